Context: an optimization exercise on an open-source flow, tuned for a short achievable clock period and few clock cycles. The choices shown serve that exercise and are no tape-out recipe. At most, simulation tests tie the RTL to the original design; equivalence was not proved. Order is by start time. A run may have started before the one above it ended, and the first run may already hold edits. Some runs may be left out. An edit can pass the tests and still lose a function that they never use. Only the layout flow was run in runs 2 to 4 and 7; the RTL was not checked for function there. Power and IR drop assume default switching activity.

==> flow/design.v <==
module alu (
    input  [18:0] a,
    input  [18:0] b,
    input  [4:0]  opcode,
    output reg [37:0] outau
);
always @(*) begin
    case (opcode)
        5'b00000: outau = {19'b0, a + b};         
        5'b00001: outau = {19'b0, a - b};         
        5'b00010: outau = a * b;                  
        5'b00011: outau = (b != 0) ? {19'b0, a / b} : 38'b0;  
        5'b00100: outau = {19'b0, a + 19'd1};     
        5'b00101: outau = {19'b0, a - 19'd1};     
        5'b00110: outau = {19'b0, a & b};         
        5'b00111: outau = {19'b0, a | b};         
        5'b01000: outau = {19'b0, a ^ b};         
        5'b01001: outau = {19'b0, ~a};            
        default : outau = 38'b0;                  
    endcase
end
endmodule
module program_counter (
    input clk,
    input rst,
    input pc_enable,
    input [1:0] pc_sel,            
    input [18:0] target_addr,      
    output reg [18:0] pc
);
always @(posedge clk or posedge rst) begin
    if (rst) begin
        pc <= 19'd0;
    end 
    else if (pc_enable) begin
        case (pc_sel)
            2'b00: pc <= pc + 1;         
            2'b01: pc <= target_addr;        
            2'b10: pc <= target_addr;        
            2'b11: pc <= target_addr;        
        endcase
    end
end
endmodule
module inst_reg (
    input clk,
    input load_IR,
    input [18:0] ins,               
    output reg [4:0] opcode,        
    output reg [3:0] rs1, rs2, rd,  
    output reg [13:0] addr_imm,     
    output reg [5:0] branch_offset  
);
    localparam OPC_ADD   = 5'd0,
               OPC_SUB   = 5'd1,
               OPC_MUL   = 5'd2,
               OPC_DIV   = 5'd3,
               OPC_INC   = 5'd4,
               OPC_DEC   = 5'd5,
               OPC_AND   = 5'd6,
               OPC_OR    = 5'd7,
               OPC_XOR   = 5'd8,
               OPC_NOT   = 5'd9,
               OPC_LD    = 5'd10,
               OPC_ST    = 5'd11,
               OPC_BEQ   = 5'd12,
               OPC_BNE   = 5'd13,
               OPC_JMP   = 5'd14,
               OPC_CALL  = 5'd15;
    always @(posedge clk) begin
        if (load_IR) begin
            opcode <= ins[18:14];
            rs1 <= 4'd0;
            rs2 <= 4'd0;
            rd <= 4'd0;
            addr_imm <= 14'd0;
            branch_offset <= 6'd0;
            case (ins[18:14])
                OPC_ADD, OPC_SUB, OPC_MUL, OPC_DIV,
                OPC_INC, OPC_DEC, OPC_AND, OPC_OR,
                OPC_XOR, OPC_NOT: begin
                    rs1 <= ins[13:10];
                    rs2 <= ins[9:6];
                    rd  <= ins[5:2];
                end
                OPC_LD, OPC_ST: begin
                    rs1 <= ins[13:10];             
                    rs2 <= ins[9:6];               
                    addr_imm <= {8'd0, ins[5:0]};  
                end
                OPC_BEQ, OPC_BNE: begin
                    rs1 <= ins[13:10];            
                    rs2 <= ins[9:6];              
                    branch_offset <= ins[5:0];    
                end
                OPC_JMP, OPC_CALL: begin
                    addr_imm <= ins[13:0];        
                end
                default: begin
                end
            endcase
        end
    end
endmodule
module reg_file (
    input clk,
    input rst,
    input reg_write,                  
    input [4:0] read_reg1,            
    input [4:0] read_reg2,            
    input [4:0] write_reg,            
    input [18:0] write_data,          
    output [18:0] read_data1,         
    output [18:0] read_data2          
);
    reg [18:0] registers [0:31];
    assign read_data1 = registers[read_reg1];
    assign read_data2 = registers[read_reg2];
    integer i;
    always @(posedge clk or posedge rst) begin
        if (rst) begin
            for (i = 0; i < 32; i = i + 1)
                registers[i] <= 19'd0;
        end else if (reg_write) begin
                        registers[write_reg] <= write_data;
        end
    end
endmodule
module control_unit (
    input clk, rst,
    input [4:0] opcode,                     	 
    input regs_equal,				 
    output reg mem_read,			 
    output reg mem_write,			 
    output reg reg_write,			 
    output reg load_IR,				 
    output reg pc_enable,			 
    output reg [4:0] ALU_op,			 
    output reg [1:0] pc_sel,			 
    output halted				 
);
    parameter FETCH = 3'b000, EXECUTE = 3'b001, MEMORY = 3'b010,
              WRITBK = 3'b011, CONTROL = 3'b100, HALT = 3'b101;
    reg [2:0] state, next_state;
    assign halted = (state == HALT);
    always @(posedge clk or posedge rst) begin
        if (rst)
            state <= FETCH;
        else
            state <= next_state;
    end
    always @(*) begin
        case (state)
            FETCH: next_state = EXECUTE;
            EXECUTE: begin
                case (opcode)
                    5'b01010, 5'b01011: next_state = MEMORY;   				 
                    5'b01100, 5'b01101, 5'b01110, 5'b01111: next_state = CONTROL;	 
                    5'b00000, 5'b00001, 5'b00010, 5'b00011, 5'b00100,
                    5'b00101, 5'b00110, 5'b00111, 5'b01000, 5'b01001: next_state = WRITBK;  
                    5'b11111: next_state = HALT;					 
                    default: next_state = FETCH;					 
                endcase
            end
            MEMORY: begin
                if (opcode == 5'b01010)
                    next_state = WRITBK;	  
                else
                    next_state = FETCH;  	 
            end
            WRITBK: next_state = FETCH;
            CONTROL: next_state = FETCH;
            HALT: next_state = HALT;
            default: next_state = FETCH;
        endcase
    end
    always @(*) begin
        mem_read = 0;
        mem_write = 0;
        reg_write = 0;
        load_IR = 0;
        pc_enable = 0;
        ALU_op = 5'b00000;
        pc_sel = 2'b00;
        case (state)
            FETCH: begin
                mem_read = 1;
                load_IR = 1;
                pc_enable = 1;
                pc_sel = 2'b00;
            end
            EXECUTE: begin
                ALU_op = opcode;
            end
            MEMORY: begin
                if (opcode == 5'b01010)
                    mem_read = 1;        
                else
                    mem_write = 1;       
            end
            WRITBK: begin
                ALU_op = opcode;
                if (opcode != 5'b01011)  
                    reg_write = 1;
            end
            CONTROL: begin
                case (opcode)
                    5'b01100: begin pc_enable = regs_equal;  pc_sel = 2'b01; end  
                    5'b01101: begin pc_enable = !regs_equal; pc_sel = 2'b01; end  
                    5'b01110, 5'b01111: begin pc_enable = 1; pc_sel = 2'b10; end  
                    default: ;
                endcase
            end
            default: ;
        endcase
    end
endmodule
module top_module (
    input clk,
    input rst,
    output [18:0] imem_addr,               
    input  [18:0] imem_rdata,              
    output [8:0]  dmem_addr,               
    input  [18:0] dmem_rdata,              
    output [18:0] dmem_wdata,              
    output        dmem_we,                 
    output        halt                     
);
    wire [4:0] opcode;
    wire [3:0] rs1, rs2, rd;
    wire [13:0] addr_imm;
    wire [5:0] branch_offset;
    wire [4:0] alu_opcode;
    wire [1:0] pc_sel;
    wire [18:0] reg_data1, reg_data2;
    wire [37:0] alu_result;
    wire mem_read, mem_write, reg_write, load_IR, pc_enable;
    wire [18:0] pc_value;
    wire [18:0] target_addr;
    reg [18:0] mem_read_data;
    always @(posedge clk) begin
        if (mem_read)
            mem_read_data <= dmem_rdata;
    end
    wire is_load = (opcode == 5'b01010);
    wire [3:0]  wb_reg  = is_load ? rs2 : rd;
    wire [18:0] wb_data = is_load ? mem_read_data : alu_result[18:0];
    wire [18:0] ea      = reg_data1 + {5'd0, addr_imm};
    assign imem_addr  = pc_value;
    assign dmem_addr  = ea[8:0];
    assign dmem_wdata = reg_data2;
    assign dmem_we    = mem_write;
    assign target_addr = (pc_sel == 2'b01) ? (pc_value + {{13{branch_offset[5]}}, branch_offset}) : {5'd0, addr_imm};
    program_counter PC (
        .clk(clk),
        .rst(rst),
        .pc_enable(pc_enable),
        .pc_sel(pc_sel),
        .target_addr(target_addr),
        .pc(pc_value)
    );
    inst_reg IR (
        .clk(clk),
        .load_IR(load_IR),
        .ins(imem_rdata),
        .opcode(opcode),
        .rs1(rs1),
        .rs2(rs2),
        .rd(rd),
        .addr_imm(addr_imm),
        .branch_offset(branch_offset)
    );
    control_unit CU (
        .clk(clk),
        .rst(rst),
        .opcode(opcode),
        .regs_equal(reg_data1 == reg_data2),
        .mem_read(mem_read),
        .mem_write(mem_write),
        .reg_write(reg_write),
        .load_IR(load_IR),
        .pc_enable(pc_enable),
        .ALU_op(alu_opcode),
        .pc_sel(pc_sel),
        .halted(halt)
    );
    reg_file RF (
        .clk(clk),
        .rst(rst),
        .reg_write(reg_write),
        .read_reg1({1'b0, rs1}),
        .read_reg2({1'b0, rs2}),
        .write_reg({1'b0, wb_reg}),
        .write_data(wb_data),
        .read_data1(reg_data1),
        .read_data2(reg_data2)
    );
    alu ALU (
        .a(reg_data1),
        .b(reg_data2),
        .opcode(alu_opcode),
        .outau(alu_result)
    );
endmodule
==> flow/run.sh <==
#!/bin/bash
# synth_recipe.tcl (not shown) runs the flow's synth.tcl, then flattens the netlist and writes it again
# the make line also repeats each setting of config.mk as NAME=value (left out here)
make -C /OpenROAD-flow-scripts/flow DESIGN_CONFIG=/design/flow/config.mk WORK_HOME=/design/flow/orfs CLKGATE_MAP_FILE= SYNTH_SCRIPT=/design/flow/synth_recipe.tcl finish
==> flow/config.mk <==
export PLATFORM = sky130hd
export DESIGN_NAME = top_module
export DESIGN_NICKNAME = top_module
export VERILOG_FILES = /design/flow/design.v
export SDC_FILE = /design/flow/constraint.sdc
export NUM_CORES = 4
export LEC_CHECK = 0
export CAP_MARGIN = 20
export CORE_MARGIN = 2
export CORE_UTILIZATION = 40
export SLEW_MARGIN = 20
==> flow/constraint.sdc <==
create_clock -name core_clock -period 38.5 [get_ports {clk}]
set_input_delay 7.7000 -clock core_clock [delete_from_list [all_inputs] [get_ports {clk}]]
set_output_delay 7.7000 -clock core_clock [all_outputs]
set_load 0.01 [all_outputs]
==> key figures, run 1 <==
Global route
  • Antenna violations before repair: 4
  • GRT Total Usage: 33.6%
  • Largest net degree at the start of global routing: 82
  • Global-route wire length before repair: 257000 um
  • Vias in the first global route: 38200
  • Total grt overflow: 0

Synth
  • Ys Warns: 7
  • Share of Yosys cell area claimed by the top area cell type: 20.6%
  • Most frequent cell after synthesis: nand2_1
  • Commonest cells in the netlist: nand2_1, nor2_1, a21oi_1, ha_1, o21ai_0
  • Mean post-synth cell area: between 8 and 9 um2
  • Ys flop type: dfrtp_1
  • Sequential area share after synthesis: 24.9%
  • Post-synth EDFFs: 56
  • Share of flip-flops with an asynchronous set or reset: between 80% and 90%
  • Cell taking the most area after synthesis: dfrtp_1
  • Synth area leaders: dfrtp_1, ha_1, fa_1
  • Post-synthesis net count: 5321
  • Yosys cell types: 111
  • Flops & latches, synth: around 390
  • Mapped Cells: around 4800
  • Post-Syn Area: 0.0397 mm2

Final layout
  • Nets@finish: ~5600
  • Core Util, Final: 48.2%
  • Share of layout cells above drive strength 1: 17.6%
  • Fillers: 9609
  • Syn-to-layout area delta: 19.7%
  • Post-route insts no fill: 6409
  • Design area: approximately 0.047 mm2

Min path
  • Worst Hold End: CU.state[2]
  • HP Class: register to register
  • Hold Path Stages: 1

Floorplanning
  • DIE WIDTH: 319 um
  • Core area: 0.0984 mm2
  • Die height: 319 um
  • Die Footprint: 0.102 mm2
  • Initial core utilization: 40.3%
  • FP Rows: between 100 and 150
  • I/O pins: 89

Critical path
  • Required @ worst endpoint: 38.92 ns
  • Most used cell, CP: o21a_1
  • Flop-to-flop setup slack: 1.17 ns
  • Reg2reg end: RF.registers[9][0]
  • Critical path class: register to register
  • Startpoint types: register
  • Worst Setup End Kind: register
  • Reg-to-Reg Start: IR.rs2[3]
  • Arr. time, crit path: 37.75 ns
  • Worst Path Max Fanout: 13
  • Buffer and inverter count on the worst path: 23
  • CP max-delay cell: or4_4
  • Worst reg-to-reg path cell count: 198
  • Family with the most delay on the worst path: compound AO/OA/AOI/OAI gates
  • Crit path largest cell delay: 0.57 ns

Clock network
  • # clock sinks: 385
  • CTS root buf: clkbuf_16
  • Worst skew pair latency: between 0.5 and 0.6 ns
  • TritonCTS clock tree: yes
  • Total CTS buffers: approximately 40
  • Clock slew at reported path FFs: roughly 0.07 ns
  • Clock Path Buffers: 3
  • H-tree depth: 2
  • Cts hold-fix bufs: 0

Timing
  • Max Fclk: 26.8 MHz
  • Worst-margin pin slew: 1.10 ns
  • Max Slew Vio Count: 0
  • WHS: between 0.4 and 0.5 ns
  • Final setup fails: 0
  • Post-route clock period utilization: 97.0%
  • Final hold viol count: 0
  • Rel. slew slack: 26.5%
  • Min cycle time layout: approximately 37 ns
  • Clock Skews: 0.0370 ns

Route
  • DRT Wirelength: around 180000 um
  • Iter 0 DRT Violations: 4772
  • Vias: 40700
  • Number of vias per cell: 6.35
  • Detail Route Antenna Nets: 0
  • Wire per inst: 27.8 um
  • Remaining DRCs: 0
  • DRT Pass-1 Iters: 7

Outcome
  • Status: finished clean

Run
  • Max-cap violations: 0

Placement
  • Cells after DPL: 6239
  • Post-DP HPWL: 127000 um
  • GPL Wtd Cong: 1.01
  • Number of port buffers: 88
  • Post-DP Area: 0.0440 mm2
[sequential cells by signal, indices dropped and copies added, names as in the netlist, named ones only]
name,cells
IR.rs2,4
RF.registers,304
IR.opcode,5
IR.rs1,4
IR.branch_offset,6
IR.rd,4
CU.state,3
PC.pc,19
mem_read_data,19
IR.addr_imm,14
[logic make-up (layout without fill, tap and decap cells)]
logic type | after synthesis | after routing | share of synthesized area, %
and+or+nand+nor | 1514 | 1515 | 17.9
buffers and inverters | 581 | 905 | 5.98
xor gates and xnor gates | 182 | 182 | 4.22
AOI/OAI and AO/OA | 1470 | 1470 | 24.3
muxes | 179 | 179 | 4.98
other | 0 | 1 | 0
adders and majority gates | 485 | 485 | 17.7
DFF | 385 | 385 | 24.9
[cell usage in the layout (no fill, tap or decap), types with 56 or more instances in the layout]
cell type,synthesis,layout
buf_4,12,393
o21a_1,88,85
ha_1,358,338
edfxtp_1,56,56
a21oi_1,383,363
mux2i_1,73,68
nand2_1,462,451
nor2b_1,69,57
clkdlybuf4s50_1,0,88
fa_1,127,127
xor2_1,65,65
nand3_1,94,86
o21ai_0,344,312
a22oi_1,70,66
nor3_1,125,110
inv_1,297,293
mux2_2,96,94
nor2_1,445,422
dfrtp_1,326,326
a21o_1,65,63
xnor2_1,111,111
[routing by layer]
metal	part of all wire (%)	global-route usage [%]	vias up	wire length (um)
met5	0.022	0	-	40
met1	43	48.1	19800	75800
li1	-	-	17900	-
met4	4.8	13.0	6	8520
met2	41	48.3	2527	73000
met3	12	8.27	453	20700
[final cells by class]
| type | count | area (um2) | share of cell area, % |
|---|---|---|---|
| antenna | 1 | 2.50 | 0.00527 |
| clock buffer | 54 | 1170 | 2.46 |
| clock inverter | 18 | 195 | 0.411 |
| inverter | 308 | 1180 | 2.49 |
| multi-input combinational | 3831 | 28900 | 60.8 |
| sequential | 385 | 9900 | 20.8 |
| tap | 1287 | 1610 | 3.39 |
| timing repair buffer | 525 | 4540 | 9.57 |
[repair_timing]
item	CTS	global route
endpoints found under the hold margin	0	0
endpoints found under the setup margin	16	32
pin swaps	10	137
buffers inserted	4	86
gates resized for setup	27	264
cloned	0	7
[metrics by stage]
stage	setup slack (ns)	setup TNS [ns]
after floorplan	0.0346	0
after detailed placement	-0.771	-12.07
after CTS	0.000895	0
final	1.17	0
after global placement	-0.255	-3.84
after global routing	-0.368	-5.59
[how the worst max path moves through the flow]
stage                     startpoint             endpoint  slack, ns  depth (start not counted)
final                      IR.rs2[3]   RF.registers[9][0]       1.17                        198
after global routing       IR.rs2[3]   RF.registers[9][0]      -0.37                        200
after CTS                  IR.rs2[1]   RF.registers[9][0]     0.0009                        190
after detailed placement   IR.rs2[0]  RF.registers[12][0]      -0.77                        186
after global placement     IR.rs2[3]  RF.registers[13][0]      -0.26                        188
after floorplan            IR.rs2[1]   RF.registers[9][0]       0.03                        200
Testbench counts, summed over its fixed seeds: cycles 169,994.
Power of run 1 is left out: the tool's default activity adds up to more than one toggle a clock period on the data nets, which glitch-free logic cannot reach.
==> run 2, diff against run 1 <==
==> flow/design.v (replaced) <==
module top_module (
    input clk,
    input rst,
    output [18:0] imem_addr,
    input  [18:0] imem_rdata,
    output [8:0]  dmem_addr,
    input  [18:0] dmem_rdata,
    output [18:0] dmem_wdata,
    output        dmem_we,
    output        halt
);
    reg [18:0] pc;                  
    reg [18:0] ir;                  
    reg [18:0] ir_pc1;              
    reg        d_valid;
    reg        e_valid;             
    reg        e_wr;                
    reg [3:0]  e_rd;
    reg [4:0]  e_op;
    reg [18:0] e_a, e_b;
    reg        e_slow;              
    reg        e_first;             
    reg [8:0]  da;                  
    reg [18:0] dw;                  
    reg        we;                  
    reg        halt_r;
    reg        dv_busy;
    reg [2:0]  dv_cnt;
    reg [18:0] dv_r;
    reg [19:0] dv_n;
    reg [15:0] dv_q;
    reg [18:0] rf [0:15];
    assign imem_addr  = pc;
    assign dmem_addr  = da;
    assign dmem_wdata = dw;
    assign dmem_we    = we;
    assign halt       = halt_r;
    wire [4:0] op  = ir[18:14];
    wire [3:0] rs1 = ir[13:10];
    wire [3:0] rs2 = ir[9:6];
    wire [3:0] rd  = ir[5:2];
    wire [5:0] imm = ir[5:0];
    wire d_alu  = (op <= 5'd9);
    wire d_ld   = (op == 5'd10);
    wire d_st   = (op == 5'd11);
    wire d_beq  = (op == 5'd12);
    wire d_bne  = (op == 5'd13);
    wire d_jmp  = (op == 5'd14) | (op == 5'd15);
    wire d_halt = (op == 5'd31);
    wire d_br   = d_beq | d_bne;
    wire d_wr   = d_alu | d_ld;
    wire [3:0] d_dst = d_ld ? rs2 : rd;
    wire d_slow = (op == 5'd2) | (op == 5'd3) | d_ld;
    wire [18:0] x_add = e_a + e_b;
    wire [18:0] x_sub = e_a - e_b;
    wire [18:0] x_inc = e_a + 19'd1;
    wire [18:0] x_dec = e_a - 19'd1;
    reg  [18:0] e_fast;             
    always @(*) begin
        case (e_op)
            5'd0: e_fast = x_add;
            5'd1: e_fast = x_sub;
            5'd4: e_fast = x_inc;
            5'd5: e_fast = x_dec;
            5'd6: e_fast = e_a & e_b;
            5'd7: e_fast = e_a | e_b;
            5'd8: e_fast = e_a ^ e_b;
            default: e_fast = ~e_a;
        endcase
    end
    wire [18:0] x_mul = e_a * e_b;
    wire [22:0] bm [1:15];
    genvar gk;
    generate
        for (gk = 1; gk < 16; gk = gk + 1) begin : g_mult
            assign bm[gk] = e_b * gk;
        end
    endgenerate
    function [3:0] therm;
        input [15:1] t;
        begin
            therm[3] = t[8];
            therm[2] = t[8] ? t[12] : t[4];
            therm[1] = t[8] ? (t[12] ? t[14] : t[10]) : (t[4] ? t[6] : t[2]);
            therm[0] = t[8] ? (t[12] ? (t[14] ? t[15] : t[13]) : (t[10] ? t[11] : t[9]))
                            : (t[4] ? (t[6] ? t[7] : t[5]) : (t[2] ? t[3] : t[1]));
        end
    endfunction
    wire [15:1] ge_f;
    generate
        for (gk = 1; gk < 16; gk = gk + 1) begin : g_fast
            assign ge_f[gk] = ({4'd0, e_a} >= bm[gk]);
        end
    endgenerate
    wire [3:0] q_fast = therm(ge_f);
    wire b_zero  = (e_b == 19'd0);
    wire dv_big  = !b_zero && ({4'd0, e_a[18:4]} >= {4'd0, e_b});    
    reg  [22:0] dbm [1:15];
    wire [22:0] dv_x = {dv_r, dv_n[19:16]};
    wire [15:1] ge_e;
    wire [22:0] dif [0:15];
    assign dif[0] = dv_x;
    generate
        for (gk = 1; gk < 16; gk = gk + 1) begin : g_eng
            assign dif[gk]  = dv_x - dbm[gk];
            assign ge_e[gk] = (dv_x >= dbm[gk]);
        end
    endgenerate
    wire [3:0] q_eng = therm(ge_e);
    wire [18:0] r_eng = dif[q_eng][18:0];
    wire e_div   = (e_op == 5'd3);
    wire dv_start = e_valid && e_div && e_first && dv_big;
    wire dv_last  = dv_busy && (dv_cnt == 3'd1);
    wire e_hold   = dv_start || (dv_busy && !dv_last);    
    reg [18:0] e_result;
    always @(*) begin
        case (e_op)
            5'd2:  e_result = x_mul;
            5'd3:  e_result = dv_busy ? {dv_q[14:0], q_eng} : (b_zero ? 19'd0 : {15'd0, q_fast});
            5'd10: e_result = dmem_rdata;
            default: e_result = e_fast;
        endcase
    end
    wire e_match1 = e_valid && e_wr && (e_rd == rs1);
    wire e_match2 = e_valid && e_wr && (e_rd == rs2);
    wire [18:0] rf1 = rf[rs1];
    wire [18:0] rf2 = rf[rs2];
    wire hz = e_valid && e_wr && e_slow &&
              (((d_ld | d_st | d_br) && (e_rd == rs1)) || (d_br && (e_rd == rs2)));
    wire [18:0] v1 = e_match1 ? e_fast : rf1;
    wire [18:0] v2 = e_match2 ? e_fast : rf2;
    wire [18:0] l1 = e_match1 ? e_result : rf1;
    wire [18:0] l2 = e_match2 ? e_result : rf2;
    wire stall   = d_valid && (hz || e_hold);
    wire go      = d_valid && !stall && !halt_r;
    wire taken   = go && ((d_beq && (v1 == v2)) || (d_bne && (v1 != v2)) || d_jmp);
    wire [18:0] target = d_jmp ? {5'd0, ir[13:0]} : (ir_pc1 + {{13{imm[5]}}, imm});
    wire [8:0]  ea = v1[8:0] + {3'd0, imm};
    wire d_stop  = go && d_halt;
    integer i;
    always @(posedge clk or posedge rst) begin
        if (rst) begin
            for (i = 0; i < 16; i = i + 1) rf[i] <= 19'd0;
        end else if (e_valid && e_wr && !e_hold) begin
            rf[e_rd] <= e_result;
        end
    end
    always @(posedge clk or posedge rst) begin
        if (rst) begin
            pc      <= 19'd0;
            d_valid <= 1'b0;
            halt_r  <= 1'b0;
        end else if (halt_r || d_stop) begin
            halt_r  <= 1'b1;
            d_valid <= 1'b0;
        end else if (taken) begin
            pc      <= target;
            d_valid <= 1'b0;
        end else if (!stall) begin
            pc      <= pc + 19'd1;
            d_valid <= 1'b1;
        end
    end
    always @(posedge clk) begin
        if (!stall) begin
            ir     <= imem_rdata;
            ir_pc1 <= pc + 19'd1;
        end
    end
    always @(posedge clk or posedge rst) begin
        if (rst) begin
            e_valid <= 1'b0;
            e_wr    <= 1'b0;
            we      <= 1'b0;
            e_first <= 1'b0;
        end else if (e_hold) begin
            e_first <= 1'b0;
        end else begin
            e_valid <= go;
            e_wr    <= go && d_wr;
            we      <= go && d_st;
            e_first <= 1'b1;
        end
    end
    always @(posedge clk) begin
        if (!e_hold) begin
            e_rd   <= d_dst;
            e_op   <= op;
            e_slow <= d_slow;
            e_a    <= l1;
            e_b    <= l2;
            da     <= ea;
            dw     <= l2;
        end
    end
    always @(posedge clk or posedge rst) begin
        if (rst) begin
            dv_busy <= 1'b0;
            dv_cnt  <= 3'd0;
        end else if (dv_start) begin
            dv_busy <= 1'b1;
            dv_cnt  <= 3'd5;
        end else if (dv_busy) begin
            dv_busy <= !dv_last;
            dv_cnt  <= dv_cnt - 3'd1;
        end
    end
    always @(posedge clk) begin
        if (dv_start) begin
            dv_r <= 19'd0;
            dv_n <= {1'b0, e_a};
            dv_q <= 16'd0;
            for (i = 1; i < 16; i = i + 1) dbm[i] <= bm[i];
        end else if (dv_busy) begin
            dv_r <= r_eng;
            dv_n <= {dv_n[15:0], 4'd0};
            dv_q <= {dv_q[11:0], q_eng};
        end
    end
endmodule
==> key figures, run 2 <==
Critical path
  • Worst Path Max Fanout: 31
  • Worst reg-to-reg path cell count: 32
  • Worst Setup End Kind: primary output
  • Critical path class: register to primary output
  • Crit path largest cell delay: 0.66 ns
  • Family with the most delay on the worst path: buffers and inverters
  • Reg2reg end: dv_r[16]
  • Flop-to-flop setup slack: 29.22 ns
  • Startpoint types: register
  • Required @ worst endpoint: slightly above 30 ns
  • Buffer and inverter count on the worst path: 2
  • CP max-delay cell: clkdlybuf4s50_1
  • Reg-to-Reg Start: dbm[3][0]
  • Worst-path cell chain: buf_4 > clkdlybuf4s50_1
  • Arr. time, crit path: 2.27 ns

Synth
  • Synth area leaders: ha_1, dfrtp_1, edfxtp_1
  • Share of Yosys cell area claimed by the top area cell type: between 10% and 20%
  • Most frequent cell after synthesis: ha_1
  • Share of flip-flops with an asynchronous set or reset: 52.0%
  • Mapped Cells: 7487
  • Yosys cell types: 100
  • Ys Warns: 3
  • Sequential area share after synthesis: 26.0%
  • Mean post-synth cell area: 8.85 um2
  • Post-synthesis net count: 8722
  • Cell taking the most area after synthesis: ha_1
  • Commonest cells in the netlist: ha_1, inv_1, nand2_1, o21ai_0, nor2_1
  • Post-Syn Area: 0.0662 mm2
  • Post-synth EDFFs: 273
  • Flops & latches, synth: between 600 and 700
  • Ys flop type: dfrtp_1

Route
  • Remaining DRCs: 0
  • Number of vias per cell: just over 6
  • Vias: ~61000
  • Iter 0 DRT Violations: approximately 6600
  • Detail Route Antenna Nets: 0
  • DRT Pass-1 Iters: 9
  • Wire per inst: 28.4 um
  • DRT Wirelength: approximately 280000 um

Min path
  • Hold Path Stages: 2
  • Worst Hold End: rf[1][14]
  • Hold_sp: rf[1][14]
  • HP Class: register to register

Clock network
  • Total CTS buffers: between 80 and 90
  • Clock slew at reported path FFs: 0.06 ns
  • TritonCTS clock tree: yes
  • Setup Buffers After CTS: 0
  • Post-CTS Resized: 0
  • # clock sinks: between 600 and 700
  • Worst skew pair latency: around 0.73 ns
  • CTS root buf: clkbuf_16
  • Cts hold-fix bufs: 0
  • H-tree depth: 3
  • Clock Path Buffers: 3

Timing
  • Rel. slew slack: 13.1%
  • Setup TNS: 0 ns
  • Min cycle time layout: between 9 and 10 ns
  • Final setup fails: 0
  • Final hold viol count: 0
  • Clock Skews: 0.0628 ns
  • RSZ-0062 raised after global routing: false
  • Post-route clock period utilization: between 20% and 30%
  • Max Fclk: between 100 and 150 MHz
  • Worst-margin pin slew: 1.30 ns
  • Max Slew Vio Count: 0

Outcome
  • Status: finished clean

Placement
  • Post-DP HPWL: 204000 um
  • GPL Wtd Cong: 1.00
  • Number of port buffers: 88

Floorplanning
  • FP Rows: 149
  • Die height: around 410 um
  • Core area: 0.165 mm2
  • DIE WIDTH: 411 um
  • I/O pins: 89
  • Initial core utilization: 40.2%
  • Die Footprint: 0.169 mm2

Global route
  • Largest net degree at the start of global routing: 149
  • Vias in the first global route: 59800
  • Antenna violations before repair: 14
  • Total grt overflow: 0
  • GRT Total Usage: between 30% and 40%
  • Global-route wire length before repair: 404000 um

Final layout
  • Regs by FF count: rf: 304 flops, dbm: 159 flops, dv_n: 20 flops
  • Max reg flops: between 300 and 400
  • Most frequent cells in the layout: ha_1, inv_1, nand2_1, o21ai_0, nor2_1
  • Share of layout cells above drive strength 1: 7.09%
  • Largest Register: rf
  • Syn-to-layout area delta: 10.1%
  • Nets@finish: 8770
  • Commonest non-fill, non-tap cell in the layout: ha_1

Run
  • Max-cap violations: 0
## run 2: area by class of cell
class                   count  area [um2]
flip-flops and latches    641       17200
multi-input cells        5757       45000
inverters                 778        2930
clock buffers             108        2270
fillers                 16100       91700
well taps                2189        2740
clock inverters            38         420
diodes                      7        17.5
repair buffers            276        2340
## run 2: worst min-delay path, stage by stage (launching register included)
cell,delay (ns)
dfrtp_1,0.34
nand2_1,0.05
o21ai_0,0.06
## run 2: kinds of logic (layout without fill, tap and decap cells)
family	Yosys count	count (layout)	synth area share, %
compound gates	2099	2099	20.9
simple gates	1945	1945	14.1
fa+ha+maj	1195	1195	25.1
buf+inv	1089	1200	6.27
flops	641	641	26.0
xor+xnor	272	272	3.62
mux	246	246	4.08
other cells	0	7	0
## run 2: per-layer routing
layer | part of all wire (%) | global-route usage, % | up-vias
met5 | 0.012 | 0 | -
li1 | - | - | 27100
met1 | 38 | 38.9 | 29700
met4 | 8.2 | 22.7 | 6
met2 | 45 | 51.4 | 3049
met3 | 8.8 | 7.14 | 919
## run 2: worst max path at each step
stage	from	end	slack, ns	cells past startpoint
after floorplan	rst	d_valid	21.58	1
after global placement	dmem_rdata[0]	e_b[0]	28.06	8
after detailed placement	dmem_rdata[0]	e_b[0]	28.06	8
after CTS	e_b[3]	dmem_wdata[3]	28.52	2
after global routing	e_b[3]	dmem_wdata[3]	28.51	2
final	e_b[3]	dmem_wdata[3]	28.53	2
## run 2: stage by stage
stage / worst slack, ns / instance area, um2 / hold WS (ns) / utilization, % / instances
2_1_floorplan: 21.58 / 66200 / 0.424 / - / 7487
3_3_place_gp: 28.06 / 70200 / 0.467 / 42.6 / 9639
3_5_place_dp: 28.06 / 70200 / 0.473 / 42.6 / 9639
4_1_cts: 28.52 / 72900 / 0.490 / 44.3 / 9785
5_1_grt: 28.51 / 72900 / 0.519 / 44.3 / 9789
6_report: 28.53 / 72900 / 0.492 / 44.3 / 9794
Power of run 2 is left out for the same reason.
==> run 3, diff against run 2 <==
--- a/flow/design.v
+++ b/flow/design.v
@@ -25,4 +25,8 @@
     reg        we;                  
     reg        halt_r;
+    reg [18:0] ldr;                 
+    reg [3:0]  w_rd;
+    reg        w_valid;             
+    reg        e_lda, e_ldb;        
     reg        dv_busy;
     reg [2:0]  dv_cnt;
@@ -52,8 +56,10 @@
     wire [3:0] d_dst = d_ld ? rs2 : rd;
     wire d_slow = (op == 5'd2) | (op == 5'd3) | d_ld;
-    wire [18:0] x_add = e_a + e_b;
-    wire [18:0] x_sub = e_a - e_b;
-    wire [18:0] x_inc = e_a + 19'd1;
-    wire [18:0] x_dec = e_a - 19'd1;
+    wire [18:0] ea_v = e_lda ? ldr : e_a;
+    wire [18:0] eb_v = e_ldb ? ldr : e_b;
+    wire [18:0] x_add = ea_v + eb_v;
+    wire [18:0] x_sub = ea_v - eb_v;
+    wire [18:0] x_inc = ea_v + 19'd1;
+    wire [18:0] x_dec = ea_v - 19'd1;
     reg  [18:0] e_fast;             
     always @(*) begin
@@ -63,16 +69,16 @@
             5'd4: e_fast = x_inc;
             5'd5: e_fast = x_dec;
-            5'd6: e_fast = e_a & e_b;
-            5'd7: e_fast = e_a | e_b;
-            5'd8: e_fast = e_a ^ e_b;
-            default: e_fast = ~e_a;
+            5'd6: e_fast = ea_v & eb_v;
+            5'd7: e_fast = ea_v | eb_v;
+            5'd8: e_fast = ea_v ^ eb_v;
+            default: e_fast = ~ea_v;
         endcase
     end
-    wire [18:0] x_mul = e_a * e_b;
+    wire [18:0] x_mul = ea_v * eb_v;
     wire [22:0] bm [1:15];
     genvar gk;
     generate
         for (gk = 1; gk < 16; gk = gk + 1) begin : g_mult
-            assign bm[gk] = e_b * gk;
+            assign bm[gk] = eb_v * gk;
         end
     endgenerate
@@ -90,10 +96,10 @@
     generate
         for (gk = 1; gk < 16; gk = gk + 1) begin : g_fast
-            assign ge_f[gk] = ({4'd0, e_a} >= bm[gk]);
+            assign ge_f[gk] = ({4'd0, ea_v} >= bm[gk]);
         end
     endgenerate
     wire [3:0] q_fast = therm(ge_f);
-    wire b_zero  = (e_b == 19'd0);
-    wire dv_big  = !b_zero && ({4'd0, e_a[18:4]} >= {4'd0, e_b});    
+    wire b_zero  = (eb_v == 19'd0);
+    wire dv_big  = !b_zero && ({4'd0, ea_v[18:4]} >= {4'd0, eb_v});    
     reg  [22:0] dbm [1:15];
     wire [22:0] dv_x = {dv_r, dv_n[19:16]};
@@ -118,5 +124,4 @@
             5'd2:  e_result = x_mul;
             5'd3:  e_result = dv_busy ? {dv_q[14:0], q_eng} : (b_zero ? 19'd0 : {15'd0, q_fast});
-            5'd10: e_result = dmem_rdata;
             default: e_result = e_fast;
         endcase
@@ -127,9 +132,14 @@
     wire [18:0] rf2 = rf[rs2];
     wire hz = e_valid && e_wr && e_slow &&
-              (((d_ld | d_st | d_br) && (e_rd == rs1)) || (d_br && (e_rd == rs2)));
-    wire [18:0] v1 = e_match1 ? e_fast : rf1;
-    wire [18:0] v2 = e_match2 ? e_fast : rf2;
-    wire [18:0] l1 = e_match1 ? e_result : rf1;
-    wire [18:0] l2 = e_match2 ? e_result : rf2;
+              (((d_ld | d_st | d_br) && (e_rd == rs1)) || ((d_br | (d_st & e_ld)) && (e_rd == rs2)));
+    wire w_match1 = w_valid && (w_rd == rs1);
+    wire w_match2 = w_valid && (w_rd == rs2);
+    wire [18:0] r1 = w_match1 ? ldr : rf1;
+    wire [18:0] r2 = w_match2 ? ldr : rf2;
+    wire [18:0] v1 = e_match1 ? e_fast : r1;
+    wire [18:0] v2 = e_match2 ? e_fast : r2;
+    wire e_ld    = e_valid && (e_op == 5'd10);
+    wire [18:0] l1 = e_match1 ? e_result : r1;
+    wire [18:0] l2 = e_match2 ? e_result : r2;
     wire stall   = d_valid && (hz || e_hold);
     wire go      = d_valid && !stall && !halt_r;
@@ -142,7 +152,21 @@
         if (rst) begin
             for (i = 0; i < 16; i = i + 1) rf[i] <= 19'd0;
-        end else if (e_valid && e_wr && !e_hold) begin
-            rf[e_rd] <= e_result;
-        end
+        end else begin
+            for (i = 0; i < 16; i = i + 1)
+                if (e_valid && e_wr && !e_ld && !e_hold && e_rd == i)
+                    rf[i] <= e_result;
+                else if (w_valid && w_rd == i)
+                    rf[i] <= ldr;
+        end
+    end
+    always @(posedge clk or posedge rst) begin
+        if (rst)
+            w_valid <= 1'b0;
+        else
+            w_valid <= e_ld;
+    end
+    always @(posedge clk) begin
+        ldr  <= dmem_rdata;
+        w_rd <= e_rd;
     end
     always @(posedge clk or posedge rst) begin
@@ -190,7 +214,10 @@
             e_a    <= l1;
             e_b    <= l2;
+            e_lda  <= e_match1 && e_ld;
+            e_ldb  <= e_match2 && e_ld;
             da     <= ea;
+        end
+        if (!e_hold && d_st)
             dw     <= l2;
-        end
     end
     always @(posedge clk or posedge rst) begin
@@ -209,5 +236,5 @@
         if (dv_start) begin
             dv_r <= 19'd0;
-            dv_n <= {1'b0, e_a};
+            dv_n <= {1'b0, ea_v};
             dv_q <= 16'd0;
             for (i = 1; i < 16; i = i + 1) dbm[i] <= bm[i];
--- a/flow/config.mk
+++ b/flow/config.mk
@@ -6,4 +6,5 @@
 export NUM_CORES = 4
 export LEC_CHECK = 0
+export ABC_CLOCK_PERIOD_IN_PS = 8000
 export CAP_MARGIN = 20
 export CORE_MARGIN = 2
==> key figures, run 3 <==
Critical path
  • Arr. time, crit path: 10.01 ns
  • Critical path depth: 32
  • CP max-delay cell: o21ai_0
  • Buffer and inverter count on the worst path: 6
  • Critical path class: register to register
  • Startpoint types: register
  • Most used cell, CP: o21ai_0
  • Worst Path Max Fanout: 26
  • Reg-to-Reg Start: e_ldb
  • Required @ worst endpoint: 38.91 ns
  • Worst reg-to-reg path cell count: 32
  • Crit path largest cell delay: 0.67 ns
  • CP startpoint: e_ldb
  • Reg2reg end: e_b[0]
  • Flop-to-flop setup slack: 28.90 ns
  • Family with the most delay on the worst path: compound AO/OA/AOI/OAI gates
  • Worst Setup End Kind: register
  • Crit path capture: e_b[0]

Route
  • Iter 0 DRT Violations: 8593
  • Remaining DRCs: 0
  • Detail Route Antenna Nets: 0
  • Metal3 WL: 38700 um
  • Top sig layer: met5
  • Wire per inst: about 29 um
  • Vias: 67300
  • Metal-1 WL: ~130000 um
  • DRT Pass-1 Iters: 7
  • Number of vias per cell: roughly 6.3
  • Met2 wire length: 123000 um
  • DRT Wirelength: 306000 um

Floorplanning
  • I/O pins: 89
  • Initial core utilization: 40.4%
  • Core area: ~0.18 mm2
  • FP Rows: 155
  • DIE WIDTH: 429 um
  • Die Footprint: approximately 0.18 mm2
  • Die height: approximately 430 um

Synth
  • Commonest cells in the netlist: ha_1, inv_1, nor2_1, nand2_1, a21oi_1
  • Ys Warns: 3
  • Sequential area share after synthesis: 25.4%
  • Mapped Cells: 8155
  • Flops & latches, synth: approximately 690
  • Post-Syn Area: roughly 0.072 mm2
  • Yosys cell types: around 120
  • Share of Yosys cell area claimed by the top area cell type: 16.9%
  • Mean post-synth cell area: 8.85 um2
  • Ys flop type: dfrtp_1
  • Synth area leaders: ha_1, edfxtp_1, dfrtp_1
  • Post-synthesis net count: 9389
  • Most frequent cell after synthesis: ha_1
  • Post-synth EDFFs: 294
  • Share of flip-flops with an asynchronous set or reset: 48.7%
  • Cell taking the most area after synthesis: ha_1

Global route
  • Vias in the first global route: between 60000 and 70000
  • GRT Total Usage: 32.1%
  • Largest net degree at the start of global routing: 148
  • Antenna violations before repair: 10
  • Total grt overflow: 0
  • Global-route wire length before repair: about 440000 um

Final layout
  • Commonest non-fill, non-tap cell in the layout: ha_1
  • Syn-to-layout area delta: 9.83%
  • Nets@finish: 9409
  • Most frequent cells in the layout: ha_1, inv_1, nand2_1, nor2_1, a21oi_1
  • Largest Register: rf
  • Core Util, Final: about 44%
  • Max reg flops: roughly 300
  • Regs by FF count: rf: 304 flops, dbm: 159 flops, dv_n: 20 flops
  • Share of layout cells above drive strength 1: 8.93%
  • Fillers: 17400

Timing
  • Post-route clock period utilization: between 20% and 30%
  • Final hold viol count: 0
  • Rel. slew slack: about 12%
  • Max Fclk: 104 MHz
  • Max Slew Vio Count: 0
  • Clock Skews: 0.0461 ns
  • Min cycle time layout: 9.60 ns
  • RSZ-0062 raised after global routing: false
  • Setup TNS: 0 ns
  • Worst-margin pin slew: 1.32 ns
  • WHS: ~0.5 ns
  • Final setup fails: 0

Placement
  • Post-DP HPWL: 225000 um
  • Number of port buffers: 88
  • GPL Wtd Cong: 1.02

Min path
  • HP Class: register to register
  • Hold_sp: dv_n[15]

Clock network
  • CTS root buf: clkbuf_16
  • H-tree depth: 3
  • Clock Path Buffers: 3
  • Setup Buffers After CTS: 0
  • # clock sinks: 686
  • Total CTS buffers: 84
  • Cts hold-fix bufs: 0
  • Post-CTS Resized: 0
  • Clock slew at reported path FFs: 0.06 ns
  • Worst skew pair latency: 0.73 ns
  • TritonCTS clock tree: yes

Run
  • Max-cap violations: 0

Outcome
  • Status: finished clean
[run 3: final cells by class]
type | instances | area [um2] | share of cell area (%)
antenna | 9 | 22.5 | 0.0284
clock buffer | 107 | 2270 | 2.86
clock inverter | 48 | 541 | 0.682
inverter | 772 | 2910 | 3.66
multi-input combinational | 6302 | 49500 | 62.5
sequential | 686 | 18300 | 23.1
tap | 2355 | 2950 | 3.72
timing repair buffer | 329 | 2740 | 3.45
[run 3: routing by layer]
metal / vias to the layer above / global-route usage (%)
met5: - / 0.911
met4: 10 / 12.6
met1: 32800 / 45.2
met3: 789 / 9.59
met2: 4150 / 45.6
li1: 29600 / -
[run 3: through the flow]
stage	instances	cell area [um2]	worst slack (ns)
2_1_floorplan	8155	72200	21.55
3_3_place_gp	10400	76400	27.88
3_5_place_dp	10400	76400	27.86
4_1_cts	10600	79200	28.63
5_1_grt	10600	79300	28.60
6_report	10600	79300	28.90
[run 3: worst reg2reg max path: cells and delay by family, from the launching register on]
kind            cells  cell delay (ns)
flops               1             0.41
simple gates       10             1.97
compound gates     10             2.99
buf+inv             6             1.81
mux                 1             0.16
fa+ha+maj           4             1.67
xor+xnor            1             0.30
[run 3: logic make-up after synthesis]
logic type | count (synthesis) | share of synthesized area, %
flip-flops | 686 | 25.4
AND/OR/NAND/NOR | 2125 | 14.1
XOR/XNOR | 290 | 3.56
adder cells (fa/ha/maj) | 1194 | 23.0
multiplexers | 492 | 7.28
AO/OA/AOI/OAI | 2201 | 20.3
buffers and inverters | 1167 | 6.41
[run 3: how the worst min path moves through the flow]
stage	end	slack, ns	cells past startpoint
2_1_floorplan	w_rd[0]	0.35	0
3_3_place_gp	dv_n[19]	0.47	2
3_5_place_dp	dv_q[4]	0.48	2
4_1_cts	dv_q[4]	0.49	2
5_1_grt	dv_n[19]	0.51	2
6_report	dv_n[19]	0.49	2
Power of run 3 is not shown: the default activity estimate is doubtful for this run.
==> run 4, diff against run 3 <==
==> flow/flow/run.sh (new file) <==
#!/bin/bash
# The standard layout (standard.sh, unchanged synthesis), with repair_timing
# asked to leave 29.5 ns of setup slack so that it keeps working on timing.
set -euo pipefail
bash standard.sh SETUP_SLACK_MARGIN=29.5 finish > standard_flow.log 2>&1
==> flow/standard.sh (new file) <==
#!/bin/bash
# synth_recipe.tcl (not shown) runs the flow's synth.tcl, then flattens the netlist and writes it again
# the make line also repeats each setting of config.mk as NAME=value (left out here)
make -C /OpenROAD-flow-scripts/flow DESIGN_CONFIG=/design/flow/config.mk WORK_HOME=/design/flow/orfs CLKGATE_MAP_FILE= SYNTH_SCRIPT=/design/flow/synth_recipe.tcl "${@:-finish}"
removed: flow/run.sh
==> key figures, run 4 <==
Outcome
  • Status: finished clean

Global route
  • Global-route wire length before repair: 443000 um
  • GRT Total Usage: 32.4%
  • Antenna violations before repair: 18
  • Vias in the first global route: 64500
  • Largest net degree at the start of global routing: 149
  • Total grt overflow: 0

Final layout
  • Core Util, Final: 44.5%
  • Post-route insts no fill: 10600
  • Largest Register: rf
  • Share of layout cells above drive strength 1: 10.2%
  • Nets@finish: about 9400
  • Commonest non-fill, non-tap cell in the layout: ha_1
  • Max reg flops: 304
  • Regs by FF count: rf: 304 flops, dbm: 159 flops, dv_n: 20 flops
  • Syn-to-layout area delta: 10.3%
  • Design area: 0.0796 mm2
  • Most frequent cells in the layout: ha_1, inv_1, nand2_1, nor2_1, a21oi_1

Route
  • Wire per inst: 29.0 um
  • Remaining DRCs: 0
  • DRT Pass-1 Iters: 7
  • Iter 0 DRT Violations: 7954
  • DRT Wirelength: roughly 310000 um
  • Vias: 67500
  • Detail Route Antenna Nets: 0
  • Number of vias per cell: 6.34

Timing
  • Max Slew Vio Count: 0
  • Final hold viol count: 0
  • Min cycle time layout: 9.07 ns
  • Rel. slew slack: about 16%
  • Final setup fails: 0
  • Post-route clock period utilization: 23.6%
  • RSZ-0062 raised after global routing: true
  • Worst-margin pin slew: around 1.3 ns
  • Clock Skews: 0.0598 ns
  • Max Fclk: 110 MHz
  • Setup TNS: 0 ns

Synth
  • Share of Yosys cell area claimed by the top area cell type: 16.9%
  • Post-synth EDFFs: between 200 and 300
  • Share of flip-flops with an asynchronous set or reset: 48.7%
  • Ys flop type: dfrtp_1
  • Post-synthesis net count: 9389
  • Flops & latches, synth: roughly 690
  • Yosys cell types: 115
  • Commonest cells in the netlist: ha_1, inv_1, nor2_1, nand2_1, a21oi_1
  • Post-Syn Area: between 0.07 and 0.08 mm2
  • Most frequent cell after synthesis: ha_1
  • Mapped Cells: 8155
  • Ys Warns: 3
  • Synth area leaders: ha_1, edfxtp_1, dfrtp_1
  • Cell taking the most area after synthesis: ha_1
  • Sequential area share after synthesis: 25.4%
  • Mean post-synth cell area: 8.85 um2

Critical path
  • Buffer and inverter count on the worst path: 1
  • Required @ worst endpoint: around 31 ns
  • Critical path class: register to primary output
  • Arr. time, crit path: between 1 and 1.5 ns
  • Worst Setup End Kind: primary output
  • Worst Path Max Fanout: 1
  • Flop-to-flop setup slack: 29.80 ns
  • Family with the most delay on the worst path: flip-flops
  • Crit path largest cell delay: 0.45 ns
  • Worst-path cell chain: buf_6
  • CP max-delay cell: edfxtp_1
  • Startpoint types: register

Floorplanning
  • I/O pins: 89
  • Die height: 429 um
  • Initial core utilization: 40.4%
  • Core area: around 0.18 mm2
  • FP Rows: ~160
  • Die Footprint: 0.184 mm2
  • DIE WIDTH: 429 um

Clock network
  • TritonCTS clock tree: yes
  • CTS root buf: clkbuf_16
  • Total CTS buffers: 84
  • Clock slew at reported path FFs: 0.06 ns
  • H-tree depth: 3
  • Worst skew pair latency: 0.76 ns
  • Cts hold-fix bufs: 0
  • # clock sinks: between 600 and 700
  • Clock Path Buffers: 3

Min path
  • HP Class: register to register

Placement
  • Number of port buffers: 88
  • Post-DP Area: around 0.076 mm2
  • Post-DP HPWL: around 230000 um
  • GPL Wtd Cong: 1.01
  • Cells after DPL: around 10000

Run
  • Max-cap violations: 0
run 4: changes by cell type in the layout (fill, tap and decap cells not counted), sizes merged:
cell           change
buf               +79
clkdlybuf4s50     -49
clkbuf             +9
clkinv             -7
inv                +3
bufinv             +1
clkdlybuf4s18      -1
clkinvlp           -1
diode              +1
run 4: area by class of cell:
cell class / instances / area (um2)
antenna: 10 / 25.0
clock buffer: 114 / 2410
clock inverter: 44 / 578
fill: 17400 / 99200
inverter: 772 / 2910
multi-input combinational: 6302 / 49600
sequential: 686 / 18400
tap: 2355 / 2950
timing repair buffer: 360 / 2840
run 4: final timing paths:
check | cells past startpoint | start | endpoint
setup / recovery | 1 | dw[18] | dmem_wdata[18]
hold / removal | 2 | dv_n[15] | dv_n[19]
setup reg to reg | 23 | e_ldb | e_b[0]
hold reg to reg | 2 | dv_n[15] | dv_n[19]
max in group asynchronous | 4 | rst | rf[10][12]
min in group asynchronous | 3 | rst | rf[12][16]
run 4: logic make-up (layout without fill, tap and decap cells):
logic type,after synthesis,in the layout,synth area share (%)
multiplexers,492,492,7.28
flip-flops,686,686,25.4
XOR/XNOR,290,290,3.56
AND/OR/NAND/NOR,2125,2125,14.1
other,0,10,0
adder cells (fa/ha/maj),1194,1194,23.0
buffers and inverters,1167,1290,6.41
AO/OA/AOI/OAI,2201,2201,20.3
run 4: per-stage QoR:
stage / setup WS [ns] / hold WS, ns
final: 29.43 / 0.492
after global routing: 29.44 / 0.526
after CTS: 29.33 / 0.497
after detailed placement: 28.52 / 0.484
after global placement: 28.56 / 0.473
after floorplan: 26.34 / 0.346
run 4: what timing repair did:
| item | in CTS | in global routing |
|---|---|---|
| pin swaps | 0 | 1 |
| gates resized for setup | 220 | 17 |
| endpoints found under the setup margin | 204 | 239 |
| setup buffers | 18 | 8 |
| cloned | 0 | 1 |
run 4: per-layer routing:
| layer | global-route usage [%] | routed length (um) |
|---|---|---|
| met1 | 45.2 | 131000 |
| met2 | 46.4 | 125000 |
| met3 | 9.60 | 38100 |
| met4 | 13.5 | 14300 |
| met5 | 0 | 104 |
run 4: worst reg2reg max path, delay by kind of cell (launching register included):
family          cells  cell delay [ns]
compound gates      8             2.62
simple gates        6             2.34
buf+inv             5             1.67
fa+ha+maj           3             1.10
flops               1             0.40
mux                 1             0.30
Power of run 4 is not shown: the default activity estimate is doubtful for this run.
==> run 5, diff against run 4 <==
--- a/flow/design.v
+++ b/flow/design.v
@@ -11,4 +11,5 @@
 );
     reg [18:0] pc;                  
+    reg [18:0] pc_o;                
     reg [18:0] ir;                  
     reg [18:0] ir_pc1;              
@@ -28,5 +29,4 @@
     reg [3:0]  w_rd;
     reg        w_valid;             
-    reg        e_lda, e_ldb;        
     reg        dv_busy;
     reg [2:0]  dv_cnt;
@@ -35,5 +35,6 @@
     reg [15:0] dv_q;
     reg [18:0] rf [0:15];
-    assign imem_addr  = pc;
+    reg [15:0] rf_ok;
+    assign imem_addr  = pc_o;
     assign dmem_addr  = da;
     assign dmem_wdata = dw;
@@ -56,6 +57,6 @@
     wire [3:0] d_dst = d_ld ? rs2 : rd;
     wire d_slow = (op == 5'd2) | (op == 5'd3) | d_ld;
-    wire [18:0] ea_v = e_lda ? ldr : e_a;
-    wire [18:0] eb_v = e_ldb ? ldr : e_b;
+    wire [18:0] ea_v = e_a;
+    wire [18:0] eb_v = e_b;
     wire [18:0] x_add = ea_v + eb_v;
     wire [18:0] x_sub = ea_v - eb_v;
@@ -101,5 +102,9 @@
     wire [3:0] q_fast = therm(ge_f);
     wire b_zero  = (eb_v == 19'd0);
-    wire dv_big  = !b_zero && ({4'd0, ea_v[18:4]} >= {4'd0, eb_v});    
+    wire big1 = !b_zero && (ea_v[18:4]  >= eb_v);
+    wire big2 = !b_zero && (ea_v[18:8]  >= eb_v);
+    wire big3 = !b_zero && (ea_v[18:12] >= eb_v);
+    wire big4 = !b_zero && (ea_v[18:16] >= eb_v);
+    wire dv_big  = big1;
     reg  [22:0] dbm [1:15];
     wire [22:0] dv_x = {dv_r, dv_n[19:16]};
@@ -129,6 +134,6 @@
     wire e_match1 = e_valid && e_wr && (e_rd == rs1);
     wire e_match2 = e_valid && e_wr && (e_rd == rs2);
-    wire [18:0] rf1 = rf[rs1];
-    wire [18:0] rf2 = rf[rs2];
+    wire [18:0] rf1 = rf_ok[rs1] ? rf[rs1] : 19'd0;
+    wire [18:0] rf2 = rf_ok[rs2] ? rf[rs2] : 19'd0;
     wire hz = e_valid && e_wr && e_slow &&
               (((d_ld | d_st | d_br) && (e_rd == rs1)) || ((d_br | (d_st & e_ld)) && (e_rd == rs2)));
@@ -142,21 +147,36 @@
     wire [18:0] l1 = e_match1 ? e_result : r1;
     wire [18:0] l2 = e_match2 ? e_result : r2;
+    wire ld1 = e_match1 && e_ld;
+    wire ld2 = e_match2 && e_ld;
     wire stall   = d_valid && (hz || e_hold);
     wire go      = d_valid && !stall && !halt_r;
-    wire taken   = go && ((d_beq && (v1 == v2)) || (d_bne && (v1 != v2)) || d_jmp);
-    wire [18:0] target = d_jmp ? {5'd0, ir[13:0]} : (ir_pc1 + {{13{imm[5]}}, imm});
+    wire cond    = (d_beq && (v1 == v2)) || (d_bne && (v1 != v2));
+    wire taken   = go && d_br && cond;
+    wire [18:0] target = ir_pc1 + {{13{imm[5]}}, imm};
+    wire [18:0] fi    = imem_rdata;
+    wire [18:0] pc1   = pc + 19'd1;
+    wire f_jmp  = (fi[18:15] == 4'b0111);
+    wire accept = !halt_r && !d_stop && !taken && !stall;
+    wire [18:0] pc_base = (halt_r || d_stop) ? pc : taken ? target : stall ? pc : pc1;
+    wire [18:0] pc_next = (accept && f_jmp) ? {5'd0, fi[13:0]} : pc_base;
     wire [8:0]  ea = v1[8:0] + {3'd0, imm};
     wire d_stop  = go && d_halt;
     integer i;
-    always @(posedge clk or posedge rst) begin
-        if (rst) begin
-            for (i = 0; i < 16; i = i + 1) rf[i] <= 19'd0;
+    wire rf_we = e_valid && e_wr && !e_ld && !e_hold;
+    always @(posedge clk or posedge rst) begin
+        if (rst) begin
+            rf_ok <= 16'd0;
         end else begin
             for (i = 0; i < 16; i = i + 1)
-                if (e_valid && e_wr && !e_ld && !e_hold && e_rd == i)
-                    rf[i] <= e_result;
-                else if (w_valid && w_rd == i)
-                    rf[i] <= ldr;
-        end
+                if ((rf_we && e_rd == i) || (w_valid && w_rd == i))
+                    rf_ok[i] <= 1'b1;
+        end
+    end
+    always @(posedge clk) begin
+        for (i = 0; i < 16; i = i + 1)
+            if (rf_we && e_rd == i)
+                rf[i] <= e_result;
+            else if (w_valid && w_rd == i)
+                rf[i] <= ldr;
     end
     always @(posedge clk or posedge rst) begin
@@ -175,21 +195,24 @@
             d_valid <= 1'b0;
             halt_r  <= 1'b0;
-        end else if (halt_r || d_stop) begin
-            halt_r  <= 1'b1;
-            d_valid <= 1'b0;
-        end else if (taken) begin
-            pc      <= target;
-            d_valid <= 1'b0;
-        end else if (!stall) begin
-            pc      <= pc + 19'd1;
-            d_valid <= 1'b1;
+        end else begin
+            pc <= pc_next;
+            if (halt_r || d_stop) begin
+                halt_r  <= 1'b1;
+                d_valid <= 1'b0;
+            end else if (taken) begin
+                d_valid <= 1'b0;
+            end else if (!stall) begin
+                d_valid <= 1'b1;
+            end
         end
     end
     always @(posedge clk) begin
         if (!stall) begin
-            ir     <= imem_rdata;
-            ir_pc1 <= pc + 19'd1;
-        end
-    end
+            ir      <= fi;
+            ir_pc1  <= pc1;
+        end
+    end
+    always @(posedge clk)
+        pc_o <= rst ? 19'd0 : pc_next;
     always @(posedge clk or posedge rst) begin
         if (rst) begin
@@ -212,12 +235,9 @@
             e_op   <= op;
             e_slow <= d_slow;
-            e_a    <= l1;
-            e_b    <= l2;
-            e_lda  <= e_match1 && e_ld;
-            e_ldb  <= e_match2 && e_ld;
-            da     <= ea;
-        end
-        if (!e_hold && d_st)
-            dw     <= l2;
+            e_a    <= ld1 ? dmem_rdata : l1;
+            e_b    <= ld2 ? dmem_rdata : l2;
+        end
+        da <= ea;
+        dw <= l2;
     end
     always @(posedge clk or posedge rst) begin
@@ -227,5 +247,5 @@
         end else if (dv_start) begin
             dv_busy <= 1'b1;
-            dv_cnt  <= 3'd5;
+            dv_cnt  <= big4 ? 3'd5 : big3 ? 3'd4 : big2 ? 3'd3 : 3'd2;
         end else if (dv_busy) begin
             dv_busy <= !dv_last;
@@ -235,7 +255,18 @@
     always @(posedge clk) begin
         if (dv_start) begin
-            dv_r <= 19'd0;
-            dv_n <= {1'b0, ea_v};
             dv_q <= 16'd0;
+            if (big4) begin
+                dv_r <= 19'd0;
+                dv_n <= {1'b0, ea_v};
+            end else if (big3) begin
+                dv_r <= {16'd0, ea_v[18:16]};
+                dv_n <= {ea_v[15:0], 4'd0};
+            end else if (big2) begin
+                dv_r <= {12'd0, ea_v[18:12]};
+                dv_n <= {ea_v[11:0], 8'd0};
+            end else begin
+                dv_r <= {8'd0, ea_v[18:8]};
+                dv_n <= {ea_v[7:0], 12'd0};
+            end
             for (i = 1; i < 16; i = i + 1) dbm[i] <= bm[i];
         end else if (dv_busy) begin
==> flow/flow/run.sh (replaced) <==
#!/bin/bash
# The standard layout (standard.sh, unchanged synthesis), with repair_timing
# asked to leave 30.0 ns of setup slack so that it keeps working on timing.
set -euo pipefail
bash standard.sh SETUP_SLACK_MARGIN=30.0 finish > standard_flow.log 2>&1
--- a/flow/config.mk
+++ b/flow/config.mk
@@ -6,7 +6,6 @@
 export NUM_CORES = 4
 export LEC_CHECK = 0
-export ABC_CLOCK_PERIOD_IN_PS = 8000
-export CAP_MARGIN = 20
+export CAP_MARGIN = 40
 export CORE_MARGIN = 2
 export CORE_UTILIZATION = 40
-export SLEW_MARGIN = 20
+export SLEW_MARGIN = 40
==> key figures, run 5 <==
Power
  • Leakage power: 35.9 nW
  • Pint: between 3 and 4 mW
  • Largest vdd supply drop: about 0.050 mV
  • Seq pwr share: 15.6%
  • Combinational share of power: a little under three quarters
  • Power Density: 88.5 mW/mm2
  • Sw Pwr: 3.77 mW
  • Clock Power Share: between 10% and 20%
  • Sw frac: 53.3%

Critical path
  • Critical path class: register to primary output
  • Crit path largest cell delay: 0.40 ns
  • Crit path capture: halt
  • Arr. time, crit path: between 1 and 1.5 ns
  • Startpoint types: register
  • Reg-to-Reg Start: e_b[9]
  • CP startpoint: halt_r
  • Worst reg-to-reg path cell count: 26
  • Worst-path cell chain: buf_6
  • Family with the most delay on the worst path: flip-flops
  • CP max-delay cell: dfrtp_1
  • Worst Path Max Fanout: 2
  • Required @ worst endpoint: 30.80 ns
  • Worst Setup End Kind: primary output
  • Flop-to-flop setup slack: between 30 and 40 ns
  • Buffer and inverter count on the worst path: 1
  • Reg2reg end: pc_o[0]
  • Critical path depth: 1

Clock network
  • CTS root buf: clkbuf_16
  • Clock slew at reported path FFs: 0.06 ns
  • Worst skew pair latency: 0.78 ns
  • H-tree depth: 3
  • Clock Path Buffers: 3
  • # clock sinks: 719
  • TritonCTS clock tree: yes
  • Cts hold-fix bufs: 0
  • Total CTS buffers: 86

Run
  • Max-cap violations: 0

Timing
  • WHS: 0.487 ns
  • Worst-margin pin slew: 0.981 ns
  • Max Slew Vio Count: 0
  • RSZ-0062 raised after global routing: true
  • Final hold viol count: 0
  • Final setup fails: 0
  • Setup TNS: 0 ns
  • Min cycle time layout: between 8 and 9 ns
  • Max Fclk: between 100 and 150 MHz
  • Clock Skews: 0.0455 ns
  • Rel. slew slack: 34.2%
  • Post-route clock period utilization: 23.3%

Final layout
  • Syn-to-layout area delta: 10.9%
  • Share of layout cells above drive strength 1: 9.73%
  • Commonest non-fill, non-tap cell in the layout: ha_1
  • Regs by FF count: rf: 304 flops, dbm: 159 flops, dv_n: 20 flops
  • Max reg flops: between 300 and 400
  • Most frequent cells in the layout: ha_1, inv_1, nand2_1, o21ai_0, edfxtp_1
  • Nets@finish: 9302
  • Fillers: 17300
  • Largest Register: rf

Floorplanning
  • FP Rows: 155
  • DIE WIDTH: 428 um
  • Core area: between 0.15 and 0.2 mm2
  • Initial core utilization: 40.3%
  • Die height: between 400 and 500 um
  • Die Footprint: 0.183 mm2
  • I/O pins: 89

Synth
  • Ys Warns: 3
  • Mapped Cells: 7973
  • Post-synthesis net count: 9240
  • Share of flip-flops with an asynchronous set or reset: 6.40%
  • Post-Syn Area: 0.0719 mm2
  • Yosys cell types: 98
  • Share of Yosys cell area claimed by the top area cell type: between 20% and 30%
  • Sequential area share after synthesis: 28.5%
  • Most frequent cell after synthesis: ha_1
  • Flops & latches, synth: between 700 and 800
  • Synth area leaders: edfxtp_1, ha_1, fa_1
  • Post-synth EDFFs: 588
  • Commonest cells in the netlist: ha_1, inv_1, nand2_1, o21ai_0, edfxtp_1
  • Cell taking the most area after synthesis: edfxtp_1
  • Ys flop type: edfxtp_1
  • Mean post-synth cell area: 9.02 um2

Global route
  • GRT Total Usage: 34.3%
  • Largest net degree at the start of global routing: 71
  • Vias in the first global route: between 60000 and 70000
  • Global-route wire length before repair: 460000 um
  • Antenna violations before repair: 15
  • Total grt overflow: 0

Route
  • DRT Wirelength: 325000 um
  • Wire per inst: slightly above 30 um
  • Number of vias per cell: approximately 6.4
  • Detail Route Antenna Nets: 0
  • DRT Pass-1 Iters: 9
  • Vias: about 67000
  • Remaining DRCs: 0
  • Iter 0 DRT Violations: 8897

Placement
  • Post-DP HPWL: 237000 um
  • GPL Wtd Cong: 1.04
  • Number of port buffers: 88

Min path
  • HP Class: register to register

Outcome
  • Status: finished clean
## run 5: worst min path at each step
stage	from	endpoint	slack, ns	depth (start not counted)
after floorplan	e_rd[0]	w_rd[0]	0.35	0
after global placement	rf_ok[10]	rf_ok[10]	0.46	1
after detailed placement	we	we	0.47	2
after CTS	e_wr	e_wr	0.48	2
after global routing	rf_ok[0]	rf_ok[0]	0.50	1
final	e_wr	e_wr	0.49	2
## run 5: tightest hold or removal path, cell delays in order, from the launching register on
cell and delay, ns:
dfrtp_1 0.35, nand2_1 0.05, o31ai_1 0.05
## run 5: cell families (layout without fill, tap and decap cells)
group	count (synthesis)	after routing	synth area share, %
compound gates	2260	2260	20.9
xor+xnor	319	319	3.90
fa+ha+maj	1227	1227	23.6
buf+inv	1186	1319	6.31
flops	719	719	28.5
mux	200	201	3.14
other cells	0	8	0
simple gates	2062	2063	13.6
## run 5: through the flow
step | total power, mW | std cells | util [%] | worst slack (ns) | area [um2]
floorplan | 4.26 | 7973 | - | 29.50 | 72000
global placement | 5.92 | 10300 | 42.7 | 28.43 | 76300
detailed placement | 6.00 | 10300 | 42.8 | 28.46 | 76500
CTS | 6.89 | 10400 | 44.5 | 29.49 | 79500
global route | 7.49 | 10500 | 44.7 | 29.50 | 79800
finish | 7.06 | 10500 | 44.7 | 29.52 | 79800
## run 5: final cells by class
cell class | count | area, um2 | share of cell area [%]
clock buffers | 121 | 2490 | 3.12
inverters | 799 | 3010 | 3.77
clock inverters | 40 | 472 | 0.591
repair buffers | 359 | 2900 | 3.63
diodes | 8 | 20.0 | 0.0251
well taps | 2355 | 2950 | 3.69
multi-input cells | 6070 | 47400 | 59.4
flip-flops and latches | 719 | 20600 | 25.8
## run 5: repair_timing
action                                  CTS  global route
pin swaps                                 4             7
cloned                                    0             2
endpoints found under the setup margin   85            78
resized for setup                       258            47
buffers inserted                          4            14
## run 5: power by group through the flow
stage	registers, mW	clock network (mW)	logic (mW)
after global placement	1.11	0	4.80
after floorplan	1.18	0	3.08
final	1.10	0.875	5.08
after global routing	1.11	0.904	5.47
after detailed placement	1.11	0	4.88
after CTS	1.10	0.877	4.91
## run 5: layer usage
metal / part of all wire, % / up-vias / track usage, %
met4: 7.6 / 16 / 21.6
met1: 38 / 32600 / 43.4
met5: 0.042 / - / 0
met3: 11 / 1141 / 8.60
met2: 43 / 4192 / 52.3
li1: - / 29100 / -
Testbench counts for the RTL of run 5, summed over its fixed seeds: cycles 59,443.
==> run 6, diff against run 5 <==
--- a/flow/config.mk
+++ b/flow/config.mk
@@ -9,3 +9,5 @@
 export CORE_MARGIN = 2
 export CORE_UTILIZATION = 40
+export CTS_CLUSTER_DIAMETER = 100
+export CTS_CLUSTER_SIZE = 20
 export SLEW_MARGIN = 40
==> key figures, run 6 <==
Route
  • DRT Pass-1 Iters: 6
  • Wire per inst: 31.0 um
  • Iter 0 DRT Violations: 8526
  • DRT Wirelength: 322000 um
  • Remaining DRCs: 0
  • Detail Route Antenna Nets: 0
  • Number of vias per cell: 6.38
  • Vias: ~66000

Floorplanning
  • Initial core utilization: 40.3%
  • DIE WIDTH: 428 um
  • FP Rows: between 150 and 200
  • Core area: 0.179 mm2
  • Die Footprint: 0.183 mm2
  • I/O pins: 89
  • Die height: 428 um

Critical path
  • Critical path class: register to primary output
  • Reg2reg end: pc_o[9]
  • Arr. time, crit path: 1.25 ns
  • Worst Setup End Kind: primary output
  • Worst reg-to-reg path cell count: 25
  • Crit path largest cell delay: 0.41 ns
  • Buffer and inverter count on the worst path: 1
  • Crit path capture: dmem_we
  • Reg-to-Reg Start: e_b[9]
  • Required @ worst endpoint: approximately 30 ns
  • Startpoint types: register
  • Family with the most delay on the worst path: flip-flops
  • CP startpoint: we
  • Critical path depth: 1
  • Worst Path Max Fanout: 2
  • Flop-to-flop setup slack: a little over 30 ns
  • CP max-delay cell: dfrtp_1
  • Worst-path cell chain: buf_6

Clock network
  • Worst skew pair latency: 0.75 ns
  • Clock slew at reported path FFs: 0.09 ns
  • TritonCTS clock tree: yes
  • H-tree depth: 2
  • CTS root buf: clkbuf_16
  • # clock sinks: 719
  • Clock Path Buffers: 3
  • Total CTS buffers: 47

Timing
  • Min cycle time layout: 8.95 ns
  • Worst-margin pin slew: 0.970 ns
  • Final setup fails: 0
  • Final hold viol count: 0
  • Max Slew Vio Count: 0
  • Setup TNS: 0 ns
  • Clock Skews: 0.0722 ns
  • Max Fclk: 112 MHz
  • Post-route clock period utilization: 23.2%
  • RSZ-0062 raised after global routing: true
  • Rel. slew slack: 35.0%

Min path
  • Hold Path Stages: 2
  • HP Class: register to register
  • Hold_sp: dv_q[3]

Final layout
  • Post-route insts no fill: just over 10000
  • Most frequent cells in the layout: ha_1, inv_1, nand2_1, o21ai_0, edfxtp_1
  • Core Util, Final: 43.9%
  • Commonest non-fill, non-tap cell in the layout: ha_1
  • Regs by FF count: rf: 304 flops, dbm: 159 flops, dv_n: 20 flops
  • Nets@finish: 9262
  • Share of layout cells above drive strength 1: slightly below 9%
  • Syn-to-layout area delta: 8.91%
  • Fillers: 17400
  • Largest Register: rf
  • Max reg flops: 304

Global route
  • GRT Total Usage: 34.0%
  • Largest net degree at the start of global routing: 71
  • Vias in the first global route: 64000
  • Antenna violations before repair: 11
  • Total grt overflow: 0
  • Global-route wire length before repair: 457000 um

Synth
  • Mapped Cells: 7973
  • Cell taking the most area after synthesis: edfxtp_1
  • Share of Yosys cell area claimed by the top area cell type: 24.5%
  • Yosys cell types: 98
  • Commonest cells in the netlist: ha_1, inv_1, nand2_1, o21ai_0, edfxtp_1
  • Mean post-synth cell area: 9.02 um2
  • Share of flip-flops with an asynchronous set or reset: 6.40%
  • Sequential area share after synthesis: between 20% and 30%
  • Most frequent cell after synthesis: ha_1
  • Synth area leaders: edfxtp_1, ha_1, fa_1
  • Post-synthesis net count: roughly 9000
  • Post-Syn Area: 0.0719 mm2
  • Ys Warns: 3
  • Flops & latches, synth: 719
  • Post-synth EDFFs: 588
  • Ys flop type: edfxtp_1

Power
  • Power Density: 86.1 mW/mm2
  • Largest vdd supply drop: 0.0637 mV
  • Leakage power: approximately 35 nW

Placement
  • GPL Wtd Cong: about 1.0
  • Cells after DPL: roughly 10000
  • Post-DP HPWL: approximately 240000 um
  • Number of port buffers: 88

Outcome
  • Status: finished clean

Run
  • Max-cap violations: 0
## run 6: cell counts after synthesis
No cell type changed its count.
## run 6: cell type report
class                           instances  area, um2  area share (%)
Timing Repair Buffer                  358       2900            3.70
Clock buffer                           70       1270            1.62
Inverter                              799       3010            3.84
Multi-Input combinational cell       6070      47400            60.5
Clock inverter                         15        229           0.292
Tap cell                             2355       2950            3.76
Antenna cell                           11       27.5          0.0351
Sequential cell                       719      20600            26.2
## run 6: logic make-up (layout without fill, tap and decap cells)
logic type	after synthesis	in the layout	share of synthesized area [%]
compound gates	2260	2260	20.9
simple gates	2062	2063	13.6
fa+ha+maj	1227	1227	23.6
buf+inv	1186	1242	6.31
flops	719	719	28.5
xor+xnor	319	319	3.90
mux	200	201	3.14
other cells	0	11	0
## run 6: worst min-delay path by stage
| stage | slack (ns) | to |
|---|---|---|
| floorplan | 0.35 | w_rd[0] |
| global placement | 0.46 | rf_ok[10] |
| detailed placement | 0.47 | we |
| CTS | 0.49 | dv_q[3] |
| global route | 0.51 | rf_ok[0] |
| finish | 0.49 | dv_q[3] |
## run 6: timing repair
item,CTS,global route
hold endpoints to repair,0,0
pin swaps,4,8
setup buffers,3,14
hold buffers,0,0
setup endpoints to repair,86,81
gates resized for setup,266,42
cloned,0,2
## run 6: power by group
| group | switching [mW] | internal, mW |
|---|---|---|
| logic | 3.29 | 1.78 |
| registers | 0.0843 | 1.02 |
| clock network | 0.324 | 0.246 |
## run 6: metal layers
layer / track usage, % / share of wire [%]
met5: 0 / 0.016
met4: 22.1 / 7.8
met3: 8.26 / 11
met2: 51.5 / 43
met1: 43.1 / 38
## run 6: stage by stage
stage                     power, mW  setup WS (ns)  area, um2  hold slack (ns)
after floorplan                4.26          29.50      72000            0.346
after global placement         5.92          28.43      76300            0.464
after detailed placement       6.00          28.46      76500            0.473
after CTS                      6.58          29.53      78000            0.493
after global routing           7.17          29.53      78300            0.511
final                          6.74          29.55      78300            0.492
==> run 7, diff against run 6 <==
--- a/flow/design.v
+++ b/flow/design.v
@@ -26,4 +26,5 @@
     reg        we;                  
     reg        halt_r;
+    reg        halt_o;              
     reg [18:0] ldr;                 
     reg [3:0]  w_rd;
@@ -40,5 +41,5 @@
     assign dmem_wdata = dw;
     assign dmem_we    = we;
-    assign halt       = halt_r;
+    assign halt       = halt_o;
     wire [4:0] op  = ir[18:14];
     wire [3:0] rs1 = ir[13:10];
@@ -215,9 +216,12 @@
     always @(posedge clk)
         pc_o <= rst ? 19'd0 : pc_next;
+    always @(posedge clk) begin
+        we     <= go && d_st;
+        halt_o <= halt_r || d_stop;
+    end
     always @(posedge clk or posedge rst) begin
         if (rst) begin
             e_valid <= 1'b0;
             e_wr    <= 1'b0;
-            we      <= 1'b0;
             e_first <= 1'b0;
         end else if (e_hold) begin
@@ -226,5 +230,4 @@
             e_valid <= go;
             e_wr    <= go && d_wr;
-            we      <= go && d_st;
             e_first <= 1'b1;
         end
--- a/flow/config.mk
+++ b/flow/config.mk
@@ -8,5 +8,5 @@
 export CAP_MARGIN = 40
 export CORE_MARGIN = 2
-export CORE_UTILIZATION = 40
+export CORE_UTILIZATION = 60
 export CTS_CLUSTER_DIAMETER = 100
 export CTS_CLUSTER_SIZE = 20
==> key figures, run 7 <==
Critical path
  • Critical path class: register to primary output
  • Required @ worst endpoint: 30.80 ns
  • Family with the most delay on the worst path: flip-flops
  • Worst Setup End Kind: primary output
  • Crit path largest cell delay: 0.36 ns
  • Startpoint types: register
  • CP startpoint: pc_o[5]
  • Arr. time, crit path: 1.15 ns
  • Buffer and inverter count on the worst path: 1
  • Reg-to-Reg Start: e_b[5]
  • Worst Path Max Fanout: 1
  • CP max-delay cell: dfxtp_2
  • Worst-path cell chain: buf_6

Final layout
  • Commonest non-fill, non-tap cell in the layout: ha_1
  • Max reg flops: 304
  • Design area: 0.0769 mm2
  • Regs by FF count: rf: 304 flops, dbm: 159 flops, dv_n: 20 flops
  • Nets@finish: slightly above 9000
  • Share of layout cells above drive strength 1: between 8 and 9%
  • Fillers: 9752
  • Largest Register: rf
  • Most frequent cells in the layout: ha_1, inv_1, nand2_1, edfxtp_1, o21ai_0
  • Syn-to-layout area delta: 7.49%

Synth
  • Commonest cells in the netlist: ha_1, inv_1, nand2_1, o21ai_0, edfxtp_1
  • Ys flop type: edfxtp_1
  • Most frequent cell after synthesis: ha_1
  • Post-synth EDFFs: around 600
  • Mean post-synth cell area: 9.12 um2
  • Sequential area share after synthesis: 28.7%
  • Mapped Cells: between 7000 and 8000
  • Cell taking the most area after synthesis: edfxtp_1
  • Share of flip-flops with an asynchronous set or reset: roughly 6.3%
  • Post-Syn Area: a little over 0.07 mm2
  • Synth area leaders: edfxtp_1, ha_1, fa_1
  • Ys Warns: 3
  • Flops & latches, synth: 720
  • Post-synthesis net count: 9109
  • Share of Yosys cell area claimed by the top area cell type: 24.7%
  • Yosys cell types: 100

Clock network
  • Clock slew at reported path FFs: 0.10 ns
  • Cts hold-fix bufs: 0
  • H-tree depth: 2
  • Worst skew pair latency: 0.74 ns
  • # clock sinks: 720
  • CTS root buf: clkbuf_16
  • Clock Path Buffers: 3
  • Total CTS buffers: 47
  • TritonCTS clock tree: yes

Timing
  • Final setup fails: 0
  • Min cycle time layout: 8.85 ns
  • Clock Skews: about 0.072 ns
  • Worst-margin pin slew: between 0.9 and 1 ns
  • Final hold viol count: 0
  • RSZ-0062 raised after global routing: true
  • Max Fclk: 113 MHz
  • Rel. slew slack: between 30% and 40%
  • Post-route clock period utilization: 23.0%
  • Setup TNS: 0 ns
  • Max Slew Vio Count: 0

Power
  • Combinational share of power: 70.9%
  • Seq pwr share: 19.3%
  • Sw Pwr: 3.00 mW
  • Sw frac: 53.0%
  • Clock Power Share: around a tenth
  • Power Density: 73.5 mW/mm2
  • Pint: 2.66 mW
  • Leakage power: 34.4 nW
  • Largest vdd supply drop: between 0.05 and 0.06 mV

Run
  • Max-cap violations: 0

Placement
  • Post-DP Area: 0.0749 mm2
  • Post-DP HPWL: 219000 um
  • Number of port buffers: 88
  • GPL Wtd Cong: roughly 1.1

Floorplanning
  • Die height: ~350 um
  • I/O pins: 89
  • FP Rows: 126
  • Core area: 0.118 mm2
  • Die Footprint: between 0.1 and 0.15 mm2
  • DIE WIDTH: 349 um
  • Initial core utilization: between 60 and 70%

Route
  • DRT Wirelength: between 300000 and 400000 um
  • DRT Pass-1 Iters: 12
  • Detail Route Antenna Nets: 0
  • Remaining DRCs: 0
  • Vias: 67000
  • Wire per inst: 32.3 um
  • Iter 0 DRT Violations: 9496
  • Number of vias per cell: 7.08

Global route
  • Largest net degree at the start of global routing: 132
  • Global-route wire length before repair: 439000 um
  • Antenna violations before repair: 26
  • Total grt overflow: 0
  • GRT Total Usage: 49.4%
  • Vias in the first global route: 64700

Min path
  • HP Class: register to register
  • Hold_sp: dv_q[2]

Outcome
  • Status: finished clean
-- run 7: changes by cell type in the layout (fill, tap and decap cells not counted), sizes merged, moves of 25 or more --
cell | previous run | this run
o31ai | 51 | 26
nor2 | 452 | 410
a22oi | 87 | 124
a222oi | 44 | 18
buf | 320 | 287
mux2 | 74 | 110
-- run 7: logic make-up after synthesis --
logic type      share of synthesized area [%]
mux                                      3.85
fa+ha+maj                                23.8
xor+xnor                                 4.19
flops                                    28.7
compound gates                           20.3
simple gates                             13.0
buf+inv                                  6.18
-- run 7: power by group through the flow --
| stage | sequential [mW] | combinational, mW | clock [mW] |
|---|---|---|---|
| finish | 1.09 | 4.01 | 0.555 |
| global route | 1.10 | 4.27 | 0.575 |
| CTS | 1.08 | 3.81 | 0.548 |
| detailed placement | 1.10 | 3.77 | 0 |
| global placement | 1.09 | 3.69 | 0 |
| floorplan | 1.14 | 2.40 | 0 |
-- run 7: layout make-up --
class                           instances  area (um2)  share of cell area, %
Antenna cell                           21        52.6                 0.0684
Sequential cell                       720       20600                   26.8
Timing Repair Buffer                  328        2750                   3.57
Inverter                              775        2940                   3.82
Tap cell                             1536        1920                   2.50
Multi-Input combinational cell       5990       47200                   61.3
Clock buffer                           74        1290                   1.67
Clock inverter                         14         193                  0.251
-- run 7: per-layer routing --
metal / vias up / share of wire, % / GRT usage [%]
met4: 18 / 11 / 42.5
met2: 5166 / 42 / 73.2
li1: 28500 / - / -
met1: 31700 / 34 / 57.0
met3: 1626 / 13 / 17.0
met5: - / 0.038 / 0
-- run 7: final timing paths --
check / endpoint / depth (start not counted) / slack [ns]
worst max-delay path: imem_addr[5] / 1 / 29.65
worst min-delay path: dv_q[2] / 2 / 0.50
worst max register to register: e_b[0] / 33 / 30.16
worst min register to register: dv_q[2] / 2 / 0.50
max in group asynchronous: pc[13] / 5 / 30.57
min in group asynchronous: rf_ok[12] / 3 / 7.40
-- run 7: repair_timing --
| item | CTS | global route |
|---|---|---|
| setup endpoints to repair | 113 | 108 |
| endpoints found under the hold margin | 0 | 0 |
| resized for setup | 267 | 60 |
| gates cloned | 2 | 1 |
| buffers inserted | 12 | 12 |
| pin swaps | 2 | 4 |
-- run 7: through the flow --
step           utilization, %  hold WS [ns]  cells  setup WS (ns)  power (mW)
2_1_floorplan               -         0.346   7842          29.44        3.54
3_3_place_gp             63.2         0.467   9310          28.59        4.78
3_5_place_dp             63.4         0.480   9321          28.58        4.87
4_1_cts                  64.7         0.498   9423          29.64        5.45
5_1_grt                  65.1         0.514   9439          29.64        5.94
6_report                 65.1         0.499   9458          29.65        5.65
==> run 8, diff against run 7 <==
--- a/flow/design.v
+++ b/flow/design.v
@@ -36,4 +36,5 @@
     reg [15:0] dv_q;
     reg [18:0] rf [0:15];
+    integer i;
     reg [15:0] rf_ok;
     assign imem_addr  = pc_o;
@@ -108,4 +109,11 @@
     wire big4 = !b_zero && (ea_v[18:16] >= eb_v);
     wire dv_big  = big1;
+    wire b_pow2  = !b_zero && ((eb_v & (eb_v - 19'd1)) == 19'd0);
+    reg [18:0] q_shift;
+    always @(*) begin
+        q_shift = 19'd0;
+        for (i = 0; i < 19; i = i + 1)
+            if (eb_v[i]) q_shift = q_shift | (ea_v >> i);
+    end
     reg  [22:0] dbm [1:15];
     wire [22:0] dv_x = {dv_r, dv_n[19:16]};
@@ -122,5 +130,5 @@
     wire [18:0] r_eng = dif[q_eng][18:0];
     wire e_div   = (e_op == 5'd3);
-    wire dv_start = e_valid && e_div && e_first && dv_big;
+    wire dv_start = e_valid && e_div && e_first && dv_big && !b_pow2;
     wire dv_last  = dv_busy && (dv_cnt == 3'd1);
     wire e_hold   = dv_start || (dv_busy && !dv_last);    
@@ -129,5 +137,5 @@
         case (e_op)
             5'd2:  e_result = x_mul;
-            5'd3:  e_result = dv_busy ? {dv_q[14:0], q_eng} : (b_zero ? 19'd0 : {15'd0, q_fast});
+            5'd3:  e_result = dv_busy ? {dv_q[14:0], q_eng} : b_pow2 ? q_shift : (b_zero ? 19'd0 : {15'd0, q_fast});
             default: e_result = e_fast;
         endcase
@@ -163,5 +171,4 @@
     wire [8:0]  ea = v1[8:0] + {3'd0, imm};
     wire d_stop  = go && d_halt;
-    integer i;
     wire rf_we = e_valid && e_wr && !e_ld && !e_hold;
     always @(posedge clk or posedge rst) begin
==> key figures, run 8 <==
Outcome
  • Status: finished clean

Power
  • Pint: 2.65 mW
  • Clock Power Share: 9.4%
  • Power Density: 73.2 mW/mm2
  • Post-layout power: 5.80 mW
  • Sw frac: 54.4%
  • Seq pwr share: 18.3%
  • Combinational share of power: 72.3%
  • Sw Pwr: roughly 3.2 mW
  • Largest vdd supply drop: between 0.08 and 0.09 mV
  • Leakage power: 34.9 nW

Placement
  • Pre-CTS WS: 28.41 ns
  • Cells after DPL: 9733
  • GPL Wtd Cong: 1.09
  • Number of port buffers: between 80 and 90
  • Post-DP HPWL: 231000 um
  • Post-DP Area: 0.0774 mm2

Global route
  • Antenna violations before repair: 32
  • GRT Total Usage: 49.5%
  • Vias in the first global route: 66500
  • Largest net degree at the start of global routing: 128
  • Total grt overflow: 0
  • Global-route wire length before repair: between 400000 and 500000 um

Synth
  • Flops & latches, synth: between 700 and 800
  • Ys flop type: edfxtp_1
  • Share of flip-flops with an asynchronous set or reset: 6.25%
  • Synth area leaders: edfxtp_1, ha_1, fa_1
  • Most frequent cell after synthesis: ha_1
  • Cell taking the most area after synthesis: edfxtp_1
  • Post-synthesis net count: 9450
  • Ys Warns: 3
  • Commonest cells in the netlist: ha_1, inv_1, nand2_1, edfxtp_1, nor2_1
  • Share of Yosys cell area claimed by the top area cell type: 23.9%
  • Post-Syn Area: 0.0740 mm2
  • Post-synth EDFFs: 588
  • Yosys cell types: around 110
  • Mapped Cells: between 8000 and 9000
  • Mean post-synth cell area: 9.05 um2
  • Sequential area share after synthesis: 27.7%

Clock network
  • Worst skew pair latency: 0.72 ns
  • Clock slew at reported path FFs: approximately 0.09 ns
  • Total CTS buffers: 46
  • H-tree depth: 2
  • CTS root buf: clkbuf_16
  • TritonCTS clock tree: yes
  • # clock sinks: a little over 700
  • Clock Path Buffers: 3

Floorplanning
  • Die Footprint: 0.126 mm2
  • Die height: 355 um
  • DIE WIDTH: 355 um
  • Initial core utilization: roughly three fifths
  • FP Rows: 128
  • Core area: 0.122 mm2
  • I/O pins: 89

Final layout
  • Commonest non-fill, non-tap cell in the layout: ha_1
  • Most frequent cells in the layout: ha_1, inv_1, nand2_1, edfxtp_1, nor2_1
  • Core Util, Final: 64.9%
  • Design area: 0.0793 mm2
  • Share of layout cells above drive strength 1: 9.66%
  • Syn-to-layout area delta: 7.09%
  • Post-route insts no fill: 9844
  • Largest Register: rf
  • Nets@finish: 9447
  • Max reg flops: 304
  • Regs by FF count: rf: 304 flops, dbm: 159 flops, dv_n: 20 flops

Route
  • Wire per inst: 32.8 um
  • DRT Pass-1 Iters: 13
  • Remaining DRCs: 0
  • DRT Wirelength: between 300000 and 400000 um
  • Iter 0 DRT Violations: around 13000
  • Vias: around 71000
  • Detail Route Antenna Nets: 0
  • Number of vias per cell: 7.26

Timing
  • Max Slew Vio Count: 0
  • Final hold viol count: 0
  • WHS: 0.470 ns
  • Max Fclk: 113 MHz
  • Setup TNS: 0 ns
  • Rel. slew slack: 30.8%
  • RSZ-0062 raised after global routing: true
  • Final setup fails: 0
  • Min cycle time layout: roughly 9 ns
  • Post-route clock period utilization: between 20% and 30%
  • Final WS setup: 29.61 ns
  • Worst-margin pin slew: 1.04 ns
  • Clock Skews: 0.0586 ns

Critical path
  • Family with the most delay on the worst path: flip-flops
  • Worst reg-to-reg path cell count: 29
  • CP max-delay cell: dfxtp_2
  • Critical path class: register to primary output
  • Worst Path Max Fanout: 1
  • Crit path largest cell delay: 0.37 ns
  • Critical path depth: 1
  • Buffer and inverter count on the worst path: 1
  • Required @ worst endpoint: 30.80 ns
  • Worst Setup End Kind: primary output
  • Worst-path cell chain: buf_6
  • Arr. time, crit path: ~1.2 ns
  • Startpoint types: register

Min path
  • HP Class: register to register
  • Hold Path Stages: 2

Run
  • Max-cap violations: 0
==> run 8: changes by cell type in the layout (fill, tap and decap cells not counted), sizes merged, moves of 29 or more <==
| cell | before | now |
|---|---|---|
| nor2 | 410 | 531 |
| nand2 | 765 | 670 |
| a21oi | 423 | 510 |
| o21ai | 616 | 541 |
| xor2 | 122 | 82 |
| a21o | 210 | 171 |
| and2 | 33 | 67 |
| nor3 | 103 | 137 |
| mux2 | 110 | 143 |
| and3 | 43 | 75 |
| a222oi | 18 | 47 |
==> run 8: cells by family after synthesis <==
family	Yosys count	synth area share (%)
buffers and inverters	1192	6.46
XOR/XNOR	323	3.84
adder cells (fa/ha/maj)	1232	23.1
multiplexers	270	4.16
AND/OR/NAND/NOR	2172	14.3
AO/OA/AOI/OAI	2269	20.5
flip-flops	720	27.7
==> run 8: final timing paths <==
kind / from / end / slack (ns)
min: dv_q[6] / dv_q[6] / 0.47
min reg2reg: dv_q[6] / dv_q[6] / 0.47
min in group asynchronous: rst / pc[8] / 7.21
max in group asynchronous: rst / pc[9] / 30.86
max: pc_o[3] / imem_addr[3] / 29.61
max reg2reg: dbm[1][16] / dv_r[18] / 30.04
==> run 8: layout make-up <==
cell class	count	area, um2
clock inverter	13	175
multi-input combinational	6266	49200
inverter	789	2990
tap	1625	2030
antenna	16	40.0
sequential	720	20600
fill	10200	42800
timing repair buffer	352	2970
clock buffer	63	1210
==> run 8: power by group through the flow <==
stage / Sequential, mW / Clock (mW) / Combinational [mW]
after floorplan: 1.12 / 0 / 2.49
after global placement: 1.06 / 0 / 3.84
after detailed placement: 1.06 / 0 / 3.94
after CTS: 1.05 / 0.535 / 3.97
after global routing: 1.06 / 0.557 / 4.44
final: 1.06 / 0.544 / 4.19
==> run 8: timing repair <==
action	4_1_cts	5_1_grt
resized for setup	274	55
setup endpoints to repair	121	91
hold buffers	0	0
cloned	0	1
buffers inserted	7	8
pin swaps	3	3
==> run 8: tightest hold or removal path, stage by stage, from the launching register on <==
cell     delay, ns
dfxtp_1       0.33
nand2_1       0.05
a21oi_1       0.05
==> run 8: metal layers <==
layer	GRT usage (%)	wire, um	vias to the layer above
met5	3.21	786	-
met4	29.5	25700	34
met3	21.6	56600	1670
met2	65.9	121000	6190
met1	65.5	119000	33800
li1	-	-	29800
Testbench counts for the RTL of run 8, summed over its fixed seeds: cycles 58,761.
==> run 9, diff against run 8 <==
--- a/flow/config.mk
+++ b/flow/config.mk
@@ -9,5 +9,5 @@
 export CORE_MARGIN = 2
 export CORE_UTILIZATION = 60
-export CTS_CLUSTER_DIAMETER = 100
-export CTS_CLUSTER_SIZE = 20
+export CTS_CLUSTER_DIAMETER = 150
+export CTS_CLUSTER_SIZE = 26
 export SLEW_MARGIN = 40
==> key figures, run 9 <==
Outcome
  • Status: finished clean

Critical path
  • Critical path class: register to primary output
  • Buffer and inverter count on the worst path: 1
  • CP max-delay cell: dfxtp_2
  • Worst Setup End Kind: primary output
  • Startpoint types: register
  • Crit path largest cell delay: 0.38 ns
  • Arr. time, crit path: 1.15 ns
  • Worst Path Max Fanout: 1
  • Family with the most delay on the worst path: flip-flops
  • Worst-path cell chain: buf_6
  • Required @ worst endpoint: 30.80 ns

Synth
  • Cell taking the most area after synthesis: edfxtp_1
  • Yosys cell types: 113
  • Mean post-synth cell area: ~9 um2
  • Mapped Cells: about 8200
  • Sequential area share after synthesis: between 20% and 30%
  • Synth area leaders: edfxtp_1, ha_1, fa_1
  • Most frequent cell after synthesis: ha_1
  • Post-Syn Area: 0.0740 mm2
  • Share of flip-flops with an asynchronous set or reset: 6.25%
  • Flops & latches, synth: 720
  • Commonest cells in the netlist: ha_1, inv_1, nand2_1, edfxtp_1, nor2_1
  • Ys Warns: 3
  • Ys flop type: edfxtp_1
  • Post-synthesis net count: between 9000 and 10000
  • Share of Yosys cell area claimed by the top area cell type: 23.9%
  • Post-synth EDFFs: 588

Floorplanning
  • Die Footprint: 0.126 mm2
  • DIE WIDTH: around 360 um
  • I/O pins: a little under 90
  • FP Rows: 128
  • Core area: around 0.12 mm2
  • Initial core utilization: about three fifths
  • Die height: 355 um

Final layout
  • Core Util, Final: between 60% and 70%
  • Area of the multi-input gates: 0.0493 mm2
  • Fillers: 10300
  • Largest Register: rf
  • Share of layout cells above drive strength 1: under 10%
  • Most frequent cells in the layout: ha_1, inv_1, nand2_1, edfxtp_1, nor2_1
  • Nets@finish: approximately 9400
  • Syn-to-layout area delta: 6.64%
  • Regs by FF count: rf: 304 flops, dbm: 159 flops, dv_n: 20 flops
  • Commonest non-fill, non-tap cell in the layout: ha_1
  • Max reg flops: around 300
  • Reg area: 0.0206 mm2

Route
  • Iter 0 DRT Violations: 13000
  • Wire per inst: 32.7 um
  • Number of vias per cell: about 7.3
  • Remaining DRCs: 0
  • DRT Wirelength: between 300000 and 400000 um
  • DRT Pass-1 Iters: 15
  • Vias: 71400
  • Detail Route Antenna Nets: 0

Global route
  • Largest net degree at the start of global routing: between 100 and 150
  • GRT Total Usage: 49.4%
  • Total grt overflow: 0
  • GR peak layer: met2
  • Routing usage on met1: 65.5%
  • Vias in the first global route: 66300
  • GR Layer Usage met3: a little over a fifth
  • Global-route wire length before repair: 456000 um
  • Global Route met2 Usage: 65.8%
  • Antenna violations before repair: 32

Timing
  • Min cycle time layout: just under 9 ns
  • WHS: between 0.4 and 0.5 ns
  • Final hold viol count: 0
  • Max Fclk: 113 MHz
  • Clock Skews: ~0.05 ns
  • Rel. slew slack: 30.9%
  • RSZ-0062 raised after global routing: true
  • Worst-margin pin slew: 1.04 ns
  • Post-route clock period utilization: 23.0%
  • Setup TNS: 0 ns
  • Max Slew Vio Count: 0
  • Final WS setup: roughly 30 ns
  • Final setup fails: 0

Placement
  • Number of port buffers: 88
  • GPL Wtd Cong: 1.09
  • Post-DP HPWL: 231000 um
  • Pre-CTS WS: 28.41 ns

Min path
  • HP Class: register to register

Clock network
  • H-tree depth: 2
  • Cts hold-fix bufs: 0
  • Clock Path Buffers: 3
  • Worst skew pair latency: approximately 0.68 ns
  • Clock slew at reported path FFs: 0.11 ns
  • # clock sinks: 720
  • CTS root buf: clkbuf_16
  • TritonCTS clock tree: yes
  • Total CTS buffers: 34

Power
  • Leakage power: between 30 and 40 nW
  • Power Density: 72.4 mW/mm2
  • Post-layout power: 5.72 mW
  • Largest vdd supply drop: 0.0862 mV

Run
  • Max-cap violations: 0
-- run 9: what timing repair did --
| action | 4_1_cts | 5_1_grt |
|---|---|---|
| pin swaps | 3 | 4 |
| resized for setup | 280 | 52 |
| gates cloned | 0 | 1 |
| setup endpoints to repair | 120 | 88 |
| buffers inserted | 6 | 9 |
-- run 9: routing by layer --
layer,share of wire (%),routed length (um)
met1,37,119000
met2,38,122000
met3,17,56200
met4,7.6,24400
met5,0.31,1000
-- run 9: worst paths after layout --
check | from | endpoint | slack, ns | cells after the start
worst max-delay path | pc_o[3] | imem_addr[3] | 29.65 | 1
worst min-delay path | dv_q[6] | dv_q[6] | 0.47 | 2
worst max register to register | dbm[1][16] | dv_r[18] | 30.15 | 29
worst min register to register | dv_q[6] | dv_q[6] | 0.47 | 2
max in group asynchronous | rst | pc[9] | 30.69 | 3
min in group asynchronous | rst | pc[3] | 7.38 | 2
-- run 9: cell families (layout without fill, tap and decap cells) --
| group | after synthesis | in the layout | synth area share, % |
|---|---|---|---|
| flip-flops | 720 | 720 | 27.7 |
| multiplexers | 270 | 270 | 4.16 |
| AND/OR/NAND/NOR | 2172 | 2172 | 14.3 |
| XOR/XNOR | 323 | 323 | 3.84 |
| other | 0 | 20 | 0 |
| adder cells (fa/ha/maj) | 1232 | 1232 | 23.1 |
| buffers and inverters | 1192 | 1200 | 6.46 |
| AO/OA/AOI/OAI | 2269 | 2269 | 20.5 |
-- run 9: final cells by class --
| cell class | instances | share of cell area [%] |
|---|---|---|
| clock inverters | 5 | 0.0935 |
| flip-flops and latches | 720 | 26.1 |
| multi-input cells | 6266 | 62.4 |
| clock buffers | 54 | 1.20 |
| well taps | 1625 | 2.58 |
| diodes | 20 | 0.0634 |
| repair buffers | 352 | 3.75 |
| inverters | 789 | 3.79 |
-- run 9: power breakdown --
part	switching [mW]	internal [mW]
Combinational	2.76	1.43
Clock	0.286	0.176
Sequential	0.0757	0.983
-- run 9: through the flow --
stage	instance area [um2]	instances
finish	78900	9831
global route	78900	9816
CTS	78600	9798
detailed placement	77400	9733
global placement	77200	9729
floorplan	74000	8178
==> run 10, diff against run 9 <==
--- a/flow/design.v
+++ b/flow/design.v
@@ -14,4 +14,6 @@
     reg [18:0] ir;                  
     reg [18:0] ir_pc1;              
+    reg [18:0] win [1:10];
+    reg [3:0]  w_cnt;
     reg        d_valid;
     reg        e_valid;             
@@ -161,11 +163,17 @@
     wire go      = d_valid && !stall && !halt_r;
     wire cond    = (d_beq && (v1 == v2)) || (d_bne && (v1 != v2));
-    wire taken   = go && d_br && cond;
+    wire taken   = go && d_br && cond && (imm != 6'd0);
     wire [18:0] target = ir_pc1 + {{13{imm[5]}}, imm};
+    wire [18:0] target1 = ir_pc1 + {{13{imm[5]}}, imm} + 19'd1;
+    wire [5:0]  back  = ~imm;
+    wire [18:0] w_word = win[back[3:0]];
+    wire w_hit   = imm[5] && (back >= 6'd1) && (back <= 6'd10) && ({2'd0, back} < {2'd0, w_cnt}) &&
+                   (w_word[18:15] != 4'b0111);
+    wire [18:0] redir_pc = w_hit ? target1 : target;
     wire [18:0] fi    = imem_rdata;
     wire [18:0] pc1   = pc + 19'd1;
     wire f_jmp  = (fi[18:15] == 4'b0111);
     wire accept = !halt_r && !d_stop && !taken && !stall;
-    wire [18:0] pc_base = (halt_r || d_stop) ? pc : taken ? target : stall ? pc : pc1;
+    wire [18:0] pc_base = (halt_r || d_stop) ? pc : taken ? redir_pc : stall ? pc : pc1;
     wire [18:0] pc_next = (accept && f_jmp) ? {5'd0, fi[13:0]} : pc_base;
     wire [8:0]  ea = v1[8:0] + {3'd0, imm};
@@ -209,5 +217,5 @@
                 d_valid <= 1'b0;
             end else if (taken) begin
-                d_valid <= 1'b0;
+                d_valid <= w_hit;
             end else if (!stall) begin
                 d_valid <= 1'b1;
@@ -215,10 +223,26 @@
         end
     end
+    wire w_seq = (pc == ir_pc1);
     always @(posedge clk) begin
-        if (!stall) begin
+        if (taken && w_hit) begin
+            ir      <= w_word;
+            ir_pc1  <= target1;
+        end else if (!stall) begin
             ir      <= fi;
             ir_pc1  <= pc1;
+            if (w_seq) begin
+                win[1] <= ir;
+                for (i = 2; i <= 10; i = i + 1) win[i] <= win[i-1];
+            end
         end
     end
+    always @(posedge clk or posedge rst) begin
+        if (rst)
+            w_cnt <= 4'd0;
+        else if (taken && w_hit)
+            w_cnt <= 4'd1;
+        else if (!stall)
+            w_cnt <= (w_seq && w_cnt != 4'd0) ? ((w_cnt == 4'd11) ? 4'd11 : w_cnt + 4'd1) : 4'd1;
+    end
     always @(posedge clk)
         pc_o <= rst ? 19'd0 : pc_next;
--- a/flow/config.mk
+++ b/flow/config.mk
@@ -9,5 +9,5 @@
 export CORE_MARGIN = 2
 export CORE_UTILIZATION = 60
-export CTS_CLUSTER_DIAMETER = 150
-export CTS_CLUSTER_SIZE = 26
+export CTS_CLUSTER_DIAMETER = 100
+export CTS_CLUSTER_SIZE = 20
 export SLEW_MARGIN = 40
==> key figures, run 10 <==
Final layout
  • Most frequent cells in the layout: ha_1, inv_1, edfxtp_1, nor2_1, nand2_1
  • Largest Register: rf
  • Post-route insts no fill: about 11000
  • Regs by FF count: rf: 304 flops, win: 190 flops, dbm: 159 flops
  • Commonest non-fill, non-tap cell in the layout: ha_1
  • Design area: 0.0883 mm2
  • Syn-to-layout area delta: 7.61%
  • Nets@finish: 10000
  • Share of layout cells above drive strength 1: 8.91%
  • Max reg flops: between 300 and 400

Route
  • Detail Route Antenna Nets: 0
  • DRT Pass-1 Iters: 17
  • Remaining DRCs: 0
  • Iter 0 DRT Violations: between 10000 and 15000
  • Vias: between 70000 and 80000
  • Number of vias per cell: about 7.2
  • Wire per inst: 33.0 um
  • DRT Wirelength: 349000 um

Clock network
  • Worst skew pair latency: about 0.78 ns
  • TritonCTS clock tree: yes
  • Clock slew at reported path FFs: 0.08 ns
  • # clock sinks: 914
  • Total CTS buffers: 60
  • H-tree depth: 2
  • Clock Path Buffers: 3
  • CTS root buf: clkbuf_16

Synth
  • Synth area leaders: edfxtp_1, ha_1, fa_1
  • Post-synthesis net count: about 10000
  • Cell taking the most area after synthesis: edfxtp_1
  • Most frequent cell after synthesis: ha_1
  • Compound-Gate Fraction of Synth Area: 20.6%
  • Post-synth EDFFs: 778
  • Share of flip-flops with an asynchronous set or reset: 5.36%
  • Largest family of logic cells by synthesized area: adder cells
  • Adder-Cell Fraction of Synth Area: 20.9%
  • Mean post-synth cell area: approximately 9.4 um2
  • Post-Syn Area: 0.0820 mm2
  • Yosys cell types: 108
  • Sequential area share after synthesis: 32.1%
  • Commonest cells in the netlist: ha_1, inv_1, edfxtp_1, nor2_1, a21oi_1
  • Post-synthesis simple-gate area fraction: about an eighth
  • Mapped Cells: about 8800
  • Multiplexer share of the synthesized area: 3.50%
  • Ys flop type: edfxtp_1
  • Flops & latches, synth: 914
  • Synth Area in XOR/XNOR: 3.94%
  • Share of Yosys cell area claimed by the top area cell type: around 28%
  • Ys Warns: 23

Floorplanning
  • FP Rows: 135
  • DIE WIDTH: 374 um
  • Die height: about 370 um
  • Core area: 0.136 mm2
  • Die Footprint: 0.140 mm2
  • I/O pins: between 80 and 90
  • Initial core utilization: 60.5%

Global route
  • GRT Total Usage: a little under 50%
  • Vias in the first global route: 73600
  • Routing usage on met1: a little under three fifths
  • GR peak layer: met2
  • GR Layer Usage met3: 14.6%
  • Largest net degree at the start of global routing: 96
  • Total grt overflow: 0
  • Global Route met2 Usage: a little over 70%
  • Global-route wire length before repair: ~500000 um
  • Antenna violations before repair: 25

Power
  • Largest vdd supply drop: between 0.07 and 0.08 mV
  • Pint: 3.55 mW
  • Combinational share of power: 73.1%
  • Leakage power: 37.8 nW
  • Seq pwr share: between 10% and 20%
  • Sw frac: between 50 and 60%
  • Clock Power Share: between 9 and 10%
  • Power Density: 87.5 mW/mm2
  • Sw Pwr: approximately 4.2 mW
  • Post-layout power: 7.72 mW

Timing
  • Setup TNS: 0 ns
  • Max Fclk: around 110 MHz
  • RSZ-0062 raised after global routing: true
  • Worst-margin pin slew: 1.06 ns
  • Rel. slew slack: 28.3%
  • Final hold viol count: 0
  • Max Slew Vio Count: 0
  • Post-route clock period utilization: a little under a quarter
  • Min cycle time layout: 8.93 ns
  • WHS: 0.429 ns
  • Clock Skews: 0.0799 ns
  • Final setup fails: 0

Placement
  • Post-DP Area: roughly 0.086 mm2
  • Cells after DPL: 10400
  • Post-DP HPWL: 252000 um
  • GPL Wtd Cong: 1.04
  • Number of port buffers: 88

Critical path
  • Critical path class: register to primary output
  • Worst Setup End Kind: primary output
  • Family with the most delay on the worst path: flip-flops
  • Worst-path cell chain: buf_6
  • CP max-delay cell: dfxtp_2
  • Buffer and inverter count on the worst path: 1
  • Arr. time, crit path: between 1 and 1.5 ns
  • Crit path largest cell delay: 0.37 ns
  • Startpoint types: register
  • Worst Path Max Fanout: 1
  • Required @ worst endpoint: a little over 30 ns
  • Flop-to-flop setup slack: 30.04 ns

Outcome
  • Status: finished clean

Min path
  • HP Class: register to register

Run
  • Max-cap violations: 0
## run 10: area by class of cell
cell class	instances	area (um2)
Multi-Input combinational cell	6589	51500
Tap cell	1781	2230
Clock buffer	90	1630
Sequential cell	914	26400
Clock inverter	18	293
Inverter	818	3110
Fill cell	11000	47400
Antenna cell	9	22.5
Timing Repair Buffer	355	3050
## run 10: worst paths after layout
path,start,to,cells after the start
max,pc_o[5],imem_addr[5],1
min,win[8][18],win[9][18],0
max reg2reg,dv_n[18],dv_r[18],31
min reg2reg,win[8][18],win[9][18],0
max in group asynchronous,rst,pc[1],3
min in group asynchronous,rst,rf_ok[2],2
## run 10: per-stage QoR
stage | util (%) | setup slack [ns]
4_1_cts | 64.8 | 29.56
5_1_grt | 65.1 | 29.57
6_report | 65.1 | 29.57
2_1_floorplan | - | 28.50
3_3_place_gp | 63.1 | 28.79
3_5_place_dp | 63.2 | 28.75
## run 10: timing repair
item                                    in CTS  in global routing
setup buffers                                2                  5
pin swaps                                    5                 10
gates cloned                                 5                  3
resized for setup                          280                 71
hold buffers                                 0                  0
endpoints found under the setup margin     123                212
endpoints found under the hold margin        0                  0
## run 10: metal layers
metal	routed length, um	vias up
met1	118000	36000
met2	147000	6223
met5	136	-
met4	37600	20
met3	46400	1904
li1	-	32100
## run 10: cells by family after synthesis
| group | after synthesis |
|---|---|
| AOI/OAI and AO/OA | 2521 |
| adders and majority gates | 1238 |
| buffers and inverters | 1248 |
| DFF | 914 |
| xor gates and xnor gates | 369 |
| muxes | 261 |
| and+or+nand+nor | 2200 |
## run 10: power groups by stage
stage	logic, mW	registers [mW]	clock network (mW)
2_1_floorplan	3.47	1.43	0
3_3_place_gp	5.19	1.37	0
3_5_place_dp	5.32	1.37	0
4_1_cts	5.37	1.35	0.704
5_1_grt	6.00	1.37	0.735
6_report	5.65	1.36	0.713
Testbench counts for the RTL of run 10, summed over its fixed seeds: cycles 56,127.
==> run 11, diff against run 10 <==
--- a/flow/design.v
+++ b/flow/design.v
@@ -148,5 +148,5 @@
     wire [18:0] rf2 = rf_ok[rs2] ? rf[rs2] : 19'd0;
     wire hz = e_valid && e_wr && e_slow &&
-              (((d_ld | d_st | d_br) && (e_rd == rs1)) || ((d_br | (d_st & e_ld)) && (e_rd == rs2)));
+              (((d_ld | d_st | d_br) && (e_rd == rs1)) || (d_br && (e_rd == rs2)));
     wire w_match1 = w_valid && (w_rd == rs1);
     wire w_match2 = w_valid && (w_rd == rs2);
@@ -273,5 +273,5 @@
         end
         da <= ea;
-        dw <= l2;
+        dw <= ld2 ? dmem_rdata : l2;
     end
     always @(posedge clk or posedge rst) begin
--- a/flow/config.mk
+++ b/flow/config.mk
@@ -9,5 +9,5 @@
 export CORE_MARGIN = 2
 export CORE_UTILIZATION = 60
-export CTS_CLUSTER_DIAMETER = 100
-export CTS_CLUSTER_SIZE = 20
+export CTS_CLUSTER_DIAMETER = 120
+export CTS_CLUSTER_SIZE = 24
 export SLEW_MARGIN = 40
==> key figures, run 11 <==
Timing
  • Clock Skews: approximately 0.077 ns
  • Rel. slew slack: ~31%
  • Min cycle time layout: between 8 and 9 ns
  • Final hold viol count: 0
  • RSZ-0062 raised after global routing: true
  • Final setup fails: 0
  • WHS: 0.451 ns
  • Max Fclk: approximately 110 MHz
  • Max Slew Vio Count: 0
  • Setup TNS: 0 ns
  • Post-route clock period utilization: 23.3%
  • Worst-margin pin slew: between 1 and 1.5 ns

Min path
  • Worst Hold End: win[10][0]
  • Hold_sp: win[9][0]
  • HP Class: register to register
  • Hold Path Stages: 0

Route
  • Met2 wire length: 140000 um
  • Number of vias per cell: 7.07
  • Iter 0 DRT Violations: 10800
  • Metal3 WL: 39500 um
  • Detail Route Antenna Nets: 0
  • Vias: 72600
  • Metal-1 WL: 117000 um
  • Remaining DRCs: 0
  • Wire per inst: 32.2 um
  • DRT Wirelength: 330000 um
  • Top sig layer: met4
  • DRT Pass-1 Iters: 11

Power
  • Power Density: 80.0 mW/mm2
  • Leakage power: 37.6 nW
  • Largest vdd supply drop: slightly above 0.05 mV

Clock network
  • CTS root buf: clkbuf_16
  • Total CTS buffers: 46
  • Clock slew at reported path FFs: 0.11 ns
  • TritonCTS clock tree: yes
  • # clock sinks: just over 900
  • Cts hold-fix bufs: 0
  • Worst skew pair latency: 0.71 ns
  • H-tree depth: 2
  • Clock Path Buffers: 3

Floorplanning
  • DIE WIDTH: 373 um
  • FP Rows: 135
  • Initial core utilization: between 60% and 70%
  • Die height: between 300 and 400 um
  • Core area: 0.135 mm2
  • I/O pins: 89
  • Die Footprint: 0.139 mm2

Critical path
  • Startpoint types: register
  • Arr. time, crit path: 1.28 ns
  • Worst reg-to-reg path cell count: 32
  • Crit path largest cell delay: roughly 0.45 ns
  • Buffer and inverter count on the worst path: 1
  • Required @ worst endpoint: 30.80 ns
  • Flop-to-flop setup slack: approximately 30 ns
  • Family with the most delay on the worst path: flip-flops
  • Worst Path Max Fanout: 1
  • Worst Setup End Kind: primary output
  • CP max-delay cell: dfxtp_4
  • Reg2reg end: dv_r[18]
  • Critical path class: register to primary output
  • Worst-path cell chain: buf_6
  • Reg-to-Reg Start: dbm[1][13]

Outcome
  • Status: finished clean

Final layout
  • Syn-to-layout area delta: 7.06%
  • Commonest non-fill, non-tap cell in the layout: ha_1
  • Nets@finish: about 9700
  • Largest Register: rf
  • Max reg flops: 304
  • Most frequent cells in the layout: ha_1, edfxtp_1, inv_1, nand2_1, a21oi_1
  • Regs by FF count: rf: 304 flops, win: 190 flops, dbm: 159 flops
  • Share of layout cells above drive strength 1: 11.2%

Synth
  • Post-Syn Area: 0.0819 mm2
  • Ys Warns: 23
  • Cell taking the most area after synthesis: edfxtp_1
  • Mapped Cells: around 8400
  • Commonest cells in the netlist: ha_1, edfxtp_1, inv_1, nand2_1, a21oi_1
  • Mean post-synth cell area: 9.73 um2
  • Post-synthesis net count: around 9700
  • Most frequent cell after synthesis: ha_1
  • Synth area leaders: edfxtp_1, ha_1, fa_1
  • Share of flip-flops with an asynchronous set or reset: 5.36%
  • Ys flop type: edfxtp_1
  • Sequential area share after synthesis: 32.2%
  • Share of Yosys cell area claimed by the top area cell type: 28.5%
  • Yosys cell types: 121
  • Post-synth EDFFs: 778
  • Flops & latches, synth: roughly 900

Placement
  • GPL Wtd Cong: 1.04
  • Number of port buffers: 88
  • Post-DP HPWL: 236000 um

Global route
  • Largest net degree at the start of global routing: 83
  • GRT Total Usage: 46.0%
  • Vias in the first global route: 69600
  • Total grt overflow: 0
  • Global-route wire length before repair: 474000 um
  • Antenna violations before repair: 11

Run
  • Max-cap violations: 0
run 11: changes by cell type in the layout (fill, tap and decap cells not counted), sizes merged, moves of 29 or more:
cell and change:
xor2 +32, a21oi -163, xnor2 -29, mux2 +192, o21a -34, nor2 -178
a22o -29, nand2 -63, a221oi -42, inv -30
run 11: cell families (layout without fill, tap and decap cells):
family | count (synthesis) | in the layout | share of synthesized area [%]
compound gates | 2258 | 2258 | 18.8
simple gates | 1997 | 1997 | 12.2
fa+ha+maj | 1238 | 1238 | 20.9
buf+inv | 1171 | 1231 | 5.64
flops | 914 | 914 | 32.2
mux | 461 | 461 | 6.27
xor+xnor | 372 | 372 | 3.98
other cells | 0 | 13 | 0
run 11: through the flow:
stage / worst slack, ns / instance area (um2) / instances / total power [mW] / utilization (%)
2_1_floorplan: 29.70 / 82000 / 8411 / 4.55 / -
3_3_place_gp: 28.64 / 85400 / 10100 / 6.07 / 63.0
3_5_place_dp: 28.66 / 85700 / 10100 / 6.18 / 63.2
4_1_cts: 29.52 / 87200 / 10200 / 6.79 / 64.4
5_1_grt: 29.50 / 87600 / 10300 / 7.41 / 64.7
6_report: 29.52 / 87600 / 10300 / 7.01 / 64.7
run 11: worst reg2reg max path, delay by kind of cell, from the launching register on:
kind / cells / cell delay [ns]
AOI/OAI and AO/OA: 19 / 4.25
and+or+nand+nor: 7 / 1.87
adders and majority gates: 2 / 0.71
buffers and inverters: 3 / 0.65
DFF: 1 / 0.50
xor gates and xnor gates: 1 / 0.17
run 11: layout make-up:
class / instances / area, um2
antenna: 13 / 32.5
clock buffer: 75 / 1260
clock inverter: 11 / 163
fill: 11200 / 47800
inverter: 795 / 3010
multi-input combinational: 6326 / 51500
sequential: 914 / 26400
tap: 1781 / 2230
timing repair buffer: 350 / 3020
run 11: worst max-delay path by stage:
| stage | from | end | slack (ns) | depth (start not counted) |
|---|---|---|---|---|
| 4_1_cts | dw[0] | dmem_wdata[0] | 29.52 | 1 |
| 6_report | dw[0] | dmem_wdata[0] | 29.52 | 1 |
| 3_5_place_dp | imem_rdata[15] | pc_o[0] | 28.66 | 8 |
| 5_1_grt | dw[0] | dmem_wdata[0] | 29.50 | 1 |
| 2_1_floorplan | imem_rdata[15] | pc_o[0] | 29.70 | 7 |
| 3_3_place_gp | imem_rdata[15] | pc_o[0] | 28.64 | 8 |
run 11: timing repair:
| action | in CTS | in global routing |
|---|---|---|
| pin swaps | 1 | 5 |
| hold endpoints to repair | 0 | 0 |
| resized for setup | 289 | 47 |
| setup buffers | 9 | 8 |
| gates cloned | 0 | 1 |
| endpoints found under the setup margin | 183 | 168 |
run 11: report_power, final:
part           switching [mW]  total, mW  internal [mW]
clock                   0.353      0.593          0.240
combinational            3.28       5.07           1.79
sequential              0.108       1.35           1.24
run 11: layer usage:
metal  track usage [%]  vias to the layer above
li1                  -                    31100
met1              55.8                    34600
met2              68.8                     5264
met3              12.0                     1569
met4              37.6                        0
met5                 0                        -
Testbench counts for the RTL of run 11, summed over its fixed seeds: cycles 56,093.
==> run 12, diff against run 11 <==
--- a/flow/config.mk
+++ b/flow/config.mk
@@ -8,6 +8,6 @@
 export CAP_MARGIN = 40
 export CORE_MARGIN = 2
-export CORE_UTILIZATION = 60
-export CTS_CLUSTER_DIAMETER = 120
-export CTS_CLUSTER_SIZE = 24
+export CORE_UTILIZATION = 72
+export CTS_CLUSTER_DIAMETER = 100
+export CTS_CLUSTER_SIZE = 20
 export SLEW_MARGIN = 40
==> key figures, run 12 <==
Final layout
  • Regs by FF count: rf: 304 flops, win: 190 flops, dbm: 159 flops
  • Syn-to-layout area delta: 7.01%
  • Commonest non-fill, non-tap cell in the layout: ha_1
  • Max reg flops: ~300
  • Post-route insts no fill: 9988
  • Largest Register: rf
  • Fillers: 7507
  • Most frequent cells in the layout: ha_1, edfxtp_1, inv_1, nand2_1, a21oi_1
  • Share of layout cells above drive strength 1: 11.4%
  • Design area: 0.0876 mm2
  • Nets@finish: 9711
  • Core Util, Final: 77.8%

Synth
  • Sequential area share after synthesis: around 32%
  • Ys Warns: 23
  • Synth area leaders: edfxtp_1, ha_1, fa_1
  • Post-synth EDFFs: 778
  • Post-Syn Area: 0.0819 mm2
  • Share of Yosys cell area claimed by the top area cell type: about 29%
  • Share of flip-flops with an asynchronous set or reset: between 5 and 6%
  • Yosys cell types: 121
  • Post-synthesis net count: 9689
  • Most frequent cell after synthesis: ha_1
  • Ys flop type: edfxtp_1
  • Cell taking the most area after synthesis: edfxtp_1
  • Commonest cells in the netlist: ha_1, edfxtp_1, inv_1, nand2_1, a21oi_1
  • Mean post-synth cell area: 9.73 um2
  • Mapped Cells: ~8400
  • Flops & latches, synth: 914

Timing
  • Final WS setup: 29.49 ns
  • Max Slew Vio Count: 0
  • Min cycle time layout: 9.01 ns
  • RSZ-0062 raised after global routing: true
  • Rel. slew slack: 29.2%
  • Post-route clock period utilization: a little under a quarter
  • Setup TNS: 0 ns
  • Final setup fails: 0
  • Max Fclk: 111 MHz
  • Worst-margin pin slew: 1.06 ns
  • Clock Skews: 0.0714 ns
  • Final hold viol count: 0

Placement
  • Pre-CTS WS: 28.69 ns
  • Post-DP Area: 0.0853 mm2
  • GPL Wtd Cong: 1.09
  • Post-DP HPWL: 229000 um
  • Number of port buffers: just under 90
  • Cells after DPL: 9855

Critical path
  • Crit path largest cell delay: 0.42 ns
  • CP max-delay cell: dfxtp_4
  • Required @ worst endpoint: 30.80 ns
  • Worst-path cell chain: buf_6
  • Worst Path Max Fanout: 1
  • Worst Setup End Kind: primary output
  • Startpoint types: register
  • Family with the most delay on the worst path: flip-flops
  • Reg-to-Reg Start: e_a[6]
  • CP startpoint: dw[18]
  • Arr. time, crit path: 1.31 ns
  • Buffer and inverter count on the worst path: 1
  • Critical path class: register to primary output

Power
  • Pint: 3.32 mW
  • Sw frac: 53.6%
  • Power Density: 81.8 mW/mm2
  • Seq pwr share: 18.9%
  • Combinational share of power: just over 70%
  • Largest vdd supply drop: 0.0642 mV
  • Leakage power: roughly 38 nW
  • Clock Power Share: 9.0%
  • Sw Pwr: 3.84 mW

Outcome
  • Status: finished clean

Global route
  • GRT Total Usage: 54.9%
  • Vias in the first global route: 73600
  • Global-route wire length before repair: 474000 um
  • Antenna violations before repair: 11
  • Total grt overflow: 0
  • Largest net degree at the start of global routing: 88

Route
  • Remaining DRCs: 0
  • Wire per inst: about 33 um
  • Iter 0 DRT Violations: 14700
  • Number of vias per cell: 7.64
  • Detail Route Antenna Nets: 0
  • DRT Wirelength: 328000 um
  • DRT Pass-1 Iters: 19
  • Vias: 76300

Clock network
  • Worst skew pair latency: 0.77 ns
  • Clock slew at reported path FFs: 0.10 ns
  • H-tree depth: 2
  • Cts hold-fix bufs: 0
  • TritonCTS clock tree: yes
  • CTS root buf: clkbuf_16
  • # clock sinks: 914
  • Clock Path Buffers: 3
  • Total CTS buffers: between 50 and 60

Run
  • Max-cap violations: 0

Floorplanning
  • Initial core utilization: a little over 70%
  • FP Rows: 123
  • Core area: between 0.1 and 0.15 mm2
  • I/O pins: slightly below 90
  • Die height: approximately 340 um
  • DIE WIDTH: about 340 um
  • Die Footprint: 0.116 mm2

Min path
  • HP Class: register to register
  • Hold_sp: win[2][15]
## run 12: cell counts after synthesis
Identical to the previous run, type by type.
## run 12: power groups by stage
| stage | registers [mW] | logic [mW] | clock network [mW] |
|---|---|---|---|
| 3_5_place_dp | 1.36 | 4.79 | 0 |
| 3_3_place_gp | 1.36 | 4.58 | 0 |
| 2_1_floorplan | 1.41 | 3.14 | 0 |
| 5_1_grt | 1.36 | 5.44 | 0.671 |
| 4_1_cts | 1.34 | 4.84 | 0.636 |
| 6_report | 1.35 | 5.17 | 0.648 |
## run 12: area by class of cell
class                           count  area [um2]  area share (%)
Antenna cell                        9        22.5          0.0257
Clock buffer                       93        1520            1.73
Clock inverter                     10         155           0.177
Inverter                          795        3020            3.44
Multi-Input combinational cell   6326       51600            58.9
Sequential cell                   914       26400            30.1
Tap cell                         1500        1880            2.14
Timing Repair Buffer              341        3000            3.42
## run 12: cell families after synthesis
logic type / Yosys count / synth area share [%]
flops: 914 / 32.2
buf+inv: 1171 / 5.64
fa+ha+maj: 1238 / 20.9
xor+xnor: 372 / 3.98
simple gates: 1997 / 12.2
compound gates: 2258 / 18.8
mux: 461 / 6.27
## run 12: metrics by stage
step	hold WS [ns]	power, mW
after floorplan	0.346	4.55
after global placement	0.428	5.94
after detailed placement	0.434	6.14
after CTS	0.453	6.82
after global routing	0.459	7.46
final	0.458	7.17
## run 12: final timing paths
path                                  endpoint  slack, ns  cells after the start
worst max-delay path            dmem_wdata[18]      29.49                      1
worst min-delay path                win[3][15]       0.46                      0
worst max register to register         e_b[16]      30.09                     26
worst min register to register      win[3][15]       0.46                      0
max in group asynchronous              dv_busy      30.63                      3
min in group asynchronous                pc[9]       7.29                      2
## run 12: layer usage
metal  track usage, %  vias to the layer above  part of all wire, %
li1                 -                    31100                    -
met1             64.5                    35300                   32
met2             77.7                     7224                   40
met3             22.6                     2629                   16
met4             47.0                       20                   12
met5            0.899                        -                 0.11
## run 12: what timing repair did
action / in CTS / in global routing
setup buffers: 11 / 7
pin swaps: 2 / 5
setup endpoints to repair: 167 / 300
resized for setup: 295 / 65
==> run 13, diff against run 12 <==
--- a/flow/config.mk
+++ b/flow/config.mk
@@ -8,5 +8,5 @@
 export CAP_MARGIN = 40
 export CORE_MARGIN = 2
-export CORE_UTILIZATION = 72
+export CORE_UTILIZATION = 60
 export CTS_CLUSTER_DIAMETER = 100
 export CTS_CLUSTER_SIZE = 20
==> key figures, run 13 <==
Outcome
  • Status: finished clean

Power
  • Largest vdd supply drop: 0.0514 mV
  • Sw Pwr: 3.77 mW
  • Post-layout power: 7.09 mW
  • Seq pwr share: 19.1%
  • Sw frac: a little over half
  • Power Density: 80.6 mW/mm2
  • Pint: between 3 and 4 mW
  • Leakage power: 37.8 nW
  • Clock Power Share: 9.4%
  • Combinational share of power: 71.5%

Clock network
  • Clock Path Buffers: 3
  • CTS root buf: clkbuf_16
  • Cts hold-fix bufs: 0
  • Clock slew at reported path FFs: 0.10 ns
  • H-tree depth: 2
  • Total CTS buffers: 57
  • # clock sinks: 914
  • Worst skew pair latency: 0.79 ns
  • TritonCTS clock tree: yes

Final layout
  • Syn-to-layout area delta: 7.51%
  • Share of layout cells above drive strength 1: 11.3%
  • Most frequent cells in the layout: ha_1, edfxtp_1, inv_1, nand2_1, a21oi_1
  • Largest Register: rf
  • Core Util, Final: 65.0%
  • Regs by FF count: rf: 304 flops, win: 190 flops, dbm: 159 flops
  • Max reg flops: slightly above 300
  • Commonest non-fill, non-tap cell in the layout: ha_1
  • Nets@finish: 9720

Timing
  • Max Slew Vio Count: 0
  • Final WS setup: 29.46 ns
  • Min cycle time layout: 9.04 ns
  • Final setup fails: 0
  • Worst-margin pin slew: around 0.98 ns
  • Clock Skews: 0.0901 ns
  • Max Fclk: 111 MHz
  • Final hold viol count: 0
  • WHS: between 0.4 and 0.5 ns
  • Post-route clock period utilization: roughly a quarter
  • Rel. slew slack: 34.0%
  • Setup TNS: 0 ns
  • RSZ-0062 raised after global routing: true

Synth
  • Post-synthesis net count: 9689
  • Commonest cells in the netlist: ha_1, edfxtp_1, inv_1, nand2_1, a21oi_1
  • Ys flop type: edfxtp_1
  • Flops & latches, synth: slightly above 900
  • Post-synth EDFFs: 778
  • Synth area leaders: edfxtp_1, ha_1, fa_1
  • Yosys cell types: approximately 120
  • Ys Warns: 23
  • Post-Syn Area: 0.0819 mm2
  • Sequential area share after synthesis: 32.2%
  • Most frequent cell after synthesis: ha_1
  • Share of Yosys cell area claimed by the top area cell type: 28.5%
  • Mapped Cells: 8411
  • Cell taking the most area after synthesis: edfxtp_1
  • Share of flip-flops with an asynchronous set or reset: 5.36%
  • Mean post-synth cell area: 9.73 um2

Placement
  • Post-DP HPWL: 236000 um
  • Pre-CTS WS: 28.66 ns
  • Number of port buffers: 88
  • GPL Wtd Cong: 1.04

Critical path
  • Worst reg-to-reg path cell count: 34
  • Critical path class: register to primary output
  • Reg2reg end: dv_r[18]
  • Worst Path Max Fanout: 1
  • CP startpoint: dw[1]
  • Required @ worst endpoint: 30.80 ns
  • Buffer and inverter count on the worst path: 1
  • Arr. time, crit path: 1.34 ns
  • Reg-to-Reg Start: dbm[9][2]
  • Family with the most delay on the worst path: flip-flops
  • CP max-delay cell: dfxtp_4
  • Critical path depth: 1
  • Worst-path cell chain: buf_6
  • Crit path capture: dmem_wdata[1]
  • Startpoint types: register
  • Flop-to-flop setup slack: about 30 ns
  • Worst Setup End Kind: primary output
  • Crit path largest cell delay: 0.42 ns

Floorplanning
  • Core area: roughly 0.14 mm2
  • DIE WIDTH: approximately 370 um
  • I/O pins: 89
  • Die height: 373 um
  • Initial core utilization: 60.4%
  • FP Rows: 135
  • Die Footprint: 0.139 mm2

Min path
  • HP Class: register to register
  • Hold_sp: win[3][14]

Route
  • DRT Pass-1 Iters: 11
  • DRT Wirelength: 331000 um
  • Vias: around 73000
  • Detail Route Antenna Nets: 0
  • Remaining DRCs: 0
  • Wire per inst: ~32 um
  • Number of vias per cell: 7.07
  • Iter 0 DRT Violations: 10200

Global route
  • Vias in the first global route: 70000
  • Total grt overflow: 0
  • Largest net degree at the start of global routing: 83
  • Antenna violations before repair: 11
  • Global-route wire length before repair: 476000 um
  • GRT Total Usage: 46.1%

Run
  • Max-cap violations: 0
-- run 13: worst reg2reg max path, delay by kind of cell, from the launching register on --
kind	cells	cell delay [ns]
mux	1	0.30
flops	1	0.58
buf+inv	3	0.65
compound gates	17	3.94
fa+ha+maj	2	0.61
xor+xnor	1	0.12
simple gates	10	1.96
-- run 13: timing repair --
item                                    4_1_cts  5_1_grt
endpoints found under the hold margin         0        0
endpoints found under the setup margin      185      178
resized for setup                           288       52
pin swaps                                     1        6
buffers inserted                              8        8
cloned                                        0        1
-- run 13: cell families after synthesis --
kind of cell / after synthesis / synth area share [%]
mux: 461 / 6.27
buf+inv: 1171 / 5.64
fa+ha+maj: 1238 / 20.9
xor+xnor: 372 / 3.98
simple gates: 1997 / 12.2
compound gates: 2258 / 18.8
flops: 914 / 32.2
-- run 13: cell type report --
class | count | area (um2)
tap | 1781 | 2230
multi-input combinational | 6326 | 51600
timing repair buffer | 348 | 2990
clock buffer | 92 | 1580
clock inverter | 14 | 206
antenna | 13 | 32.5
fill | 11100 | 47500
sequential | 914 | 26400
inverter | 795 | 3010
-- run 13: power groups by stage --
stage	registers (mW)	logic, mW	clock network (mW)
6_report	1.35	5.07	0.670
5_1_grt	1.36	5.44	0.700
4_1_cts	1.35	4.86	0.669
3_5_place_dp	1.37	4.82	0
3_3_place_gp	1.37	4.70	0
2_1_floorplan	1.41	3.14	0
-- run 13: how the worst min path moves through the flow --
stage | endpoint | slack [ns] | cells past startpoint
floorplan | w_rd[0] | 0.35 | 0
global placement | win[7][0] | 0.43 | 0
detailed placement | win[2][4] | 0.43 | 0
CTS | win[4][14] | 0.45 | 0
global route | win[4][14] | 0.46 | 0
finish | win[4][14] | 0.45 | 0
-- run 13: metrics by stage --
step	cell area, um2	cells
after global routing	88000	10300
final	88000	10300
after CTS	87600	10300
after floorplan	82000	8411
after detailed placement	85700	10100
after global placement	85400	10100
-- run 13: per-layer routing --
metal	track usage (%)	vias to the layer above	wire length, um	part of all wire (%)
li1	-	31100	-	-
met1	55.7	34600	117000	35
met2	69.3	5293	140000	42
met3	12.6	1656	39600	12
met4	37.2	12	34000	10
met5	0.309	-	121	0.037

-- re-timing with driven ports --
The flow's constraints put no driver on any port. The routed layouts listed below were extracted and timed again, unchanged, in two steps.
Step 1 (the two cells are an assumption about what drives the block):
set clk [get_ports {clk}]
set_driving_cell -lib_cell sky130_fd_sc_hd__clkbuf_16 $clk
set_driving_cell -lib_cell sky130_fd_sc_hd__buf_2 [delete_from_list [all_inputs] $clk]
Step 2 also shifts input and output timing later by t, the mid clock arrival at the registers, as if the neighbouring blocks saw the same clock.
Three values: ideal ports, drivers, drivers and shift; two values: the first two.
| run | t, ns | setup WS [ns] | cell pins on the clock port's net |
|---|---|---|---|
| run 1 | 0.622 | 1.171 / 1.171 / 1.171 | 1 |
| run 2 | 0.788 | 28.527 / 28.442 / 27.941 | 1 |
| run 3 | 0.804 | 28.900 / 28.856 / 28.394 | 1 |
| run 4 | 0.826 | 29.429 / 29.334 / 29.025 | 1 |
| run 5 | 0.844 | 29.517 / 29.430 / 29.319 | 1 |
| run 6 | 0.796 | 29.552 / 29.467 / 29.286 | 1 |
| run 7 | 0.791 | 29.652 / 29.567 / 29.307 | 1 |
| run 8 | 0.776 | 29.613 / 29.525 / 29.373 | 1 |
| run 9 | 0.742 | 29.654 / 29.564 / 29.386 | 1 |
| run 10 | 0.829 | 29.573 / 29.484 / 29.319 | 1 |
| run 11 | 0.764 | 29.517 / 29.428 / 29.395 | 1 |
| run 12 | 0.817 | 29.490 / 29.406 / 29.315 | 1 |
| run 13 | 0.836 | 29.462 / 29.372 / 29.315 | 1 |
After both steps setup and hold are still met in every run listed. For run 2, which loses most, drivers alone change the setup slack by -0.085 ns; drivers and shift together by -0.586 ns. Setup slack includes reset recovery checks.
